Source: an optimization exercise on an open RTL-to-GDS flow (aim: small area). Production flows keep margins and buffers that such runs may drop.
Function was checked by simulation only, so behaviour that the tests miss may differ from the original.
Order is by start time. A run may have started before the one above it ended, and the first run may already hold edits.
The series may have gaps, and a smaller design here may also do less where the tests do not look.
Power figures rest on the tool's default switching activity, not on a simulated workload.

## design/flow/config.mk

```make
export PLATFORM = sky130hd
export DESIGN_NAME = S_AXI_LITE
export DESIGN_NICKNAME = S_AXI_LITE
export VERILOG_FILES = /design/flow/design.v
export SDC_FILE = /design/flow/constraint.sdc
export NUM_CORES = 4
export LEC_CHECK = 0
export CAP_MARGIN = 20
export CORE_MARGIN = 2
export CORE_UTILIZATION = 40
export SLEW_MARGIN = 20
```

## design/flow/constraint.sdc

```tcl
create_clock -name core_clock -period 4.0 [get_ports {S_AXI_ACLK}]
set_input_delay 0.8000 -clock core_clock [delete_from_list [all_inputs] [get_ports {S_AXI_ACLK}]]
set_output_delay 0.8000 -clock core_clock [all_outputs]
set_load 0.01 [all_outputs]
```

## design/flow/design.v

```verilog
module S_AXI_LITE#(
		parameter integer S_AXI_LITE_SIZE = 5,
		parameter integer S_AXI_DATA_SIZE = 32 
		)(
		input S_AXI_ACLK,
		input S_AXI_ARESETN,
        input  [ 31 : 0] S_AXI_LITE_ARADDR,
        output S_AXI_LITE_ARREADY,
        input  S_AXI_LITE_ARVALID,
        output S_AXI_LITE_RVALID,
        input  S_AXI_LITE_RREADY,
        output [S_AXI_DATA_SIZE - 1: 0] S_AXI_LITE_RDATA,
        input  [ 31 : 0] S_AXI_LITE_AWADDR,
        output S_AXI_LITE_AWREADY,
        input  S_AXI_LITE_AWVALID,
        input  S_AXI_LITE_WVALID,
        output S_AXI_LITE_WREADY,
        input  [S_AXI_DATA_SIZE - 1: 0] S_AXI_LITE_WDATA,
        output S_AXI_LITE_BVALID,
        input S_AXI_LITE_BREADY
		);
		reg [S_AXI_DATA_SIZE - 1: 0] axi_reg0;
		reg [S_AXI_DATA_SIZE - 1: 0] axi_reg1;
		reg [S_AXI_DATA_SIZE - 1: 0] axi_reg2;
		reg [S_AXI_DATA_SIZE - 1: 0] axi_reg3;
		reg [S_AXI_DATA_SIZE - 1: 0] axi_reg4;
		reg [S_AXI_DATA_SIZE - 1: 0] axi_reg5;
        reg [ 31 : 0] axi_araddr ;
        reg [ 31 : 0] axi_awaddr ;
        reg [S_AXI_DATA_SIZE - 1: 0] axi_wdata;
        reg [S_AXI_DATA_SIZE - 1: 0] axi_rdata;
        reg awready;
        reg wready;
        reg awlatch;
        reg bvalid;
        reg axi_wen;
        reg axi_wack;
        reg arready;
        reg rvalid;
        reg axi_rvalid;
        assign S_AXI_LITE_AWREADY = awready;
        assign S_AXI_LITE_WREADY  = wready;
        assign S_AXI_LITE_BVALID = bvalid;
        assign S_AXI_LITE_ARREADY = arready;
        assign S_AXI_LITE_RVALID = axi_rvalid;
        assign S_AXI_LITE_RDATA = axi_rdata;
        always@(posedge S_AXI_ACLK)
          if(S_AXI_ARESETN == 'b0)
            bvalid <= 0;
          else if(S_AXI_LITE_BREADY && ~bvalid)
            bvalid <= 'b1;
          else
            bvalid <= 'b0;
        always@(posedge S_AXI_ACLK)
          if(S_AXI_ARESETN == 'b0)
            awready <= 'b0;
          else if(S_AXI_LITE_AWVALID && S_AXI_LITE_WVALID && ~awready)
            awready <= 'b1;
          else if(wready)
            awready <= 'b0;
          else
            awready <= awready;
        always@(posedge S_AXI_ACLK)
            if(S_AXI_ARESETN == 'b0)
                axi_awaddr <= 0;
            else if (awready)
                axi_awaddr <= S_AXI_LITE_AWADDR;
            else
                axi_awaddr <= axi_awaddr;
        always@(posedge S_AXI_ACLK)
          if(S_AXI_ARESETN == 'b0)
            wready <= 0;
          else if(S_AXI_LITE_WVALID && ~wready && awready)
            wready <= 'b1;
          else
            wready <= 'b0;
        always@(posedge S_AXI_ACLK)
          if(S_AXI_ARESETN == 'b0) begin
            axi_wdata <= 0;
            axi_wen <= 0;
          end else if(awready && wready) begin
            axi_wdata <= S_AXI_LITE_WDATA;
            axi_wen <= 'b1;
          end else if(axi_wen)
            axi_wen <= 'b0;
          else begin
            axi_wdata <= axi_wdata;
            axi_wen <= axi_wen;
          end
        always@(posedge S_AXI_ACLK)
          if(S_AXI_ARESETN == 'b0)begin
		    axi_reg0 <= 0;
		    axi_reg1 <= 0;
		    axi_reg2 <= 0;
		    axi_reg3 <= 0;
		    axi_reg4 <= 0;
		    axi_reg5 <= 0;
		  end else if (axi_awaddr[ S_AXI_LITE_SIZE - 1 :0] == 5'd0)begin
            if(axi_wen) begin
             axi_reg0<= axi_wdata;
             axi_wack <= 'b1;
            end else begin
             axi_reg0<= axi_reg0;
             axi_wack <= 'b0;
            end
		  end else if (axi_awaddr[ S_AXI_LITE_SIZE - 1 :0] == 5'd4)begin
            if(axi_wen) begin
             axi_reg1<= axi_wdata;
             axi_wack <= 'b1;
            end else begin
             axi_reg1<= axi_reg1;
             axi_wack <= 'b0;
            end
		  end else if (axi_awaddr[ S_AXI_LITE_SIZE - 1 :0] == 5'd8)begin
            if(axi_wen) begin
             axi_reg2<= axi_wdata;
             axi_wack <= 'b1;
            end else begin
             axi_reg2<= axi_reg2;
             axi_wack <= 'b0;
            end
		  end else if (axi_awaddr[ S_AXI_LITE_SIZE - 1 :0] == 5'd12)begin
            if(axi_wen) begin
             axi_reg3<= axi_wdata;
             axi_wack <= 'b1;
            end else begin
             axi_reg3<= axi_reg3;
             axi_wack <= 'b0;
            end
		  end else if (axi_awaddr[ S_AXI_LITE_SIZE - 1 :0] == 5'd16)begin
            if(axi_wen) begin
             axi_reg4<= axi_wdata;
             axi_wack <= 'b1;
            end else begin
             axi_reg4<= axi_reg4;
             axi_wack <= 'b0;
            end
		  end else if (axi_awaddr[ S_AXI_LITE_SIZE - 1 :0] == 5'd20)begin
            if(axi_wen) begin
             axi_reg5<= axi_wdata;
             axi_wack <= 'b1;
            end else begin
             axi_reg5<= axi_reg5;
             axi_wack <= 'b0;
            end
		  end
        always@(posedge  S_AXI_ACLK)
          if(S_AXI_ARESETN == 'b0)
            arready <= 'b0;
          else if(S_AXI_LITE_ARVALID && ~arready)
            arready <= 'b1;
          else
            arready <= 'b0;
        always@(posedge S_AXI_ACLK)
          if(S_AXI_ARESETN == 'b0)
            axi_araddr <= 0;
          else if(arready)
            axi_araddr <= S_AXI_LITE_ARADDR;
          else
            axi_araddr <= axi_araddr;
        always@(posedge  S_AXI_ACLK)
          if(S_AXI_ARESETN == 'b0)
            rvalid <= 'b0;
          else if(arready && S_AXI_LITE_RREADY && ~rvalid)
            rvalid <= 'b1;
          else
            rvalid <= 'b0;
        always@(posedge S_AXI_ACLK)
          if(S_AXI_ARESETN == 'b0)begin
            axi_rvalid <= 'b0;
            axi_rdata <= 'b0;
		  end else if(axi_araddr[ S_AXI_LITE_SIZE - 1 :0] == 5'd0)begin
            if(rvalid)begin
              axi_rdata <= axi_reg0;
              axi_rvalid <= 'b1;
            end else begin
              axi_rvalid <= 'b0;
              axi_rdata <= axi_rdata;
            end
		  end else if(axi_araddr[ S_AXI_LITE_SIZE - 1 :0] == 5'd4)begin
            if(rvalid)begin
              axi_rdata <= axi_reg1;
              axi_rvalid <= 'b1;
            end else begin
              axi_rvalid <= 'b0;
              axi_rdata <= axi_rdata;
            end
		  end else if(axi_araddr[ S_AXI_LITE_SIZE - 1 :0] == 5'd8)begin
            if(rvalid)begin
              axi_rdata <= axi_reg2;
              axi_rvalid <= 'b1;
            end else begin
              axi_rvalid <= 'b0;
              axi_rdata <= axi_rdata;
            end
		  end else if(axi_araddr[ S_AXI_LITE_SIZE - 1 :0] == 5'd12)begin
            if(rvalid)begin
              axi_rdata <= axi_reg3;
              axi_rvalid <= 'b1;
            end else begin
              axi_rvalid <= 'b0;
              axi_rdata <= axi_rdata;
            end
		  end else if(axi_araddr[ S_AXI_LITE_SIZE - 1 :0] == 5'd16)begin
            if(rvalid)begin
              axi_rdata <= axi_reg4;
              axi_rvalid <= 'b1;
            end else begin
              axi_rvalid <= 'b0;
              axi_rdata <= axi_rdata;
            end
		  end else if(axi_araddr[ S_AXI_LITE_SIZE - 1 :0] == 5'd20)begin
            if(rvalid)begin
              axi_rdata <= axi_reg5;
              axi_rvalid <= 'b1;
            end else begin
              axi_rvalid <= 'b0;
              axi_rdata <= axi_rdata;
            end
			end else begin
              axi_rvalid <= 'b0;
              axi_rdata <= axi_rdata;
            end
endmodule
```

## design/flow/run.sh

```bash
#!/bin/bash
# synth_recipe.tcl (not shown) runs the flow's synth.tcl, then flattens the netlist and writes it again
# the make line also repeats each setting of config.mk as NAME=value (left out here)
make -C /OpenROAD-flow-scripts/flow DESIGN_CONFIG=/design/flow/config.mk WORK_HOME=/design/flow/orfs CLKGATE_MAP_FILE= SYNTH_SCRIPT=/design/flow/synth_recipe.tcl finish
```

==> flow_summary.ini, run 1 <==
[routing]
vias = 9816
drt.antenna.violating_nets = 0
drt-total-wl_um = 33600
routed_via_density = 5.47
drt_drc_violations_left = 0
tritonroute_pass_1_iters = 6
dr.first_iter.drc_count = 920
detail_route.wl_per_cell_um = 18.7

[cells_and_area]
finish.net_count = 1498
fin_util_pct = 47.5
fin_area_mm2 = 0.0132
layout-area-overhead-vs-synth_pct = 17.6
antenna_cells_inserted = 0
final_layout_size_suffix_gt1_share_pct = 5.51

[global_route]
grt_remaining_overflow = 0
grt_usage_pct = 22.6
grt_start_max_net_pins = 206
grt_pass1_vias = 8981
initial_antenna_violation_count = 0
wire_length_of_the_first_global_routing_pass_um = 51900

[clock_tree]
cts_inserted_buffers = 30
htreeDepth = 1
postCtsHoldBufs = 0
clock_tree.root_cell = sky130_fd_sc_hd__clkbuf_16
cts_buffer_depth = 3
cts_tree = done
clkLatencyLatePin_ns = 0.56
cts_repair_resize_count = 0
cts.sinks = 273
number_of_setup_buffers_added_after_cts = 0
clk_pin_slew_ns = 0.06

[timing]
worst_pin_slew_ns = 1.03
slew_violations = 0
setup_viol = 0
grt_setup_unrepaired = false
post-route-worst-setup-slack_ns = 1.40
hold_ws_ns = 0.420
worst_slew_margin_pct = 31.1
timing_hold_violations_final = 0
tns_ns = 0
min_period_over_period_pct = 64.9
fin_worst_skew_ns = 0.0186
highest_clock_rate_mhz = 385
min_period_ns = 2.60

[power_and_ir_drop]
switching_share_pct = 22.6
internal_power_uw = 4540
power_per_cell_area_mw_per_mm2 = 445
power.switching_uw = 1320
combinationalPowerShare_pct = 5.1
static-leakage-power_uw = 0.00434
power.ir.vdd_worst_mv = 0.288
clock_group_share_of_total_power_pct = 47.5
power_frac_seq_pct = 47.4

[critical_path]
critical_path_cell_count = 1
crit_path_max_fanout = 10
ff2ff_setup_slack_ns = 1.44
worstSetupPathType = reg2out
path_cells = clkdlybuf4s50_1
critical_path_arrival_ns = 1.80
critical_path_cell_with_the_highest_stage_delay = sky130_fd_sc_hd__clkdlybuf4s50_1
max_stage_delay_ns = 0.63
dominant_delay_contributor_by_cell_family_on_the_critical_path = buffers and inverters
worstRegToRegCells = 4
timing.critical_path.buf_inv = 1
worst_ep_required_time_ns = 3.20
critical_path.endpoint_type = output port
start_kind = flop

[logic_synthesis]
synth_cell_types = 49
syn-cell-area_mm2 = 0.0112
ys_seq_elements = 273
synth.most_common_cell = sky130_fd_sc_hd__nand2_1
postSynth.asyncResetShare_pct = 0
synth_sequential_area_ratio_pct = 48.8
synthesis.yosys.warnings = 1
syn_avg_cell_area_um2 = 8.05
synthesis.instances = 1391
post-synth-top-area-cell = sky130_fd_sc_hd__dfxtp_1
synth_largest_type_area_fraction_pct = 48.8
yosys_most_used_dff = sky130_fd_sc_hd__dfxtp_1
synth_edf_count = 0
synth.area.top_cells = sky130_fd_sc_hd__dfxtp_1 (49%), sky130_fd_sc_hd__nand2_1 (13%), sky130_fd_sc_hd__a21oi_1 (10%)
synth_nets = 1494
post_synth_top_cells = sky130_fd_sc_hd__nand2_1 (389), sky130_fd_sc_hd__dfxtp_1 (273), sky130_fd_sc_hd__a21oi_1 (226)

[floorplan]
floorplan.die.width_um = 171
floorplan.die.height_um = 171
floorplan.io_pins = 140
floorplan.die_area_mm2 = 0.0293
core.rowCount = 61
initial_core_util_pct = 40.4
floorplan.core_area_mm2 = 0.0277

[run_status]
status = timing/DRC/antenna clean

[placement]
routabilityCongestion = 0.740
buffer_ports.inserted = 85
place_area_mm2 = 0.0122
post-dp-hpwl_um = 17900
dp_slack_ns = 1.14

[run]
drv_cap = 0

[worst_hold_path]
whs_path_depth = 1
hold_path_class = reg2reg
-- power groups by stage --
stage / combinational [uW] / sequential, uW / clock (uW)
final: 301 / 2780 / 2780
after global routing: 318 / 2780 / 2940
after CTS: 299 / 2780 / 2830
after detailed placement: 298 / 2840 / 0
after global placement: 297 / 2840 / 0
after floorplan: 176 / 2810 / 0
-- area by class of cell --
class                      count  area, um2
fill                        2760      14500
multi-input combinational    985       5200
timing repair buffer         102       1020
inverter                       3       16.3
clock buffer                  48        878
tap                          378        473
sequential                   273       5470
clock inverter                 5        111
-- state kept, by name, summed over array words and instances (netlist names), 5 cells and up --
| signal | flops |
|---|---|
| axi_awaddr | 5 |
| axi_reg0 | 32 |
| axi_reg3 | 32 |
| axi_reg4 | 32 |
| axi_reg5 | 32 |
| axi_reg1 | 32 |
| axi_araddr | 5 |
| axi_reg2 | 32 |
| axi_wdata | 32 |
| axi_rdata | 32 |
-- cells by family after synthesis --
family / count (synthesis) / synth area share [%]
AO/OA/AOI/OAI: 419 / 22.7
multiplexers: 43 / 3.86
buffers and inverters: 133 / 5.02
flip-flops: 273 / 48.8
AND/OR/NAND/NOR: 523 / 19.6
-- per-layer routing --
layer	global-route usage, %	vias to the layer above	routed length (um)
met5	0	-	0
met4	6.04	0	651
met3	2.99	52	2280
met2	38.1	340	15700
met1	30.6	4620	14900
li1	-	4804	-
-- through the flow --
step,cells,power (uW)
after floorplan,1391,2990
after CTS,1794,5910
after global routing,1794,6040
after detailed placement,1741,3140
after global placement,1741,3140
final,1794,5860
-- layout by cell type, fill, tap and decap left out, types with 2 or more instances in the layout --
master                            synthesis  final
sky130_fd_sc_hd__or3_1                    2      2
sky130_fd_sc_hd__nand3_1                 35     35
sky130_fd_sc_hd__nand2_1                389    388
sky130_fd_sc_hd__nor2_1                  46     45
sky130_fd_sc_hd__a211oi_1                31     31
sky130_fd_sc_hd__a21oi_1                226    225
sky130_fd_sc_hd__a21boi_0                17     17
sky130_fd_sc_hd__and3_1                  26     23
sky130_fd_sc_hd__mux2i_1                 42     42
sky130_fd_sc_hd__and3_2                   0      3
sky130_fd_sc_hd__clkbuf_8                 0      6
sky130_fd_sc_hd__o32ai_1                 21     21
sky130_fd_sc_hd__o211ai_1                10     10
sky130_fd_sc_hd__and4b_1                  3      2
sky130_fd_sc_hd__nand4bb_1                2      2
sky130_fd_sc_hd__o21ai_0                 50     50
sky130_fd_sc_hd__o221ai_1                 9      9
sky130_fd_sc_hd__buf_4                    3     14
sky130_fd_sc_hd__buf_12                   0      3
sky130_fd_sc_hd__clkdlybuf4s50_1          0     85
sky130_fd_sc_hd__a22o_1                  32     32
sky130_fd_sc_hd__clkbuf_16                0     30
sky130_fd_sc_hd__a21boi_1                 5      5
sky130_fd_sc_hd__bufinv_16                0      3
sky130_fd_sc_hd__o21ai_1                  4      4
sky130_fd_sc_hd__inv_1                    2      2
sky130_fd_sc_hd__o22a_1                   9      9
sky130_fd_sc_hd__nor2b_1                  3      3
sky130_fd_sc_hd__clkbuf_1                82     12
sky130_fd_sc_hd__dfxtp_1                273    271
-- worst paths after layout --
kind | from | to
setup / recovery | awready | S_AXI_LITE_AWREADY
hold / removal | bvalid | bvalid
setup reg to reg | axi_araddr[4] | axi_rdata[31]
hold reg to reg | bvalid | bvalid
==> inputs of run 2 (changes only) <==
==> design/flow/design.v (replaced) <==
module S_AXI_LITE#(
		parameter integer S_AXI_LITE_SIZE = 5,
		parameter integer S_AXI_DATA_SIZE = 32
		)(
		input S_AXI_ACLK,
		input S_AXI_ARESETN,
        input  [ 31 : 0] S_AXI_LITE_ARADDR,
        output S_AXI_LITE_ARREADY,
        input  S_AXI_LITE_ARVALID,
        output S_AXI_LITE_RVALID,
        input  S_AXI_LITE_RREADY,
        output [S_AXI_DATA_SIZE - 1: 0] S_AXI_LITE_RDATA,
        input  [ 31 : 0] S_AXI_LITE_AWADDR,
        output S_AXI_LITE_AWREADY,
        input  S_AXI_LITE_AWVALID,
        input  S_AXI_LITE_WVALID,
        output S_AXI_LITE_WREADY,
        input  [S_AXI_DATA_SIZE - 1: 0] S_AXI_LITE_WDATA,
        output S_AXI_LITE_BVALID,
        input S_AXI_LITE_BREADY
		);
        reg [S_AXI_DATA_SIZE - 1: 0] axi_reg0;
        reg [S_AXI_DATA_SIZE - 1: 0] axi_reg1;
        reg [S_AXI_DATA_SIZE - 1: 0] axi_reg2;
        reg [S_AXI_DATA_SIZE - 1: 0] axi_reg3;
        reg [S_AXI_DATA_SIZE - 1: 0] axi_reg4;
        reg [S_AXI_DATA_SIZE - 1: 0] axi_reg5;
        reg [S_AXI_DATA_SIZE - 1: 0] axi_rdata;
        reg awready;
        reg wready;
        reg bvalid;
        reg arready;
        reg rpend;       
        reg axi_rvalid;
        assign S_AXI_LITE_AWREADY = awready;
        assign S_AXI_LITE_WREADY  = wready;
        assign S_AXI_LITE_BVALID  = bvalid;
        assign S_AXI_LITE_ARREADY = arready;
        assign S_AXI_LITE_RVALID  = axi_rvalid;
        assign S_AXI_LITE_RDATA   = axi_rdata;
        wire [4:0] wa = S_AXI_LITE_AWADDR[4:0];
        wire [4:0] ra = S_AXI_LITE_ARADDR[4:0];
        wire wr = awready & wready;
        wire rmapped = (ra[1:0] == 2'b00) & ~(ra[4] & ra[3]);
        always @(posedge S_AXI_ACLK) begin
          if (!S_AXI_ARESETN) begin
            bvalid     <= 1'b0;
            awready    <= 1'b0;
            wready     <= 1'b0;
            arready    <= 1'b0;
            rpend      <= 1'b0;
            axi_rvalid <= 1'b0;
          end else begin
            bvalid     <= S_AXI_LITE_BREADY & ~bvalid;
            awready    <= awready ? ~wready : (S_AXI_LITE_AWVALID & S_AXI_LITE_WVALID);
            wready     <= S_AXI_LITE_WVALID & ~wready & awready;
            arready    <= S_AXI_LITE_ARVALID & ~arready;
            rpend      <= arready & S_AXI_LITE_RREADY & rmapped;
            axi_rvalid <= rpend;
          end
        end
        always @(posedge S_AXI_ACLK) begin
          if (!S_AXI_ARESETN) begin
            axi_reg0 <= 0;
            axi_reg1 <= 0;
            axi_reg2 <= 0;
            axi_reg3 <= 0;
            axi_reg4 <= 0;
            axi_reg5 <= 0;
          end else if (wr) begin
            case (wa)
              5'd0:  axi_reg0 <= S_AXI_LITE_WDATA;
              5'd4:  axi_reg1 <= S_AXI_LITE_WDATA;
              5'd8:  axi_reg2 <= S_AXI_LITE_WDATA;
              5'd12: axi_reg3 <= S_AXI_LITE_WDATA;
              5'd16: axi_reg4 <= S_AXI_LITE_WDATA;
              5'd20: axi_reg5 <= S_AXI_LITE_WDATA;
              default: ;
            endcase
          end
        end
        always @(posedge S_AXI_ACLK)
          if (arready)
            casez (ra[4:2])
              3'b000: axi_rdata <= axi_reg0;
              3'b001: axi_rdata <= axi_reg1;
              3'b010: axi_rdata <= axi_reg2;
              3'b011: axi_rdata <= axi_reg3;
              3'b1?0: axi_rdata <= axi_reg4;
              3'b1?1: axi_rdata <= axi_reg5;
            endcase
endmodule
==> run 2 against run 1 <==
  * Sequential share of layout area up 0.61 points
  * Still clean
  * Maximum frequency increased by 4.1%
  * Largest power group unchanged
  * Power fell by 17%
  * Final area fell by 11%
  * First-iteration DRC count decreased by 57%
  * Critical path depth increased by 4
  * Global-route usage fell by 4.5 points
  * Clock-buffer cell count down 6
  * Die area down 12%
  * Routed wire length is 31% lower
  * Setup slack improved by 0.10 ns
==> flow_summary.ini, run 2 <==
[timing]
fin_worst_skew_ns = 0.0134
worst_pin_slew_ns = 1.03
worst_slew_margin_pct = 31.6
tns_ns = 0
slew_violations = 0
grt_setup_unrepaired = false
timing_hold_violations_final = 0
highest_clock_rate_mhz = 401
setup_viol = 0
min_period_over_period_pct = 62.3
min_period_ns = 2.49

[power_and_ir_drop]
clock_group_share_of_total_power_pct = 45.5
static-leakage-power_uw = 0.00493
power.switching_uw = 1080
switching_share_pct = 22.1
power_per_cell_area_mw_per_mm2 = 417
power.ir.vdd_worst_mv = 0.168
internal_power_uw = 3800
combinationalPowerShare_pct = 6.0
power_frac_seq_pct = 48.5

[cells_and_area]
final_layout_size_suffix_gt1_share_pct = 6.97
antenna_cells_inserted = 0
commonest_non_fill_non_tap_cells_in_the_layout = sky130_fd_sc_hd__nand2_1 (258), sky130_fd_sc_hd__mux2i_1 (225), sky130_fd_sc_hd__dfxtp_1 (197)
finish.net_count = 1133
layout-area-overhead-vs-synth_pct = 19.5
layout_commonest_cell = sky130_fd_sc_hd__nand2_1
num-fill-cells = 2253
fin_util_pct = 48.3

[logic_synthesis]
post_synth_top_cells = sky130_fd_sc_hd__nand2_1 (259), sky130_fd_sc_hd__mux2i_1 (225), sky130_fd_sc_hd__dfxtp_1 (198)
post-synth-top-area-cell = sky130_fd_sc_hd__dfxtp_1
synth_sequential_area_ratio_pct = 50.4
synth.area.top_cells = sky130_fd_sc_hd__dfxtp_1 (41%), sky130_fd_sc_hd__mux2i_1 (23%), sky130_fd_sc_hd__nand2_1 (9.9%)
synth_edf_count = 32
synth_cell_types = 28
synthesis.yosys.warnings = 1
ys_seq_elements = 230
postSynth.asyncResetShare_pct = 0
synth.most_common_cell = sky130_fd_sc_hd__nand2_1
synth_largest_type_area_fraction_pct = 40.5
syn-cell-area_mm2 = 0.00978
synth_nets = 1080
synthesis.instances = 977
yosys_most_used_dff = sky130_fd_sc_hd__dfxtp_1
syn_avg_cell_area_um2 = 10.0

[critical_path]
ff2ff_setup_slack_ns = 1.96
worstSetupPathType = in2reg
worst_ep_required_time_ns = 4.43
crit_path_max_fanout = 12
start_kind = input pin
critical_path.endpoint_type = flop
critical_path_arrival_ns = 2.92

[placement]
post-dp-hpwl_um = 13100
buffer_ports.inserted = 85
routabilityCongestion = 0.717

[clock_tree]
clock_tree.root_cell = sky130_fd_sc_hd__clkbuf_16
cts_inserted_buffers = 25
htreeDepth = 1
postCtsHoldBufs = 0
clkLatencyLatePin_ns = 0.51
cts_buffer_depth = 3
cts.sinks = 230
clk_pin_slew_ns = 0.06
cts_repair_resize_count = 0
cts_tree = done
number_of_setup_buffers_added_after_cts = 0

[floorplan]
floorplan.die.width_um = 160
core.rowCount = 57
initial_core_util_pct = 40.4
floorplan.die.height_um = 160
floorplan.die_area_mm2 = 0.0257
floorplan.io_pins = 140
floorplan.core_area_mm2 = 0.0242

[routing]
detail_route.wl_per_cell_um = 16.9
vias = 7036
drt-total-wl_um = 23200
tritonroute_pass_1_iters = 4
drt.antenna.violating_nets = 0
drt_drc_violations_left = 0
routed_via_density = 5.13
dr.first_iter.drc_count = 400

[worst_hold_path]
hold_path_class = reg2reg

[global_route]
grt_start_max_net_pins = 94
grt_usage_pct = 18.1
initial_antenna_violation_count = 0
grt_pass1_vias = 6959
grt_remaining_overflow = 0
wire_length_of_the_first_global_routing_pass_um = 37800

[run_status]
status = timing/DRC/antenna clean

[run]
drv_cap = 0
run 2: path summary, 6_finish.rpt:
check	start	to	cells after the start
worst min register to register	rpend	axi_rvalid	1
worst max register to register	awready	axi_reg2[11]	4
worst min-delay path	rpend	axi_rvalid	1
worst max-delay path	S_AXI_LITE_AWADDR[1]	axi_reg4[20]	5
run 2: logic make-up (layout without fill, tap and decap cells):
group	after synthesis	in the layout	share of synthesized area (%)
simple gates	312	312	13.6
buf+inv	114	185	5.23
flops	230	230	50.4
compound gates	96	96	7.78
mux	225	225	23.0
run 2: routing by layer:
metal / GRT usage [%] / part of all wire, % / vias to the layer above
met5: 0 / 0 / -
met4: 4.34 / 1.3 / 0
met3: 2.12 / 4.0 / 23
met2: 30.6 / 47 / 116
met1: 24.9 / 47 / 3379
li1: - / - / 3518
run 2: layout make-up:
class | count | area (um2) | area share [%]
flip-flops and latches | 230 | 4930 | 42.2
multi-input cells | 633 | 4370 | 37.4
repair buffers | 108 | 1070 | 9.15
clock buffers | 42 | 781 | 6.68
well taps | 324 | 405 | 3.47
inverters | 32 | 120 | 1.03
clock inverters | 3 | 15.0 | 0.128
run 2: metrics by stage:
stage               cell area [um2]  hold WS (ns)  setup WS (ns)  instances  power [uW]
global route                  11700         0.464           1.39       1372        5050
detailed placement            10900         0.423          0.983       1327        2710
finish                        11700         0.435           1.51       1372        4880
floorplan                      9780         0.412           1.79        977        2560
CTS                           11700         0.439           1.52       1372        4930
global placement              10900         0.416           1.02       1327        2710
run 2: power by group through the flow:
stage	registers [uW]	clock network (uW)	logic, uW
finish	2370	2220	292
global route	2370	2370	314
CTS	2370	2270	295
detailed placement	2420	0	294
global placement	2420	0	295
floorplan	2430	0	132
run 2: worst max-delay path, cell delays in order:
cell	delay (ns)
sky130_fd_sc_hd__clkdlybuf4s50_1	0.49
sky130_fd_sc_hd__nor3_1	0.43
sky130_fd_sc_hd__and3b_2	0.59
sky130_fd_sc_hd__buf_4	0.35
sky130_fd_sc_hd__mux2i_1	0.23
==> inputs of run 3 (changes only) <==
--- a/design/flow/design.v
+++ b/design/flow/design.v
@@ -27,2 +27,3 @@
         reg [S_AXI_DATA_SIZE - 1: 0] axi_reg5;
+        reg [5:0] written;
         reg [S_AXI_DATA_SIZE - 1: 0] axi_rdata;
@@ -42,3 +43,2 @@
         wire [4:0] ra = S_AXI_LITE_ARADDR[4:0];
-        wire wr = awready & wready;
         wire rmapped = (ra[1:0] == 2'b00) & ~(ra[4] & ra[3]);
@@ -61,32 +61,48 @@
         end
-        always @(posedge S_AXI_ACLK) begin
-          if (!S_AXI_ARESETN) begin
-            axi_reg0 <= 0;
-            axi_reg1 <= 0;
-            axi_reg2 <= 0;
-            axi_reg3 <= 0;
-            axi_reg4 <= 0;
-            axi_reg5 <= 0;
-          end else if (wr) begin
-            case (wa)
-              5'd0:  axi_reg0 <= S_AXI_LITE_WDATA;
-              5'd4:  axi_reg1 <= S_AXI_LITE_WDATA;
-              5'd8:  axi_reg2 <= S_AXI_LITE_WDATA;
-              5'd12: axi_reg3 <= S_AXI_LITE_WDATA;
-              5'd16: axi_reg4 <= S_AXI_LITE_WDATA;
-              5'd20: axi_reg5 <= S_AXI_LITE_WDATA;
-              default: ;
-            endcase
+        wire wsel = awready & wready & (wa[1:0] == 2'b00);
+        wire [5:0] we;
+        assign we[0] = wsel & (wa[4:2] == 3'd0);
+        assign we[1] = wsel & (wa[4:2] == 3'd1);
+        assign we[2] = wsel & (wa[4:2] == 3'd2);
+        assign we[3] = wsel & (wa[4:2] == 3'd3);
+        assign we[4] = wsel & (wa[4:2] == 3'd4);
+        assign we[5] = wsel & (wa[4:2] == 3'd5);
+        always @(posedge S_AXI_ACLK)
+          if (!S_AXI_ARESETN)
+            written <= 6'b0;
+          else
+            written <= written | we;
+        always @(posedge S_AXI_ACLK) if (we[0]) axi_reg0 <= S_AXI_LITE_WDATA;
+        always @(posedge S_AXI_ACLK) if (we[1]) axi_reg1 <= S_AXI_LITE_WDATA;
+        always @(posedge S_AXI_ACLK) if (we[2]) axi_reg2 <= S_AXI_LITE_WDATA;
+        always @(posedge S_AXI_ACLK) if (we[3]) axi_reg3 <= S_AXI_LITE_WDATA;
+        always @(posedge S_AXI_ACLK) if (we[4]) axi_reg4 <= S_AXI_LITE_WDATA;
+        always @(posedge S_AXI_ACLK) if (we[5]) axi_reg5 <= S_AXI_LITE_WDATA;
+        wire [5:0] rs;
+        assign rs[0] = arready & written[0] & ~ra[4] & ~ra[3] & ~ra[2];
+        assign rs[1] = arready & written[1] & ~ra[4] & ~ra[3] &  ra[2];
+        assign rs[2] = arready & written[2] & ~ra[4] &  ra[3] & ~ra[2];
+        assign rs[3] = arready & written[3] & ~ra[4] &  ra[3] &  ra[2];
+        assign rs[4] = arready & written[4] &  ra[4] & ~ra[2];
+        assign rs[5] = arready & written[5] &  ra[4] &  ra[2];
+        wire [S_AXI_DATA_SIZE - 1: 0] rdata_d;
+        genvar i;
+        generate
+          for (i = 0; i < S_AXI_DATA_SIZE; i = i + 1) begin : g_rd
+            S_AXI_LITE_rbit u_rbit (
+              .r({axi_reg5[i], axi_reg4[i], axi_reg3[i], axi_reg2[i], axi_reg1[i], axi_reg0[i]}),
+              .s(rs), .h(~arready), .q(axi_rdata[i]), .d(rdata_d[i]));
           end
-        end
+        endgenerate
         always @(posedge S_AXI_ACLK)
-          if (arready)
-            casez (ra[4:2])
-              3'b000: axi_rdata <= axi_reg0;
-              3'b001: axi_rdata <= axi_reg1;
-              3'b010: axi_rdata <= axi_reg2;
-              3'b011: axi_rdata <= axi_reg3;
-              3'b1?0: axi_rdata <= axi_reg4;
-              3'b1?1: axi_rdata <= axi_reg5;
-            endcase
+          axi_rdata <= rdata_d;
 endmodule
+module S_AXI_LITE_rbit (
+        input  [5:0] r,
+        input  [5:0] s,
+        input        h,
+        input        q,
+        output       d
+        );
+        assign d = |(r & s) | (h & q);
+endmodule
--- a/design/flow/config.mk
+++ b/design/flow/config.mk
@@ -11 +11,2 @@
 export SLEW_MARGIN = 20
+export SYNTH_HIERARCHICAL = 1
==> run 3 against run 2 <==
  * Final area fell by 13%
  * Combinational power fell by 65%
  * Hold slack got worse by 0.0025 ns
  * Maximum frequency rose by 7.9%
  * Non-clock buffer count did not move
  * Die area fell by 18%
  * Highest routed layer unchanged
  * Clock power barely moved
  * Sequential power rose by 12%
  * First-iteration DRC count fell by 7.8%
  * Synthesized cell count fell by 58%
  * Via count fell by 36%
==> flow_summary.ini, run 3 <==
[run_status]
status = timing/DRC/antenna clean

[routing]
routed_via_density = 5.47
dr.first_iter.drc_count = 369
drt.antenna.violating_nets = 0
vias = 4536
detail_route.wl_per_cell_um = 21.4
tritonroute_pass_1_iters = 8
drt-total-wl_um = 17700
drt_drc_violations_left = 0

[timing]
worst_slew_margin_pct = 47.0
setup_viol = 0
slew_violations = 0
timing_hold_violations_final = 0
min_period_ns = 2.31
min_period_over_period_pct = 57.8
highest_clock_rate_mhz = 433
post-route-worst-setup-slack_ns = 1.69
grt_setup_unrepaired = false
fin_worst_skew_ns = 0.0140
worst_pin_slew_ns = 0.794

[logic_synthesis]
yosys_most_used_dff = sky130_fd_sc_hd__edfxtp_1
synth.most_common_cell = sky130_fd_sc_hd__edfxtp_1
ys_seq_elements = 236
post-synth-top-area-cell = sky130_fd_sc_hd__edfxtp_1
syn_avg_cell_area_um2 = 19.2
post_synth_top_cells = sky130_fd_sc_hd__edfxtp_1 (192), sky130_fd_sc_hd__a22oi_1 (64), sky130_fd_sc_hd__dfxtp_1 (44)
synth_edf_count = 192
synthesis.yosys.warnings = 7
synthesis.instances = 413
synth_nets = 516
synth_sequential_area_ratio_pct = 83.7
synth.area.top_cells = sky130_fd_sc_hd__edfxtp_1 (73%), sky130_fd_sc_hd__dfxtp_1 (11%), sky130_fd_sc_hd__a22oi_1 (6.0%)
synth_largest_type_area_fraction_pct = 72.6
synth_cell_types = 25
postSynth.asyncResetShare_pct = 0
syn-cell-area_mm2 = 0.00794

[global_route]
grt_start_max_net_pins = 33
grt_pass1_vias = 4803
grt_usage_pct = 16.6
initial_antenna_violation_count = 0
grt_remaining_overflow = 0
wire_length_of_the_first_global_routing_pass_um = 27200

[power_and_ir_drop]
static-leakage-power_uw = 0.00330
power_per_cell_area_mw_per_mm2 = 492
power.ir.vdd_worst_mv = 0.319
post-layout-total-power_uw = 5000

[clock_tree]
clkLatencyLatePin_ns = 0.51
htreeDepth = 1
cts.sinks = 236
cts_repair_resize_count = 0
clock_tree.root_cell = sky130_fd_sc_hd__clkbuf_16
cts_buffer_depth = 3
cts_inserted_buffers = 25
number_of_setup_buffers_added_after_cts = 0
postCtsHoldBufs = 0
clk_pin_slew_ns = 0.06
cts_tree = done

[cells_and_area]
multi_input_combinational_cell_area_mm2 = 0.00132
num-fill-cells = 1575
antenna_cells_inserted = 0
register_area_mm2 = 0.00665
finish.net_count = 649
layout-area-overhead-vs-synth_pct = 27.8
layout_commonest_cell = sky130_fd_sc_hd__edfxtp_1
final_layout_size_suffix_gt1_share_pct = 13.1
commonest_non_fill_non_tap_cells_in_the_layout = sky130_fd_sc_hd__edfxtp_1 (192), sky130_fd_sc_hd__clkdlybuf4s50_1 (85), sky130_fd_sc_hd__a22oi_1 (64)

[critical_path]
critical_path.endpoint_type = output port
path_cells = clkdlybuf4s50_1
dominant_delay_contributor_by_cell_family_on_the_critical_path = buffers and inverters
worstSetupPathType = reg2out
start_kind = flop
max_stage_delay_ns = 0.58
worst_ep_required_time_ns = 3.20
critical_path_cell_with_the_highest_stage_delay = sky130_fd_sc_hd__clkdlybuf4s50_1
critical_path_arrival_ns = 1.51
timing.critical_path.buf_inv = 1
crit_path_max_fanout = 6

[placement]
post-dp-hpwl_um = 10300
buffer_ports.inserted = 85
dp_slack_ns = 1.32
routabilityCongestion = 0.733

[floorplan]
initial_core_util_pct = 40.8
floorplan.die_area_mm2 = 0.0210
core.rowCount = 51
floorplan.die.width_um = 145
floorplan.io_pins = 140
floorplan.die.height_um = 145
floorplan.core_area_mm2 = 0.0195

[worst_hold_path]
hold_path_class = reg2reg

[run]
drv_cap = 0
run 3: final timing paths:
kind | from | end | cells after the start | slack (ns)
max | arready | S_AXI_LITE_ARREADY | 1 | 1.69
min | rpend | axi_rvalid | 1 | 0.43
max reg2reg | arready | axi_rdata[11] | 4 | 2.28
min reg2reg | rpend | axi_rvalid | 1 | 0.43
run 3: where the power goes:
part           internal (uW)  switching (uW)
Sequential              2650            2.93
Clock                   1350             892
Combinational           50.9            51.9
Total                   4050             947
run 3: metal layers:
metal	GRT usage [%]	vias to the layer above	part of all wire [%]
met4	4.36	0	1.5
met2	28.5	145	50
met3	3.18	28	6.3
li1	-	2061	-
met5	0	-	0
met1	21.9	2302	42
run 3: cell families (layout without fill, tap and decap cells):
kind of cell    after synthesis  count (layout)  synth area share (%)
buf+inv                       5             156                 0.346
compound gates              103             103                  11.0
simple gates                 69              69                  4.96
flops                       236             236                  83.7
run 3: metrics by stage:
stage	instances	hold WS [ns]	TNS (ns)	utilization, %	cell area [um2]
floorplan	413	0.412	-48.00	-	7940
global route	829	0.438	0	52.2	10200
global placement	784	0.424	0	48.0	9350
detailed placement	784	0.419	0	48.0	9350
CTS	829	0.433	0	52.2	10200
finish	829	0.432	0	52.2	10200
run 3: modules after synthesis (local to each module, per instance):
module | area [um2] | flip-flops and latches | copies in the design
S_AXI_LITE | 6980 | 236 | 1
S_AXI_LITE_rbit | 30.0 | 0 | 32
run 3: area by class of cell:
type                    instances  area share (%)
multi-input cells             172            13.0
well taps                     265            3.27
repair buffers                108            10.2
flip-flops and latches        236            65.5
inverters                       3           0.111
clock buffers                  31            6.38
clock inverters                14            1.53
==> inputs of run 4 (changes only) <==
==> design/flow/flow/run.sh (new file) <==
#!/bin/bash
# Standard ORFS layout (standard.sh), with two changes:
#  - every port still gets its own buffer, but the smallest buffer cell
#    (buf_1) instead of the resizer's default pick;
#  - clock tree: larger sink clusters on clkbuf_16 and no dummy loads.
set -euo pipefail
export BUFFER_PORTS_ARGS="-buffer_cell sky130_fd_sc_hd__buf_1"
export CTS_ARGS="-sink_clustering_enable -repair_clock_nets -dont_use_dummy_load -sink_clustering_size 30 -sink_clustering_max_diameter 150 -buf_list sky130_fd_sc_hd__clkbuf_16"
bash standard.sh finish > standard_flow.log 2>&1
==> design/flow/standard.sh (new file) <==
#!/bin/bash
# synth_recipe.tcl (not shown) runs the flow's synth.tcl, then flattens the netlist and writes it again
# the make line also repeats each setting of config.mk as NAME=value (left out here)
make -C /OpenROAD-flow-scripts/flow DESIGN_CONFIG=/design/flow/config.mk WORK_HOME=/design/flow/orfs CLKGATE_MAP_FILE= SYNTH_SCRIPT=/design/flow/synth_recipe.tcl "${@:-finish}"
removed: design/flow/run.sh
==> run 4 against run 3 <==
  * Still clean
  * Clock power is 48% lower
  * Combinational power is 34% lower
  * Final area is 11% lower
  * Register-to-register slack worse by 0.38 ns
  * Clock-buffer cell count is 20 lower
  * Largest power group unchanged
==> flow_summary.ini, run 4 <==
[placement]
place_area_mm2 = 0.00880
routabilityCongestion = 0.769
post-place-cells = 782
buffer_ports.inserted = 85
post-dp-hpwl_um = 10000

[logic_synthesis]
yosys_most_used_dff = sky130_fd_sc_hd__edfxtp_1
synthesis.instances = 413
post-synth-top-area-cell = sky130_fd_sc_hd__edfxtp_1
synth_cell_types = 25
synth_nets = 516
post_synth_top_cells = sky130_fd_sc_hd__edfxtp_1 (192), sky130_fd_sc_hd__a22oi_1 (64), sky130_fd_sc_hd__dfxtp_1 (44)
syn-cell-area_mm2 = 0.00794
synth.most_common_cell = sky130_fd_sc_hd__edfxtp_1
synthesis.yosys.warnings = 7
synth.area.top_cells = sky130_fd_sc_hd__edfxtp_1 (73%), sky130_fd_sc_hd__dfxtp_1 (11%), sky130_fd_sc_hd__a22oi_1 (6.0%)
ys_seq_elements = 236
syn_avg_cell_area_um2 = 19.2
synth_edf_count = 192
synth_sequential_area_ratio_pct = 83.7
postSynth.asyncResetShare_pct = 0
synth_largest_type_area_fraction_pct = 72.6

[floorplan]
core.rowCount = 51
floorplan.die.width_um = 145
floorplan.io_pins = 140
initial_core_util_pct = 40.8
floorplan.die_area_mm2 = 0.0210
floorplan.die.height_um = 145
floorplan.core_area_mm2 = 0.0195

[cells_and_area]
final_layout_size_suffix_gt1_share_pct = 8.90
antenna_cells_inserted = 0
layout.cells.non_filler = 793
commonest_non_fill_non_tap_cells_in_the_layout = sky130_fd_sc_hd__edfxtp_1 (192), sky130_fd_sc_hd__buf_1 (85), sky130_fd_sc_hd__a22oi_1 (64)
layout-area-overhead-vs-synth_pct = 14.3
fin_area_mm2 = 0.00908
finish.net_count = 633
layout_commonest_cell = sky130_fd_sc_hd__edfxtp_1

[timing]
worst_pin_slew_ns = 0.841
highest_clock_rate_mhz = 457
fin_worst_skew_ns = 0.00836
worst_slew_margin_pct = 43.9
min_period_over_period_pct = 54.7
min_period_ns = 2.19
timing_hold_violations_final = 0
slew_violations = 0
grt_setup_unrepaired = false
setup_viol = 0

[critical_path]
critical_path_cell_with_the_highest_stage_delay = sky130_fd_sc_hd__nor3_4
critical_path_arrival_ns = 2.60
max_stage_delay_ns = 0.69
start_kind = input pin
worst_ep_required_time_ns = 4.41
path_cells = buf_1 > nand2b_1 > nor3_4 > buf_4 > a222oi_1 > nand3_1
critical_path.endpoint_type = flop
crit_path_max_fanout = 18
worstSetupPathType = in2reg

[global_route]
grt_pass1_vias = 4509
grt_usage_pct = 15.7
wire_length_of_the_first_global_routing_pass_um = 25600
grt_start_max_net_pins = 33
grt_remaining_overflow = 0
initial_antenna_violation_count = 0

[clock_tree]
cts_buffer_depth = 3
cts.sinks = 236
htreeDepth = 1
clkLatencyLatePin_ns = 0.46
postCtsHoldBufs = 0
cts_repair_resize_count = 0
clock_tree.root_cell = sky130_fd_sc_hd__clkbuf_16
number_of_setup_buffers_added_after_cts = 0
cts_tree = done
clk_pin_slew_ns = 0.11
cts_inserted_buffers = 11

[routing]
dr.first_iter.drc_count = 370
detail_route.wl_per_cell_um = 21.3
routed_via_density = 5.54
vias = 4397
drt.antenna.violating_nets = 0
drt_drc_violations_left = 0
tritonroute_pass_1_iters = 9
drt-total-wl_um = 16900

[power_and_ir_drop]
power.ir.vdd_worst_mv = 0.394
power_per_cell_area_mw_per_mm2 = 427
static-leakage-power_uw = 0.00284

[run_status]
status = timing/DRC/antenna clean

[run]
drv_cap = 0

[worst_hold_path]
hold_path_class = reg2reg
## run 4: cell types whose count changed in the layout (fill, tap and decap cells not counted), sizes merged
cell           delta
buf              +83
bufinv            -3
clkbuf           -20
clkdlybuf4s50    -85
clkinv            -7
clkinvlp          -3
inv               -1
## run 4: per-stage QoR
stage	setup TNS (ns)	util [%]	total power, uW	setup WS, ns	hold slack, ns
final	0	46.6	3880	1.81	0.442
after global routing	0	46.6	3990	1.74	0.486
after CTS	0	46.6	3910	1.55	0.445
after detailed placement	0	45.2	2780	1.07	0.420
after global placement	0	45.2	2770	1.06	0.418
after floorplan	-48.00	-	2720	-0.750	0.412
## run 4: layout make-up
| type | count | area [um2] |
|---|---|---|
| tap | 265 | 332 |
| inverter | 3 | 11.3 |
| sequential | 236 | 6650 |
| multi-input combinational | 172 | 1340 |
| fill | 1645 | 10400 |
| clock buffer | 11 | 275 |
| timing repair buffer | 106 | 477 |
## run 4: final timing paths
path	start	to	slack, ns	cells after the start
worst max register to register	arready	axi_rdata[5]	1.90	5
worst min register to register	rpend	axi_rvalid	0.44	1
worst min-delay path	rpend	axi_rvalid	0.44	1
worst max-delay path	S_AXI_LITE_ARADDR[4]	axi_rdata[5]	1.81	6
## run 4: worst max-delay path, delay by kind of cell
kind                   cells  cell delay [ns]
buffers and inverters      2             0.53
AOI/OAI and AO/OA          1             0.16
and+or+nand+nor            3             1.10
## run 4: cells by family after synthesis
kind of cell	Yosys count	share of synthesized area [%]
AOI/OAI and AO/OA	103	11.0
DFF	236	83.7
and+or+nand+nor	69	4.96
buffers and inverters	5	0.346
## run 4: metal layers
metal	routed length, um	part of all wire (%)	GRT usage (%)
met1	6960	41	20.7
met2	8520	50	27.5
met3	1140	6.8	2.67
met4	261	1.5	3.17
met5	0	0	0
## run 4: modules after synthesis, one instance, submodules excluded
module / flops+latches / copies in the design / cells / area [um2]
S_AXI_LITE_rbit: 0 / 32 / 4 / 30.0
S_AXI_LITE: 236 / 1 / 285 / 6980
## run 4: report_power, final
group          switching (uW)  internal, uW  leakage, uW
clock network             661           499     0.000136
logic                    51.2          17.0     0.000627
registers                2.91          2650      0.00208
total                     715          3170      0.00284
==> inputs of run 5 (changes only) <==
--- a/design/flow/design.v
+++ b/design/flow/design.v
@@ -21,2 +21,3 @@
 		);
+        localparam integer H = S_AXI_DATA_SIZE / 2;
         reg [S_AXI_DATA_SIZE - 1: 0] axi_reg0;
@@ -62,9 +63,8 @@
         wire wsel = awready & wready & (wa[1:0] == 2'b00);
-        wire [5:0] we;
-        assign we[0] = wsel & (wa[4:2] == 3'd0);
-        assign we[1] = wsel & (wa[4:2] == 3'd1);
-        assign we[2] = wsel & (wa[4:2] == 3'd2);
-        assign we[3] = wsel & (wa[4:2] == 3'd3);
-        assign we[4] = wsel & (wa[4:2] == 3'd4);
-        assign we[5] = wsel & (wa[4:2] == 3'd5);
+        wire [1:0] wlo = {wsel & wa[2], wsel & ~wa[2]};
+        wire [2:0] whi = {wa[4] & ~wa[3], ~wa[4] & wa[3], ~wa[4] & ~wa[3]};
+        wire [5:0] we, we_l, we_h;
+        S_AXI_LITE_dec u_wdec_l (.lo(wlo), .hi(whi), .y(we_l));
+        S_AXI_LITE_dec u_wdec_h (.lo(wlo), .hi(whi), .y(we_h));
+        assign we = we_l;
         always @(posedge S_AXI_ACLK)
@@ -74,15 +74,24 @@
             written <= written | we;
-        always @(posedge S_AXI_ACLK) if (we[0]) axi_reg0 <= S_AXI_LITE_WDATA;
-        always @(posedge S_AXI_ACLK) if (we[1]) axi_reg1 <= S_AXI_LITE_WDATA;
-        always @(posedge S_AXI_ACLK) if (we[2]) axi_reg2 <= S_AXI_LITE_WDATA;
-        always @(posedge S_AXI_ACLK) if (we[3]) axi_reg3 <= S_AXI_LITE_WDATA;
-        always @(posedge S_AXI_ACLK) if (we[4]) axi_reg4 <= S_AXI_LITE_WDATA;
-        always @(posedge S_AXI_ACLK) if (we[5]) axi_reg5 <= S_AXI_LITE_WDATA;
-        wire [5:0] rs;
-        assign rs[0] = arready & written[0] & ~ra[4] & ~ra[3] & ~ra[2];
-        assign rs[1] = arready & written[1] & ~ra[4] & ~ra[3] &  ra[2];
-        assign rs[2] = arready & written[2] & ~ra[4] &  ra[3] & ~ra[2];
-        assign rs[3] = arready & written[3] & ~ra[4] &  ra[3] &  ra[2];
-        assign rs[4] = arready & written[4] &  ra[4] & ~ra[2];
-        assign rs[5] = arready & written[5] &  ra[4] &  ra[2];
+        always @(posedge S_AXI_ACLK) begin
+          if (we_l[0]) axi_reg0[H-1:0] <= S_AXI_LITE_WDATA[H-1:0];
+          if (we_h[0]) axi_reg0[S_AXI_DATA_SIZE-1:H] <= S_AXI_LITE_WDATA[S_AXI_DATA_SIZE-1:H];
+          if (we_l[1]) axi_reg1[H-1:0] <= S_AXI_LITE_WDATA[H-1:0];
+          if (we_h[1]) axi_reg1[S_AXI_DATA_SIZE-1:H] <= S_AXI_LITE_WDATA[S_AXI_DATA_SIZE-1:H];
+          if (we_l[2]) axi_reg2[H-1:0] <= S_AXI_LITE_WDATA[H-1:0];
+          if (we_h[2]) axi_reg2[S_AXI_DATA_SIZE-1:H] <= S_AXI_LITE_WDATA[S_AXI_DATA_SIZE-1:H];
+          if (we_l[3]) axi_reg3[H-1:0] <= S_AXI_LITE_WDATA[H-1:0];
+          if (we_h[3]) axi_reg3[S_AXI_DATA_SIZE-1:H] <= S_AXI_LITE_WDATA[S_AXI_DATA_SIZE-1:H];
+          if (we_l[4]) axi_reg4[H-1:0] <= S_AXI_LITE_WDATA[H-1:0];
+          if (we_h[4]) axi_reg4[S_AXI_DATA_SIZE-1:H] <= S_AXI_LITE_WDATA[S_AXI_DATA_SIZE-1:H];
+          if (we_l[5]) axi_reg5[H-1:0] <= S_AXI_LITE_WDATA[H-1:0];
+          if (we_h[5]) axi_reg5[S_AXI_DATA_SIZE-1:H] <= S_AXI_LITE_WDATA[S_AXI_DATA_SIZE-1:H];
+        end
+        wire [1:0] rlo = {arready & ra[2], arready & ~ra[2]};
+        wire [2:0] rhi = {ra[4], ~ra[4] & ra[3], ~ra[4] & ~ra[3]};
+        wire [5:0] rs_l, rs_h;
+        S_AXI_LITE_decg u_rdec_l (.lo(rlo), .hi(rhi), .g(written), .y(rs_l));
+        S_AXI_LITE_decg u_rdec_h (.lo(rlo), .hi(rhi), .g(written), .y(rs_h));
+        wire [1:0] hold;
+        S_AXI_LITE_inv u_hold_l (.a(arready), .y(hold[0]));
+        S_AXI_LITE_inv u_hold_h (.a(arready), .y(hold[1]));
         wire [S_AXI_DATA_SIZE - 1: 0] rdata_d;
@@ -93,3 +102,4 @@
               .r({axi_reg5[i], axi_reg4[i], axi_reg3[i], axi_reg2[i], axi_reg1[i], axi_reg0[i]}),
-              .s(rs), .h(~arready), .q(axi_rdata[i]), .d(rdata_d[i]));
+              .s(i < H ? rs_l : rs_h), .h(i < H ? hold[0] : hold[1]),
+              .q(axi_rdata[i]), .d(rdata_d[i]));
           end
@@ -98,2 +108,25 @@
           axi_rdata <= rdata_d;
+endmodule
+module S_AXI_LITE_dec (
+        input  [1:0] lo,
+        input  [2:0] hi,
+        output [5:0] y
+        );
+        assign y = {hi[2] & lo[1], hi[2] & lo[0], hi[1] & lo[1], hi[1] & lo[0],
+                    hi[0] & lo[1], hi[0] & lo[0]};
+endmodule
+module S_AXI_LITE_decg (
+        input  [1:0] lo,
+        input  [2:0] hi,
+        input  [5:0] g,
+        output [5:0] y
+        );
+        assign y = g & {hi[2] & lo[1], hi[2] & lo[0], hi[1] & lo[1], hi[1] & lo[0],
+                        hi[0] & lo[1], hi[0] & lo[0]};
+endmodule
+module S_AXI_LITE_inv (
+        input  a,
+        output y
+        );
+        assign y = ~a;
 endmodule
@@ -106,3 +139,12 @@
         );
-        assign d = |(r & s) | (h & q);
+        wire n1, n2;
+        S_AXI_LITE_aoi222 u_n1 (.a1(r[0]), .a2(s[0]), .b1(r[1]), .b2(s[1]), .c1(h),    .c2(q),    .y(n1));
+        S_AXI_LITE_aoi222 u_n2 (.a1(r[2]), .a2(s[2]), .b1(r[3]), .b2(s[3]), .c1(r[4]), .c2(s[4]), .y(n2));
+        assign d = ~(n1 & n2 & ~(r[5] & s[5]));
 endmodule
+module S_AXI_LITE_aoi222 (
+        input  a1, a2, b1, b2, c1, c2,
+        output y
+        );
+        assign y = ~((a1 & a2) | (b1 & b2) | (c1 & c2));
+endmodule
==> design/flow/flow/run.sh (replaced) <==
#!/bin/bash
# Standard ORFS layout (standard.sh), with two changes:
#  - every port still gets its own buffer, but the smallest buffer cell
#    (buf_1) instead of the resizer's default pick;
#  - clock tree: clkbuf_4 sink buffers on clusters of up to 10 flip-flops,
#    and no dummy loads.
set -euo pipefail
export BUFFER_PORTS_ARGS="-buffer_cell sky130_fd_sc_hd__buf_1"
export CTS_ARGS="-sink_clustering_enable -repair_clock_nets -dont_use_dummy_load -sink_clustering_size 10 -sink_clustering_max_diameter 60 -buf_list sky130_fd_sc_hd__clkbuf_4"
bash standard.sh finish > standard_flow.log 2>&1
==> run 5 against run 4 <==
  * Still clean on timing, DRC and antenna
  * Critical path depth fell by 3
  * Final area fell by 2.8%
  * Non-clock buffer count decreased by 13
  * Clock skew is 0.032 ns higher
  * Setup slack got worse by 0.034 ns
  * Hold slack got worse by 0.038 ns
  * First-iteration DRC count up 28%
  * Cell count up 1.1%
  * Synthesized cell count rose by 0.97%
  * Clock-buffer cell count up 16
  * Via count grew 1.1%
  * Flip-flop and latch count did not move
  * Critical endpoint is now axi_reg1[31]
  * Largest cell class unchanged
==> flow_summary.ini, run 5 <==
[critical_path]
max_stage_delay_ns = 0.89
rr_startpoint = awready
critical_path.endpoint_type = flop
critical_path_arrival_ns = 2.45
worst_ep_required_time_ns = 4.23
worst_setup_path_startpoint = awready
start_kind = flop
crit_path_max_fanout = 16
path_cells = nand2_1 > nor4b_2 > and2_1
critical_path_cell_with_the_highest_stage_delay = sky130_fd_sc_hd__and2_1
worstSetupPathType = reg2reg

[clock_tree]
clkLatencyLatePin_ns = 0.64
htreeDepth = 1
cts.sinks = 236
cts_inserted_buffers = 27
clk_pin_slew_ns = 0.11
cts_buffer_depth = 3
cts_repair_resize_count = 0
number_of_setup_buffers_added_after_cts = 0
clock_tree.root_cell = sky130_fd_sc_hd__clkbuf_4
postCtsHoldBufs = 0
cts_tree = done

[routing]
dr.first_iter.drc_count = 472
drt-total-wl_um = 17200
drt.antenna.violating_nets = 0
routed_via_density = 5.54
drt_drc_violations_left = 0
met1_length_um = 6790
vias = 4444
wl_met2_um = 8720
detail_route.wl_per_cell_um = 21.4
top_sig_layer = met4
tritonroute_pass_1_iters = 5
routed-wl-met3_um = 1220

[run_status]
status = timing/DRC/antenna clean

[power_and_ir_drop]
static-leakage-power_uw = 0.00286
power_per_cell_area_mw_per_mm2 = 421
post-layout-total-power_uw = 3720
power.ir.vdd_worst_mv = 0.207

[logic_synthesis]
post_synth_top_cells = sky130_fd_sc_hd__edfxtp_1 (192), sky130_fd_sc_hd__a222oi_1 (64), sky130_fd_sc_hd__dfxtp_1 (44)
yosys_most_used_dff = sky130_fd_sc_hd__edfxtp_1
synthesis.instances = 417
syn-cell-area_mm2 = 0.00792
synth.most_common_cell = sky130_fd_sc_hd__edfxtp_1
post-synth-top-area-cell = sky130_fd_sc_hd__edfxtp_1
synth_cell_types = 19
synthesis.yosys.warnings = 7
synth_largest_type_area_fraction_pct = 72.8
synth_edf_count = 192
ys_seq_elements = 236
synth_nets = 520
syn_avg_cell_area_um2 = 19.0
synth.area.top_cells = sky130_fd_sc_hd__edfxtp_1 (73%), sky130_fd_sc_hd__dfxtp_1 (11%), sky130_fd_sc_hd__a222oi_1 (8.1%)
postSynth.asyncResetShare_pct = 0
synth_sequential_area_ratio_pct = 83.9

[timing]
setup_viol = 0
worst_pin_slew_ns = 1.04
fin_worst_skew_ns = 0.0407
worst_slew_margin_pct = 30.6
tns_ns = 0
min_period_over_period_pct = 55.6
highest_clock_rate_mhz = 450
slew_violations = 0
timing_hold_violations_final = 0
min_period_ns = 2.22
grt_setup_unrepaired = false

[worst_hold_path]
hold_path_class = in2reg
hold_path_startpoint = S_AXI_LITE_AWVALID

[cells_and_area]
layout_commonest_cell = sky130_fd_sc_hd__edfxtp_1
layout-area-overhead-vs-synth_pct = 11.5
finish.net_count = 641
register_area_mm2 = 0.00665
final_layout_size_suffix_gt1_share_pct = 6.72
layout.cells.non_filler = 802
multi_input_combinational_cell_area_mm2 = 0.00126
num-fill-cells = 1723
commonest_non_fill_non_tap_cells_in_the_layout = sky130_fd_sc_hd__edfxtp_1 (192), sky130_fd_sc_hd__buf_1 (85), sky130_fd_sc_hd__a222oi_1 (64)

[run]
drv_cap = 0

[global_route]
wire_length_of_the_first_global_routing_pass_um = 25500
grt_usage_pct = 16.5
grt_start_max_net_pins = 18
grt_remaining_overflow = 0
initial_antenna_violation_count = 1
grt_pass1_vias = 4600

[floorplan]
floorplan.die_area_mm2 = 0.0209
floorplan.core_area_mm2 = 0.0195
initial_core_util_pct = 40.7
floorplan.die.width_um = 145
floorplan.io_pins = 140
core.rowCount = 51
floorplan.die.height_um = 145

[placement]
post-dp-hpwl_um = 9730
buffer_ports.inserted = 85
post-place-cells = 774
routabilityCongestion = 0.725
==> run 5: cell types whose count changed after synthesis, moves of 6 or more <==
cell / delta
sky130_fd_sc_hd__a22oi_1: -64
sky130_fd_sc_hd__and3_1: +11
sky130_fd_sc_hd__nor3_1: -7
sky130_fd_sc_hd__and2_1: +13
sky130_fd_sc_hd__nand2_1: +23
sky130_fd_sc_hd__a222oi_1: +32
sky130_fd_sc_hd__o21a_1: +6
==> run 5: modules after synthesis, one instance, submodules excluded <==
module,copies in the design,cells
S_AXI_LITE_decg,2,6
S_AXI_LITE_dec,2,6
S_AXI_LITE_rbit,32,2
S_AXI_LITE,1,263
S_AXI_LITE_aoi222,64,1
S_AXI_LITE_inv,2,1
==> run 5: path summary, 6_finish.rpt <==
path / end / slack (ns) / cells after the start
min: awready / 0.40 / 3
max reg2reg: axi_reg1[31] / 1.78 / 3
max: axi_reg1[31] / 1.78 / 3
min reg2reg: axi_rdata[22] / 0.44 / 2
==> run 5: per-stage QoR <==
step	hold WS, ns	worst slack [ns]	utilization, %	area, um2
floorplan	0.412	1.86	-	7920
global placement	0.416	1.39	44.3	8620
detailed placement	0.432	1.32	44.3	8620
CTS	0.355	1.73	45.3	8820
global route	0.392	1.62	45.3	8820
finish	0.404	1.78	45.3	8830
==> run 5: cells by family after synthesis <==
family	count (synthesis)	synth area share, %
compound gates	70	8.66
buf+inv	3	0.190
simple gates	108	7.21
flops	236	83.9
==> run 5: final cells by class <==
cell class / instances / share of cell area [%]
inverters: 2 / 0.0851
clock buffers: 27 / 2.30
well taps: 265 / 3.76
multi-input cells: 178 / 14.2
diodes: 1 / 0.0284
repair buffers: 93 / 4.30
flip-flops and latches: 236 / 75.3
==> run 5: worst max-delay path: cells and delay by family, from the launching register on <==
kind / cells / cell delay (ns)
flops: 1 / 0.40
simple gates: 3 / 1.42
==> run 5: power breakdown <==
| part | internal (uW) | total, uW | switching, uW | leakage [uW] |
|---|---|---|---|---|
| combinational | 15.8 | 59.3 | 43.4 | 0.000660 |
| sequential | 2650 | 2650 | 2.64 | 0.00208 |
| clock | 310 | 1000 | 693 | 0.000124 |
==> run 5: routing by layer <==
| metal | GRT usage [%] | up-vias |
|---|---|---|
| li1 | - | 2022 |
| met1 | 19.7 | 2224 |
| met2 | 30.1 | 160 |
| met3 | 3.39 | 38 |
| met4 | 5.01 | 0 |
| met5 | 0 | - |
==> inputs of run 6 (changes only) <==
--- a/design/flow/config.mk
+++ b/design/flow/config.mk
@@ -10,2 +10,3 @@
 export CORE_UTILIZATION = 40
+export GPL_TIMING_DRIVEN = 0
 export SLEW_MARGIN = 20
==> run 6 against run 5 <==
  * Synthesized cell count unchanged
  * Routed wire length grew 0.69%
  * Hold slack better by 0.0045 ns
  * Area after synthesis stayed put
  * Non-clock buffer count shrank 7
  * Final area down 0.62%
  * Flip-flop and latch count is the same
  * Core utilization decreased by 0.28 points
  * Cell count down 1.0%
  * Clock power about the same
  * Maximum frequency decreased by 5.0%
  * Largest cell class unchanged
==> flow_summary.ini, run 6 <==
[run_status]
status = timing/DRC/antenna clean

[critical_path]
path_cells = nand2_1 > nor4_1 > and2_1
worst_ep_required_time_ns = 4.26
ff2ff_setup_slack_ns = 1.66
crit_path_max_fanout = 17
start_kind = flop
critical_path_cell_with_the_highest_stage_delay = sky130_fd_sc_hd__and2_1
critical_path_arrival_ns = 2.60
max_stage_delay_ns = 0.96
dominant_delay_contributor_by_cell_family_on_the_critical_path = simple AND/OR/NAND/NOR gates
critical_path.endpoint_type = flop
timing.critical_path.buf_inv = 0
worstSetupPathType = reg2reg

[clock_tree]
htreeDepth = 1
clkLatencyLatePin_ns = 0.64
cts_inserted_buffers = 27
postCtsHoldBufs = 0
cts_tree = done
number_of_setup_buffers_added_after_cts = 0
clk_pin_slew_ns = 0.11
clock_tree.root_cell = sky130_fd_sc_hd__clkbuf_4
cts.sinks = 236
cts_buffer_depth = 3
cts_repair_resize_count = 0

[logic_synthesis]
synth_largest_type_area_fraction_pct = 72.8
synth_sequential_area_ratio_pct = 83.9
synth.area.top_cells = sky130_fd_sc_hd__edfxtp_1 (73%), sky130_fd_sc_hd__dfxtp_1 (11%), sky130_fd_sc_hd__a222oi_1 (8.1%)
post_synth_top_cells = sky130_fd_sc_hd__edfxtp_1 (192), sky130_fd_sc_hd__a222oi_1 (64), sky130_fd_sc_hd__dfxtp_1 (44)
synth_nets = 520
synth.most_common_cell = sky130_fd_sc_hd__edfxtp_1
synthesis.instances = 417
synth_cell_types = 19
syn_avg_cell_area_um2 = 19.0
synth_edf_count = 192
postSynth.asyncResetShare_pct = 0
syn-cell-area_mm2 = 0.00792
synthesis.yosys.warnings = 7
post-synth-top-area-cell = sky130_fd_sc_hd__edfxtp_1
yosys_most_used_dff = sky130_fd_sc_hd__edfxtp_1
ys_seq_elements = 236

[global_route]
grt_pass1_vias = 4585
grt.met3_usage_pct = 3.69
met2_usage_pct = 30.0
initial_antenna_violation_count = 0
global_route.usage.met1_pct = 20.7
wire_length_of_the_first_global_routing_pass_um = 25900
grt_usage_pct = 16.8
global_route.peak_usage_layer = met2
grt_remaining_overflow = 0
grt_start_max_net_pins = 18

[cells_and_area]
final_layout_size_suffix_gt1_share_pct = 5.48
num-fill-cells = 1727
fin_area_mm2 = 0.00877
multi_input_combinational_cell_area_mm2 = 0.00126
finish.net_count = 634
layout-area-overhead-vs-synth_pct = 10.8
commonest_non_fill_non_tap_cells_in_the_layout = sky130_fd_sc_hd__edfxtp_1 (192), sky130_fd_sc_hd__buf_1 (85), sky130_fd_sc_hd__a222oi_1 (64)
layout_commonest_cell = sky130_fd_sc_hd__edfxtp_1
antenna_cells_inserted = 0
fin_util_pct = 45.1
register_area_mm2 = 0.00665

[power_and_ir_drop]
static-leakage-power_uw = 0.00282
power.ir.vdd_worst_mv = 0.255
power_per_cell_area_mw_per_mm2 = 423

[routing]
drt_drc_violations_left = 0
dr.first_iter.drc_count = 517
detail_route.wl_per_cell_um = 21.8
tritonroute_pass_1_iters = 8
drt.antenna.violating_nets = 0
routed_via_density = 5.59
vias = 4436
drt-total-wl_um = 17300

[timing]
timing_hold_violations_final = 0
hold_ws_ns = 0.409
highest_clock_rate_mhz = 427
min_period_over_period_pct = 58.5
fin_worst_skew_ns = 0.0539
slew_violations = 0
min_period_ns = 2.34
tns_ns = 0
worst_slew_margin_pct = 26.3
worst_pin_slew_ns = 1.11
setup_viol = 0
grt_setup_unrepaired = false

[floorplan]
floorplan.core_area_mm2 = 0.0195
core.rowCount = 51
floorplan.die.width_um = 145
floorplan.die_area_mm2 = 0.0209
floorplan.io_pins = 140
floorplan.die.height_um = 145
initial_core_util_pct = 40.7

[run]
drv_cap = 0

[placement]
routabilityCongestion = 0.738
place_area_mm2 = 0.00857
post-dp-hpwl_um = 9670
buffer_ports.inserted = 85

[worst_hold_path]
hold_path_class = in2reg
## run 6: cell counts after synthesis
Identical to the previous run, type by type.
## run 6: final cells by class
class / instances / area share (%)
Sequential cell: 236 / 75.8
Clock buffer: 27 / 2.31
Tap cell: 265 / 3.78
Timing Repair Buffer: 85 / 3.64
Multi-Input combinational cell: 178 / 14.3
Buffer: 1 / 0.0856
Inverter: 2 / 0.0856
## run 6: stage by stage
stage	worst slack (ns)	std cells	power, uW
4_1_cts	1.62	794	3750
5_1_grt	1.41	794	3850
6_report	1.66	794	3710
3_3_place_gp	1.15	767	2760
2_1_floorplan	1.86	417	2720
3_5_place_dp	1.10	767	2770
## run 6: power by group
group          internal, uW  switching (uW)  leakage, uW  total, uW
Sequential             2650            2.78      0.00208       2650
Combinational          16.4            44.0     0.000621       60.4
Clock                   310             685     0.000124        996
## run 6: cell families after synthesis
kind of cell / synth area share (%)
flops: 83.9
simple gates: 7.21
compound gates: 8.66
buf+inv: 0.190
## run 6: metal layers
metal	up-vias	share of wire, %
li1	2008	-
met1	2212	38
met2	178	51
met3	38	8.3
met4	0	2.5
met5	-	0
## run 6: Yosys stat by module (local to each module, per instance)
module / cells inside / times used
S_AXI_LITE_dec: 6 / 2
S_AXI_LITE_rbit: 2 / 32
S_AXI_LITE_aoi222: 1 / 64
S_AXI_LITE_inv: 1 / 2
S_AXI_LITE_decg: 6 / 2
S_AXI_LITE: 263 / 1
## run 6: final timing paths
kind         cells past startpoint            end                from
max                              3    axi_reg0[6]             awready
max reg2reg                      3    axi_reg0[6]             awready
min reg2reg                      2  axi_rdata[25]        axi_reg5[25]
min                              3        awready  S_AXI_LITE_AWVALID
## run 6: worst register-to-register path, stage by stage, from the launching register on
cell and delay [ns]:
sky130_fd_sc_hd__dfxtp_1 0.40, sky130_fd_sc_hd__nand2_1 0.10, sky130_fd_sc_hd__nor4_1 0.51, sky130_fd_sc_hd__and2_1 0.96
==> inputs of run 7 (changes only) <==
==> design/flow/run.sh (new file) <==
#!/bin/bash
# synth_recipe.tcl (not shown) runs the flow's synth.tcl, then flattens the netlist and writes it again
# the make line also repeats each setting of config.mk as NAME=value (left out here)
make -C /OpenROAD-flow-scripts/flow DESIGN_CONFIG=/design/flow/config.mk WORK_HOME=/design/flow/orfs CLKGATE_MAP_FILE= SYNTH_SCRIPT=/design/flow/synth_recipe.tcl finish
--- a/design/flow/config.mk
+++ b/design/flow/config.mk
@@ -10,2 +10,5 @@
 export CORE_UTILIZATION = 40
+export CTS_BUF_LIST = sky130_fd_sc_hd__clkbuf_4
+export CTS_CLUSTER_DIAMETER = 60
+export CTS_CLUSTER_SIZE = 10
 export GPL_TIMING_DRIVEN = 0
removed: design/flow/flow/run.sh
removed: design/flow/standard.sh
==> run 7 against run 6 <==
  * Clock power rose by 35%
  * Clock-buffer cell count rose by 21
  * Via count barely moved
  * Register-to-register slack barely moved
  * Routed wire length fell by 1.0%
  * Flip-flop and latch count did not move
  * Sequential share of layout area fell by 5.8 points
  * Critical path type is now in2reg
  * Largest power group unchanged
==> flow_summary.ini, run 7 <==
[power_and_ir_drop]
static-leakage-power_uw = 0.00315
internal_power_uw = 3300
power_per_cell_area_mw_per_mm2 = 431
post-layout-total-power_uw = 4090
combinationalPowerShare_pct = 2.3
clock_group_share_of_total_power_pct = 32.8
power.switching_uw = 790
power_frac_seq_pct = 64.9
power.ir.vdd_worst_mv = 0.245
switching_share_pct = 19.3

[critical_path]
worst_ep_required_time_ns = 4.25
crit_path_max_fanout = 17
max_stage_delay_ns = 0.90
critical_path_arrival_ns = 2.79
timing.critical_path.buf_inv = 1
critical_path.endpoint_type = flop
dominant_delay_contributor_by_cell_family_on_the_critical_path = simple AND/OR/NAND/NOR gates
path_cells = clkdlybuf4s50_1 > nor4_1 > and2_1
critical_path_cell_with_the_highest_stage_delay = sky130_fd_sc_hd__and2_1
worstSetupPathType = in2reg
start_kind = input pin

[clock_tree]
htreeDepth = 1
postCtsHoldBufs = 0
clkLatencyLatePin_ns = 0.65
cts_tree = done
clk_pin_slew_ns = 0.11
cts_buffer_depth = 3
cts_inserted_buffers = 27
clock_tree.root_cell = sky130_fd_sc_hd__clkbuf_4
cts_repair_resize_count = 0
cts.sinks = 236
number_of_setup_buffers_added_after_cts = 0

[cells_and_area]
final_layout_size_suffix_gt1_share_pct = 9.26
finish.net_count = 634
commonest_non_fill_non_tap_cells_in_the_layout = sky130_fd_sc_hd__edfxtp_1 (192), sky130_fd_sc_hd__clkdlybuf4s50_1 (85), sky130_fd_sc_hd__a222oi_1 (64)
layout-area-overhead-vs-synth_pct = 19.9
layout_commonest_cell = sky130_fd_sc_hd__edfxtp_1

[timing]
highest_clock_rate_mhz = 395
worst_slew_margin_pct = 28.5
worst_pin_slew_ns = 1.07
grt_setup_unrepaired = false
post-route-worst-setup-slack_ns = 1.47
tns_ns = 0
slew_violations = 0
min_period_over_period_pct = 63.3
timing_hold_violations_final = 0
fin_worst_skew_ns = 0.0356
min_period_ns = 2.53
setup_viol = 0

[routing]
vias = 4438
dr.first_iter.drc_count = 582
detail_route.wl_per_cell_um = 20.9
drt-total-wl_um = 17100
routed_via_density = 5.43
tritonroute_pass_1_iters = 8
drt.antenna.violating_nets = 0
drt_drc_violations_left = 0

[placement]
dp_slack_ns = 0.808
routabilityCongestion = 0.706
buffer_ports.inserted = 85
post-dp-hpwl_um = 9540

[floorplan]
floorplan.die.height_um = 145
core.rowCount = 51
floorplan.die.width_um = 145
floorplan.die_area_mm2 = 0.0209
floorplan.io_pins = 140
floorplan.core_area_mm2 = 0.0195
initial_core_util_pct = 40.7

[global_route]
wire_length_of_the_first_global_routing_pass_um = 25900
initial_antenna_violation_count = 2
grt_usage_pct = 16.7
grt_pass1_vias = 4567
grt_start_max_net_pins = 18
grt_remaining_overflow = 0

[logic_synthesis]
synth_cell_types = 19
syn_avg_cell_area_um2 = 19.0
synth_sequential_area_ratio_pct = 83.9
syn-cell-area_mm2 = 0.00792
post_synth_top_cells = sky130_fd_sc_hd__edfxtp_1 (192), sky130_fd_sc_hd__a222oi_1 (64), sky130_fd_sc_hd__dfxtp_1 (44)
synth.area.top_cells = sky130_fd_sc_hd__edfxtp_1 (73%), sky130_fd_sc_hd__dfxtp_1 (11%), sky130_fd_sc_hd__a222oi_1 (8.1%)
yosys_most_used_dff = sky130_fd_sc_hd__edfxtp_1
postSynth.asyncResetShare_pct = 0
post-synth-top-area-cell = sky130_fd_sc_hd__edfxtp_1
synth_nets = 520
synth_edf_count = 192
synthesis.yosys.warnings = 7
synthesis.instances = 417
synth_largest_type_area_fraction_pct = 72.8
ys_seq_elements = 236
synth.most_common_cell = sky130_fd_sc_hd__edfxtp_1

[run_status]
status = timing/DRC/antenna clean

[worst_hold_path]
hold_path_class = reg2reg

[run]
drv_cap = 0
run 7: metrics by stage:
step / std cells / hold slack, ns / util [%] / cell area [um2]
after floorplan: 417 / 0.412 / - / 7920
after global placement: 767 / 0.419 / 46.8 / 9100
after detailed placement: 767 / 0.420 / 46.8 / 9100
final: 817 / 0.444 / 48.8 / 9490
after CTS: 816 / 0.446 / 48.8 / 9490
after global routing: 817 / 0.458 / 48.8 / 9490
run 7: routing by layer:
metal  routed length (um)  vias to the layer above  GRT usage (%)
met3                 1260                       35           3.65
met4                  393                        0           5.11
met2                 8730                      169           29.8
li1                     -                     2029              -
met1                 6720                     2205           20.2
met5                    0                        -              0
run 7: kinds of logic after synthesis:
kind of cell,after synthesis,synth area share (%)
DFF,236,83.9
buffers and inverters,3,0.190
AOI/OAI and AO/OA,70,8.66
and+or+nand+nor,108,7.21
run 7: final cells by class:
type,count,area [um2]
diodes,1,2.50
plain buffers,1,7.51
clock buffers,48,360
clock inverters,1,30.0
fillers,1666,9970
inverters,2,7.51
multi-input cells,178,1260
flip-flops and latches,236,6650
well taps,265,332
repair buffers,85,851
run 7: final timing paths:
path	from	slack, ns	to	cells past startpoint
setup reg to reg	awready	1.66	axi_reg0[4]	3
hold reg to reg	rpend	0.44	axi_rvalid	1
setup / recovery	S_AXI_LITE_AWADDR[1]	1.47	axi_reg0[4]	3
hold / removal	rpend	0.44	axi_rvalid	1
run 7: power groups by stage:
stage                     Clock [uW]  Combinational, uW  Sequential, uW
after floorplan                    0               12.3            2710
after global placement             0               91.7            2710
after detailed placement           0               96.0            2710
after CTS                       1390               96.4            2650
after global routing            1490                103            2650
final                           1340               95.4            2650
run 7: per-module statistics from Yosys, one instance, submodules excluded:
module	times used	flip-flops and latches
S_AXI_LITE_aoi222	64	0
S_AXI_LITE_dec	2	0
S_AXI_LITE	1	236
S_AXI_LITE_rbit	32	0
S_AXI_LITE_inv	2	0
S_AXI_LITE_decg	2	0

==> separate check: timing with driven ports <==
No port has a modelled driver above. Below, the same layouts with a new extraction and two added sets of constraints.
Step 1 sets driving cells, clkbuf_16 on the clock port and buf_2 on the other inputs (assumed; they add their load-dependent delay and slew).
Step 2, shift: input delay + t, output delay - t, t = (earliest + latest rising clock arrival at the registers) / 2. This alone moves slack from input paths to output paths.
Slacks: no drivers / after step 1 / after step 2; pairs: no drivers / after step 1.
| run | shift t [ns] | setup WS [ns] | worst hold slack (ns) | latest minus earliest clock arrival (ns) |
|---|---|---|---|---|
| run 1 | 0.597 | 1.404 / 1.357 / 1.103 | 0.420 / 0.420 / 0.420 | 0.020 / 0.020 |
| run 2 | 0.548 | 1.507 / 1.530 / 0.981 | 0.435 / 0.435 / 0.435 | 0.015 / 0.015 |
| run 3 | 0.542 | 1.689 / 1.647 / 1.281 | 0.432 / 0.432 / 0.432 | 0.014 / 0.015 |
| run 4 | 0.494 | 1.810 / 1.824 / 1.330 | 0.442 / 0.442 / 0.442 | 0.011 / 0.010 |
| run 5 | 0.660 | 1.776 / 1.776 / 1.338 | 0.404 / 0.389 / 0.438 | 0.044 / 0.044 |
| run 6 | 0.647 | 1.659 / 1.659 / 1.140 | 0.409 / 0.393 / 0.440 | 0.054 / 0.055 |
| run 7 | 0.673 | 1.466 / 1.474 / 0.809 | 0.444 / 0.444 / 0.444 | 0.038 / 0.038 |
After both steps every run listed still meets setup and hold. For run 7, which loses most, drivers alone change the setup slack by +0.008 ns; drivers and shift together by -0.657 ns.
